Source: an optimization exercise on an open RTL-to-GDS flow (aim: small area). Production flows keep margins and buffers that such runs may drop.
The RTL was checked by simulation tests, not by an equivalence proof against the original design.
Order is by start time. A run may have started before the one above it ended, and the first run may already hold edits.
Not every run is shown, and edits may drop behaviour that the tests do not exercise.
In runs 8 and 9 the design's own scripts or RTL, not TritonCTS, make the clock network.
No driver is modelled on the clock port, so clock power and skew are understated where the tree is cut down; a real chip needs a root buffer or a tree.
Power figures rest on the tool's default switching activity, not on a simulated workload.

$ cat flow/run.sh
#!/bin/bash
# synth_recipe.tcl (not shown) runs the flow's synth.tcl, then flattens the netlist and writes it again
# the make line also repeats each setting of config.mk as NAME=value (left out here)
make -C /OpenROAD-flow-scripts/flow DESIGN_CONFIG=/design/flow/config.mk WORK_HOME=/design/flow/orfs CLKGATE_MAP_FILE= SYNTH_SCRIPT=/design/flow/synth_recipe.tcl finish
$ cat flow/config.mk
export PLATFORM = sky130hd
export DESIGN_NAME = top
export DESIGN_NICKNAME = top
export VERILOG_FILES = /design/flow/design.v
export SDC_FILE = /design/flow/constraint.sdc
export NUM_CORES = 4
export LEC_CHECK = 0
export CAP_MARGIN = 20
export CORE_MARGIN = 2
export CORE_UTILIZATION = 40
export SLEW_MARGIN = 20
$ cat flow/constraint.sdc
create_clock -name core_clock -period 10.0 [get_ports {clk}]
set_input_delay 2.0000 -clock core_clock [delete_from_list [all_inputs] [get_ports {clk}]]
set_output_delay 2.0000 -clock core_clock [all_outputs]
set_load 0.01 [all_outputs]
$ cat flow/design.v
module clock_div(
	input clk,
	input rst,
	output scan,
	output wrap);
reg [3:0] c;
assign scan = (c == 4'd4);
assign wrap = c[3] & c[0];	 
always @(posedge clk)
	if (rst | wrap)
		c <= 4'd0;
	else
		c <= c + 4'd1;
endmodule
module seg7_counter(
	input clk,
	input rst,
	input en,
	output reg [3:0] d,
	output nine);
assign nine = d[3] & ~d[1] & d[0];
wire [3:0] inc;
assign inc[0] = ~d[0];
assign inc[1] = ~d[3] & (d[1] ^ d[0]);
assign inc[2] = d[2] ^ (d[1] & d[0]);
assign inc[3] = (~d[3] & d[2] & d[1] & d[0]) | (d[3] & ~d[0]);
always @(posedge clk)
	if (rst)
		d <= 4'hf;
	else if (en)
		d <= inc;
endmodule
module seg7_decode(
	input [3:0] d,
	output reg [6:0] seg);
always @(*)
	case (d)
		4'd0: seg = 7'b100_0000;
		4'd1: seg = 7'b111_1001;
		4'd2: seg = 7'b010_0100;
		4'd3: seg = 7'b011_0000;
		4'd4: seg = 7'b001_1001;
		4'd5: seg = 7'b001_0010;
		4'd6: seg = 7'b000_0010;
		4'd7: seg = 7'b111_1000;
		4'd8: seg = 7'b000_0000;
		4'd9: seg = 7'b001_0000;
		4'd15: seg = 7'b100_0000;
		default: seg = 7'bxxx_xxxx;
	endcase
endmodule
module top(
	input clk,
	input rst,
	output reg [5:0] seg_sel,
	output [7:0] seg_data
	);
wire scan, wrap;
clock_div div (.clk(clk), .rst(rst), .scan(scan), .wrap(wrap));
wire tick = wrap & ~(seg_sel[0] & seg_sel[2] & seg_sel[4]);
wire [3:0] d0, d1, d2, d3, d4, d5;
wire n0, n1, n2, n3, n4, n5;
wire e0 = tick;
wire e1 = e0 & n0;
wire e2 = e1 & n1;
wire e3 = e2 & n2;
wire e4 = e3 & n3;
wire e5 = e4 & n4;
seg7_counter c0 (.clk(clk), .rst(rst), .en(e0), .d(d0), .nine(n0));
seg7_counter c1 (.clk(clk), .rst(rst), .en(e1), .d(d1), .nine(n1));
seg7_counter c2 (.clk(clk), .rst(rst), .en(e2), .d(d2), .nine(n2));
seg7_counter c3 (.clk(clk), .rst(rst), .en(e3), .d(d3), .nine(n3));
seg7_counter c4 (.clk(clk), .rst(rst), .en(e4), .d(d4), .nine(n4));
seg7_counter c5 (.clk(clk), .rst(rst), .en(e5), .d(d5), .nine(n5));
wire [5:0] sel_n = {seg_sel[4:0], ~&seg_sel[4:0]};
wire [3:0] dsel = ({4{~sel_n[0]}} & d5) | ({4{~sel_n[1]}} & d4) |
                  ({4{~sel_n[2]}} & d3) | ({4{~sel_n[3]}} & d2) |
                  ({4{~sel_n[4]}} & d1) | ({4{~sel_n[5]}} & d0);
wire [6:0] seg;
seg7_decode dec (.d(dsel), .seg(seg));
reg [6:0] seg_r;
always @(posedge clk)
	if (rst) begin
		seg_sel <= 6'b11_1111;
		seg_r <= 7'b111_1111;
	end else if (scan) begin
		seg_sel <= sel_n;
		seg_r <= seg;
	end
assign seg_data = {seg_sel[0], seg_r};
endmodule
==> results of run 1 <==
cells in the mapped netlist (2+ instances only):
cell        n  area share [%]
clkbuf_1    5            0.88
nor3_1      6             1.4
ha_1       12             7.0
inv_1      23             4.1
o31ai_2     2             1.2
mux2i_1     5             2.3
xnor2_1     4             1.6
a31oi_1     3            0.88
nor2b_1     5             1.5
and3_1      6             1.8
nand4_1     2            0.59
a21oi_1    14             3.3
nand2b_1    3            0.88
nand3b_1    5             1.8
o211ai_1    4             1.4
dfxtp_1    41              39
a211o_1     4             1.6
nor2_1      8             1.4
o21ai_0     7             1.6
nand2_1    34             6.0
o22ai_1     5             1.5
a2111oi_4   3             3.9
xor2_1      4             1.6
nor4_1      2            0.59
o21ai_1     3            0.70
nand3_1    12             2.8
o221ai_1    2            0.82
buf_4       7             2.5
metal layers:
| metal | vias to the layer above | global-route usage (%) | wire length [µm] |
|---|---|---|---|
| met5 | - | 0 | 0 |
| met4 | 0 | 7.68 | 106 |
| met3 | 9 | 3.18 | 164 |
| met2 | 29 | 23.3 | 2000 |
| met1 | 799 | 22.5 | 2130 |
| li1 | 857 | - | - |
final timing paths:
check | from | end | depth (start not counted)
hold reg to reg | seg_sel[5] | seg_sel[5] | 2
setup / recovery | rst | div.c[2] | 3
setup reg to reg | seg_sel[4] | seg_r[6] | 8
hold / removal | seg_sel[5] | seg_sel[5] | 2
cells by family (layout without fill, tap and decap cells):
group	Yosys count	count (layout)	synth area share, %
AO/OA/AOI/OAI	52	52	18.9
XOR/XNOR	8	8	3.29
adder cells (fa/ha/maj)	12	12	7.05
buffers and inverters	38	46	8.34
flip-flops	41	41	38.5
multiplexers	5	5	2.35
AND/OR/NAND/NOR	88	88	21.6
worst max-delay path: cells and delay by family:
kind	cells	cell delay, ns
and+or+nand+nor	1	0.30
buffers and inverters	2	1.55
per-stage QoR:
stage                     total power, W  util, %  std cells  setup slack, ns  hold WS [ns]
after detailed placement        0.000222     44.3        314             5.96         0.462
after CTS                       0.000328     45.9        322             6.28         0.485
after global routing            0.000340     45.9        322             6.14         0.520
final                           0.000323     45.9        322             6.33         0.484
after global placement          0.000222     44.3        314             6.00         0.461
after floorplan                 0.000213        -        244             7.18         0.453
power by group:
group          internal, W  switching, W   total, W
Clock            0.0000496     0.0000551   0.000105
Combinational    0.0000215     0.0000265  0.0000480
Sequential        0.000166    0.00000391   0.000170
cell type report:
class / count / area (µm²)
Timing Repair Buffer: 15 / 150
Sequential cell: 41 / 821
Clock buffer: 8 / 80.1
Multi-Input combinational cell: 165 / 1130
Tap cell: 70 / 87.6
Inverter: 23 / 86.3
Fill cell: 538 / 2780
==> run notes, run 1 <==
- Clock Tree Buf Depth: 2
- Max rail drop VDD: about 0.055 mV
- Avg Vias per Cell: about 5.3
- Cells after synthesis: ~240
- Row cnt: 26
- Via count: 1,694
- Pins over their slew limit: 0
- H-tree depth: 2
- Layout cells sized above 1: under 10%
- Wire per inst: approximately 14 µm
- Post-CTS setup repair buffer count: 0
- Ys flop type: dfxtp_1
- Placement Cell Area: ~2300 µm²
- PortBufs: 15
- Sequential area share after synthesis: about two fifths
- Core area: just over 5000 µm²
- Grt ovf: 0
- Clock Skews: 0.00442 ns
- Total CTS buffers: 5
- Largest net degree at the start of global routing: 27
- Routed Antenna Nets: 0
- HP Class: flip-flop to flip-flop
- Area grow syn2layout: 10.6%
- Syn Nets: between 200 and 300
- Max-Cap Viols: 0
- Crit-path slowest cell: clkdlybuf4s50_1
- RSZ-0062 raised after global routing: false
- Async set or reset register ratio after synthesis: 0%
- Initial antenna violation count: 0
- Startpoint types: input port
- WS Path Type: input port to flip-flop
- Post-route design area: around 2400 µm²
- Mapped Area: ~2100 µm²
- Netlist cell types: between 40 and 50
- Endpoints failing hold: 0
- # IOs: 16
- CTS tree: done
- Worst slew pin tran: slightly above 1 ns
- Leak: 1.04 nW
- Clock-pin slew on the worst setup and hold paths: 0.07 ns
- DRC viols: 0
- Clock latency at the later pin of the worst-skew pair: between 0.2 and 0.3 ns
- Crit. End Element: flip-flop
- Routability congestion estimate: 0.808
- Fmax: approximately 270 MHz
- Initial cell density of the core: between 40% and 50%
- Post-CTS sizing: 0
- Slew HR: 32.4%
- Crit path DAT: approximately 3.9 ns
- Slowest Stage Delay on Critical Path: ~0.97 ns
- CTS Root Cell: clkbuf_8
- Final worst-path cycle share: 36.7%
- Setup TNS: 0 ns
- Drt pass-1 iters: 4
- Ys Warns: 4
- EDFF count, synth: 0
- CP Cell Sequence: clkdlybuf4s50_1 -> inv_1 -> and3_1
- Seq cells post-synth: between 40 and 50
- Synth Area per Inst: between 8 and 9 µm²
- NumNets Final: 265
- Number of global-route vias before repair: about 1,600
- Die width: between 70 and 80 µm
- Minimum clock period: approximately 3.7 ns
- DIE AREA: about 5900 µm²
- Required time worst endpoint: slightly above 10 ns
- Total GRT Usage: between 10% and 20%
- Post-DP HPWL: about 3.2 mm
- Clk sink count: 41
- Commonest non-fill, non-tap cell in the layout: dfxtp_1
- PwrDens: between 100 and 150 nW/µm²
- Number of hold buffers added after CTS: 0
- First-pass GRT wire length: 7.56 mm
- Final setup vio count: 0
- CP Max Fanout: 26
- Reg2reg setup slack: 7.61 ns
- Total wire length: around 4.4 mm
- Outcome: complete, no violations
- Die H: between 70 and 80 µm
- Commonest cells after routing, fill and taps aside: dfxtp_1 (41), nand2_1 (34), inv_1 (23)
- Initial detailed-routing violation count: between 90 and 100
- Diodes inserted: 0
==> run 2, diff against run 1 <==
==> flow/design.v (replaced) <==
module clock_div(
	input clk,
	input rst,
	output [9:0] cd,
	output scan);
reg [4:0] q;
assign cd[0] = ~q[0] & ~q[4];
assign cd[1] = q[0] & ~q[1];
assign cd[2] = q[1] & ~q[2];
assign cd[3] = q[2] & ~q[3];
assign cd[4] = q[3] & ~q[4];
assign cd[5] = q[0] & q[4];
assign cd[6] = ~q[0] & q[1];
assign cd[7] = ~q[1] & q[2];
assign cd[8] = ~q[2] & q[3];
assign cd[9] = ~q[3] & q[4];
assign scan = cd[4];
always @(posedge clk)
	if (rst)
		q <= 5'd0;
	else
		q <= {q[3:0], ~q[4]};
endmodule
module seg7_counter(
	input [3:0] d,
	input en,
	input clr,
	output [3:0] q,
	output nine);
assign nine = d[3] & ~d[1] & d[0];
wire [3:0] inc;
assign inc[0] = ~d[0];
assign inc[1] = ~d[3] & (d[1] ^ d[0]);
assign inc[2] = d[2] ^ (d[1] & d[0]);
assign inc[3] = (~d[3] & d[2] & d[1] & d[0]) | (d[3] & ~d[0]);
assign q = clr ? 4'hf : en ? inc : d;
endmodule
module seg7_decode(
	input [3:0] d,
	output [6:0] seg);
assign seg[0] = ~((~d[3] & d[1]) | (d[3] & ~d[2]) | (~d[2] & ~d[0]) | (d[2] & d[0]));
assign seg[1] = ~(~d[2] | (~d[1] & ~d[0]) | (d[1] & d[0]));
assign seg[2] = ~((~d[3] & d[2]) | ~d[1] | d[0]);
assign seg[3] = ~((~d[3] & d[1] & ~d[0]) | (d[3] & d[0]) | (~d[2] & d[1]) | (~d[2] & ~d[0]) | (d[2] & ~d[1] & d[0]));
assign seg[4] = ~((~d[3] & d[1] & ~d[0]) | (d[3] & d[2] & d[0]) | (~d[2] & ~d[0]));
assign seg[5] = ~((~d[3] & d[2] & ~d[0]) | (d[3] & d[0]) | (d[2] & ~d[1]) | (~d[1] & ~d[0]));
assign seg[6] = (~d[3] & ~d[2] & ~d[1]) | (d[3] & d[2]) | (d[2] & d[1] & d[0]);
endmodule
module top(
	input clk,
	input rst,
	output [5:0] seg_sel,
	output [7:0] seg_data
	);
localparam BLANK = 4'd14;
wire scan;
wire [9:0] cd;
clock_div div (.clk(clk), .rst(rst), .cd(cd), .scan(scan));
reg [2:0] idx;
wire blank = idx[2] & idx[1];
wire start = ((idx == 3'd0) & cd[6]) | ((idx == 3'd1) & cd[4]) |
             ((idx == 3'd4) & cd[8]);
wire last  = ((idx == 3'd0) & cd[1]) | ((idx == 3'd2) & cd[9]) |
             ((idx == 3'd5) & cd[3]);
reg [3:0] r0, r1, r2, r3, r4, r5;
reg carry;
wire clr = rst | blank;
wire en = start | carry;
wire [3:0] head;
wire nine;
seg7_counter hd (.d(r5), .en(en), .clr(clr), .q(head), .nine(nine));
always @(posedge clk) begin
	r0 <= head;
	r1 <= r0;
	r2 <= r1;
	r3 <= r2;
	r4 <= r3;
	r5 <= r4;
	carry <= en & nine & ~clr & ~last;
end
reg [3:0] dsel;
always @(*)
	case (idx)
		3'd0: dsel = r3;
		3'd1: dsel = r2;
		3'd2: dsel = r1;
		3'd3: dsel = r0;
		3'd4: dsel = r5;
		default: dsel = r4;
	endcase
reg [3:0] hold;
always @(posedge clk)
	if (rst) begin
		idx <= 3'd7;
		hold <= BLANK;
	end else if (scan) begin
		idx <= (blank | idx == 3'd5) ? 3'd0 : idx + 3'd1;
		hold <= dsel;
	end
genvar i;
generate for (i = 0; i < 6; i = i + 1) begin : g_sel
	assign seg_sel[i] = ~(idx == i);
end endgenerate
seg7_decode dec (.d(hold), .seg(seg_data[6:0]));
assign seg_data[7] = seg_sel[0];
endmodule
--- a/flow/config.mk
+++ b/flow/config.mk
@@ -5,6 +5,7 @@
 export SDC_FILE = /design/flow/constraint.sdc
 export NUM_CORES = 4
 export LEC_CHECK = 0
+export ABC_AREA = 1
 export CAP_MARGIN = 20
 export CORE_MARGIN = 2
 export CORE_UTILIZATION = 40
==> run notes, run 2 <==
- Endpoints failing hold: 0 (unchanged)
- Core area: 3660 µm² (-29%)
- PwrDens: 174 nW/µm² (+27%)
- Minimum clock period: 3.78 ns (+0.110 ns)
- Mapped Area: 1530 µm² (-28%)
- Crit. End Element: output port
- Die H: 65.8 µm (-15%)
- Slew HR: 74.4% (+42 points)
- HP Class: flip-flop to flip-flop
- Slowest Stage Delay on Critical Path: 0.57 ns (-0.40 ns)
- Async set or reset register ratio after synthesis: 0% (unchanged)
- Max rail drop VDD: 0.104 mV (+90%)
- Initial antenna violation count: 0 (unchanged)
- Outcome: complete, no violations
- Internal: 0.000258 W (+8.6%)
- NumNets Final: 216 (-18%)
- Syn Nets: 197 (-24%)
- Via count: 1,255 (-26%)
- Most frequent cell after synthesis: nand2_1
- Non-filler cells, final: 257 (-20%)
- Drt pass-1 iters: 4 (unchanged)
- Number of global-route vias before repair: 1,174 (-26%)
- RR Startpoint: idx[1]
- Post-CTS sizing: 0 (unchanged)
- CTS Root Cell: clkbuf_8
- CP Cell Sequence: inv_1 -> ha_1 -> nand2_1 -> clkdlybuf4s50_1
- Ys Warns: 2 (-2)
- Layout cells sized above 1: 9.09% (+3.5 points)
- Commonest cells after routing, fill and taps aside: nand2_1 (38), dfxtp_1 (37), nor2_1 (23)
- DP Worst Slack: 6.53 ns (+0.569 ns)
- Ys flop type: dfxtp_1
- Total GRT Usage: 17.0% (+0.99 points)
- Synth Area per Inst: 8.08 µm² (-7.4%)
- Cells after synthesis: 189 (-23%)
- Clock Skews: 0.00167 ns (-0.00275 ns)
- CP Launch Point: idx[1]
- Area grow syn2layout: 21.8%
- Met3 Usage GRT: 5.28% (+2.1 points)
- Netlist cell types: 24 (-41%)
- Sw Pwr: 0.0000657 W (-23%)
- Seq cells post-synth: 37 (-9.8%)
- GRT Max-Usage Layer: met2
- CP Max Fanout: 5 (-81%)
- Post-CTS setup repair buffer count: 0 (unchanged)
- Number of hold buffers added after CTS: 0 (unchanged)
- Leak: 0.881 nW (-15%)
- WS Path Type: flip-flop to output port
- Crit path DAT: 1.78 ns (-2.08 ns)
- Flop pwr share: 46.6% (-6.1 points)
- Reg2reg setup slack: 8.32 ns (+0.71 ns)
- Final hold slack: 0.352 ns (-0.132 ns)
- Largest register FFs: 5
- # IOs: 16 (unchanged)
- Largest net degree at the start of global routing: 14 (-48%)
- Final-layout fill cell count: 344 (-36%)
- Wire per inst: 12.5 µm (-8.6%)
- Setup TNS: 0 ns (unchanged)
- Worst slew pin tran: 0.383 ns (-0.625 ns)
- PortBufs: 15 (unchanged)
- Sequential area share after synthesis: 48.5% (+10 points)
- Clk sink count: 37 (-9.8%)
- Initial detailed-routing violation count: 50 (-46%)
- DIE AREA: 4330 µm² (-27%)
- Row cnt: 22 (-15%)
- Synth cell count leaders: nand2_1 (38), dfxtp_1 (37), nor2_1 (23)
- Grt ovf: 0 (unchanged)
- M2 GR Usage: 27.3% (+3.9 points)
- EDFF count, synth: 0 (unchanged)
- Total wire length: 3.21 mm (-27%)
- Routed Antenna Nets: 0 (unchanged)
- Diodes inserted: 0 (unchanged)
- Net Sw Frac: 20.3% (-6.2 points)
- Initial cell density of the core: 41.7% (+0.27 points)
- Met1 Resource Use GR: 20.9% (-1.6 points)
- Commonest non-fill, non-tap cell in the layout: nand2_1
- H-tree depth: 2 (unchanged)
- Crit-path slowest cell: clkdlybuf4s50_1
- Fmax: 264 MHz (-2.9%)
- CTS tree: done
- Biggest register: div.q
- Startpoint types: flip-flop
- Clock latency at the later pin of the worst-skew pair: 0.29 ns (about the same)
- Final worst-path cycle share: 37.8% (+1.1 points)
- Final setup vio count: 0 (unchanged)
- First-pass GRT wire length: 5.42 mm (-28%)
- Required time worst endpoint: 8.00 ns (-2.18 ns)
- RSZ-0062 raised after global routing: false
- Avg Vias per Cell: 4.88 (-7.2%)
- Routability congestion estimate: 0.887 (+9.9%)
- Post-DP HPWL: 2.42 mm (-23%)
- Most area-hungry cell type in the Yosys netlist: dfxtp_1
- DRC viols: 0 (unchanged)
- Gate power share: 5.8% (-9.1 points)
- Placed Instances: 249 (-21%)
- Total CTS buffers: 5 (unchanged)
- Clock group share of total power: 47.5% (+15 points)
- Final worst setup slack: 6.22 ns (-0.110 ns)
- Max-Cap Viols: 0 (unchanged)
- Share of the synthesized area in the top cell type: 48.5% (+10 points)
- HP Start: r2[2]
- Die width: 65.8 µm (-15%)
- Pins over their slew limit: 0 (unchanged)
- Clock-pin slew on the worst setup and hold paths: 0.07 ns (about the same)
- Clock Tree Buf Depth: 2 (unchanged)
- Top cells by area, synth: dfxtp_1 (48%), nand2_1 (9.3%), nand3_1 (6.6%)
## run 2: metal layers
layer	vias up	part of all wire, %
li1	646	-
met1	572	48
met2	35	47
met3	2	4.7
met4	0	0.90
met5	-	0
## run 2: final timing paths
check,endpoint,cells after the start
worst min-delay path,r3[2],0
worst max-delay path,seg_sel[4],4
worst max register to register,r0[2],8
worst min register to register,r3[2],0
## run 2: power groups by stage
| stage | Clock [W] | Combinational (W) | Sequential (W) |
|---|---|---|---|
| final | 0.000154 | 0.0000189 | 0.000151 |
| after global routing | 0.000162 | 0.0000211 | 0.000151 |
| after CTS | 0.000157 | 0.0000189 | 0.000151 |
| after detailed placement | 0 | 0.0000188 | 0.000154 |
| after global placement | 0 | 0.0000185 | 0.000154 |
| after floorplan | 0 | 0.0000114 | 0.000154 |
## run 2: metrics by stage
stage	area, µm²	util [%]	total power (W)
2_1_floorplan	1530	-	0.000165
3_3_place_gp	1720	47.1	0.000173
3_5_place_dp	1720	47.1	0.000173
4_1_cts	1860	50.8	0.000327
5_1_grt	1860	50.8	0.000335
6_report	1860	50.8	0.000324
## run 2: cells by family (layout without fill, tap and decap cells)
group,Yosys count,after routing,share of synthesized area (%)
flops,37,37,48.5
xor+xnor,1,1,0.573
fa+ha+maj,6,6,4.91
buf+inv,27,47,6.88
compound gates,27,27,11.6
simple gates,91,91,27.5
## run 2: critical path: cells and delay by family (launching register included)
family / cells / cell delay (ns)
buffers and inverters: 2 / 0.68
flip-flops: 1 / 0.38
adder cells (fa/ha/maj): 1 / 0.27
AND/OR/NAND/NOR: 1 / 0.18
## run 2: cell type report
cell class / count / area [µm²] / share of cell area, %
Multi-Input combinational cell: 125 / 682 / 36.7
Timing Repair Buffer: 15 / 150 / 8.07
Inverter: 24 / 90.1 / 4.84
Clock inverter: 3 / 68.8 / 3.70
Clock buffer: 5 / 68.8 / 3.70
Tap cell: 48 / 60.1 / 3.23
Sequential cell: 37 / 741 / 39.8
==> run 3, diff against run 2 <==
--- a/flow/config.mk
+++ b/flow/config.mk
@@ -5,7 +5,6 @@
 export SDC_FILE = /design/flow/constraint.sdc
 export NUM_CORES = 4
 export LEC_CHECK = 0
-export ABC_AREA = 1
 export CAP_MARGIN = 20
 export CORE_MARGIN = 2
 export CORE_UTILIZATION = 40
==> run notes, run 3 <==
- Crit. End Element: output port
- Post-CTS setup repair buffer count: 0 (unchanged)
- Final setup vio count: 0 (unchanged)
- Clock Tree Buf Depth: 2 (unchanged)
- Final worst setup slack: 5.84 ns (-0.379 ns)
- Final hold slack: 0.351 ns (-0.00190 ns)
- Non-filler cells, final: 214 (-17%)
- Sequential area share after synthesis: 50.2% (+1.7 points)
- Placed Instances: 206 (-17%)
- Reg2reg setup slack: 7.90 ns (-0.42 ns)
- Netlist cell types: 39 (+63%)
- Largest register FFs: 5 (unchanged)
- Initial cell density of the core: 40.9% (-0.82 points)
- Slew HR: 63.2% (-11 points)
- Via count: 1,145 (-8.8%)
- Total wire length: 2.89 mm (-9.9%)
- Clk sink count: 37 (unchanged)
- CTS tree: done
- Hold-critical path depth: 0 (unchanged)
- Post-DP HPWL: 2.09 mm (-14%)
- FF+latch area: 741 µm² (unchanged)
- Tot Pwr: 0.000303 W (-6.2%)
- Total CTS buffers: 5 (unchanged)
- CTS Root Cell: clkbuf_8
- Multi-input gate area: 642 µm² (-5.9%)
- CP Max Fanout: 19 (+14)
- Fmax: 240 MHz (-9.1%)
- Post-CTS sizing: 0 (unchanged)
- Layout cells sized above 1: 6.63% (-2.5 points)
- Number of global-route vias before repair: 1,085 (-7.6%)
- Max rail drop VDD: 0.103 mV (-0.35%)
- Ys flop type: dfxtp_1
- Syn Nets: 160 (-19%)
- Required time worst endpoint: 8.00 ns (about the same)
- WS Path Type: flip-flop to output port
- Slowest Stage Delay on Critical Path: 0.67 ns (+0.10 ns)
- Max-Cap Viols: 0 (unchanged)
- Initial antenna violation count: 0 (unchanged)
- Commonest non-fill, non-tap cell in the layout: dfxtp_1
- PwrDens: 173 nW/µm² (-0.33%)
- Async set or reset register ratio after synthesis: 0% (unchanged)
- Endpoints failing hold: 0 (unchanged)
- Clock-pin slew on the worst setup and hold paths: 0.07 ns (about the same)
- Worst slew pin tran: 0.551 ns (+0.167 ns)
- First-pass GRT wire length: 5.06 mm (-6.6%)
- Hold EP: r2[1]
- DIE AREA: 4190 µm² (-3.2%)
- Initial detailed-routing violation count: 47 (-6.0%)
- Commonest cells after routing, fill and taps aside: dfxtp_1 (37), clkdlybuf4s50_1 (15), nor2_1 (13)
- Routed Antenna Nets: 0 (unchanged)
- Most area-hungry cell type in the Yosys netlist: dfxtp_1
- Startpoint types: flip-flop
- Wire per inst: 13.5 µm (+8.2%)
- Clock latency at the later pin of the worst-skew pair: 0.29 ns (about the same)
- Die H: 64.7 µm (-1.6%)
- Final worst-path cycle share: 41.6% (+3.8 points)
- PortBufs: 15 (unchanged)
- Core area: 3610 µm² (-1.5%)
- Crit-path slowest cell: dfxtp_1
- Top cells by area, synth: dfxtp_1 (50%), ha_1 (5.1%), nor2_1 (3.3%)
- FF-to-FF End: hold[0]
- Most frequent cell after synthesis: dfxtp_1
- Seq cells post-synth: 37 (unchanged)
- Avg Vias per Cell: 5.35 (+9.6%)
- DP Worst Slack: 6.19 ns (-0.338 ns)
- Clock Skews: 0.00425 ns (+0.00257 ns)
- Crit path DAT: 2.16 ns (+0.38 ns)
- H-tree depth: 2 (unchanged)
- Largest net degree at the start of global routing: 20 (+6)
- Final-layout fill cell count: 337 (-2.0%)
- Ys Warns: 2 (unchanged)
- Synth cell count leaders: dfxtp_1 (37), nor2_1 (13), inv_1 (10), nand2_1 (10)
- # IOs: 16 (unchanged)
- Share of the synthesized area in the top cell type: 50.2% (+1.7 points)
- DRC viols: 0 (unchanged)
- Die width: 64.7 µm (-1.6%)
- Mapped Area: 1480 µm² (-3.4%)
- EDFF count, synth: 0 (unchanged)
- Diodes inserted: 0 (unchanged)
- Routability congestion estimate: 0.771 (-13%)
- Pins over their slew limit: 0 (unchanged)
- RR Startpoint: idx[2]
- CP Cell Sequence: inv_1 -> ha_1 -> inv_1 -> clkdlybuf4s50_1
- Biggest register: div.q
- NumNets Final: 173 (-20%)
- Number of hold buffers added after CTS: 0 (unchanged)
- Cells after synthesis: 152 (-20%)
- HP Class: flip-flop to flip-flop
- Area grow syn2layout: 18.7%
- Setup TNS: 0 ns (unchanged)
- FF-to-FF path depth: 6 (-2)
- Critical path's most frequent cell: inv_1
- HP Start: r1[1]
- Total GRT Usage: 15.9% (-1.1 points)
- Drt pass-1 iters: 4 (unchanged)
- Minimum clock period: 4.16 ns (+0.379 ns)
- RSZ-0062 raised after global routing: false
- Synth Area per Inst: 9.71 µm² (+20%)
- Grt ovf: 0 (unchanged)
- Outcome: complete, no violations
- Leak: 0.693 nW (-21%)
- Row cnt: 22 (unchanged)
[run 3: cell types whose count changed after synthesis, sizes merged, moves of 3 or more]
cell    before  now
nor2b        0    4
buf          1    5
o211ai       4    0
nand2       43   10
inv         24   10
nor2        24   13
o31ai        0    6
a211oi       0    3
nand3       21    5
[run 3: power breakdown]
part	switching, W	total, W	internal [W]	leakage, nW
combinational	0.00000951	0.0000194	0.00000988	0.335
sequential	0.00000269	0.000152	0.000149	0.301
clock	0.0000512	0.000132	0.0000810	0.0574
total	0.0000634	0.000303	0.000240	0.693
[run 3: routing by layer]
layer	up-vias	routed length (µm)	global-route usage, %
met2	33	1330	24.5
li1	567	-	-
met1	537	1350	20.0
met5	-	0	0
met3	8	135	3.65
met4	0	78	9.57
[run 3: worst max path at each step]
stage | endpoint | depth (start not counted) | slack, ns | startpoint
floorplan | seg_sel[0] | 5 | 6.93 | idx[0]
global placement | seg_sel[3] | 4 | 6.24 | idx[2]
detailed placement | seg_sel[3] | 4 | 6.19 | idx[2]
CTS | seg_sel[3] | 4 | 5.88 | idx[2]
global route | seg_sel[3] | 4 | 5.70 | idx[2]
finish | seg_sel[3] | 4 | 5.84 | idx[2]
[run 3: worst max-delay path: cells and delay by family, from the launching register on]
| family | cells | cell delay, ns |
|---|---|---|
| fa+ha+maj | 1 | 0.36 |
| buf+inv | 3 | 0.86 |
| flops | 1 | 0.67 |
[run 3: area by class of cell]
type / instances / share of cell area (%)
flip-flops and latches: 37 / 42.3
multi-input cells: 96 / 36.7
repair buffers: 15 / 8.58
clock buffers: 6 / 4.72
well taps: 48 / 3.43
clock inverters: 2 / 2.14
inverters: 10 / 2.14
[run 3: kinds of logic (layout without fill, tap and decap cells)]
logic type / Yosys count / after routing / share of synthesized area [%]
mux: 1 / 1 / 0.679
fa+ha+maj: 6 / 6 / 5.09
buf+inv: 19 / 33 / 6.28
flops: 37 / 37 / 50.2
compound gates: 42 / 42 / 19.2
simple gates: 44 / 44 / 16.8
xor+xnor: 3 / 3 / 1.78
[run 3: through the flow]
stage,area [µm²],util [%]
floorplan,1480,-
global placement,1630,45.2
detailed placement,1630,45.2
CTS,1750,48.5
global route,1750,48.5
finish,1750,48.5
==> run 4, diff against run 3 <==
==> flow/flow/run.sh (new file) <==
#!/bin/bash
# Own layout flow: the standard synthesis, then an area-oriented re-mapping of
# the combinational logic only (every flip-flop instance, name and cell is
# kept), then the standard ORFS layout with small port buffers and a small
# clock tree. Each tool's output goes to a log file of its own here.
set -euo pipefail
W=$PWD
R=$W/orfs/results/$FLOW_PLATFORM/top/base
LIB=$FLOW_HOME/platforms/$FLOW_PLATFORM/lib/sky130_fd_sc_hd__tt_025C_1v80.lib

# 1. standard synthesis, unchanged
bash standard.sh synth > $W/synth_std.log 2>&1
cp $R/1_2_yosys.v $W/std_synth.v

# 2. re-map the combinational logic for area
sed -e "s|@LIB@|$LIB|g" -e "s|@IN@|$W/std_synth.v|" -e "s|@OUT@|$W/remapped.v|" \
    -e "s|@ABC@|$W/flow/remap.abc|" -e "s|@DONTUSE@|$(cat $W/flow/dont_use.txt)|" \
    $W/flow/remap.ys > $W/remap_run.ys
yosys -s $W/remap_run.ys > $W/remap.log 2>&1
cp $W/remapped.v $R/1_2_yosys.v
rm -f $R/1_synth.odb $R/1_synth.sdc
bash standard.sh synth > $W/synth_odb.log 2>&1

# 3. the standard layout, with buf_1 port buffers and a small clock tree
export BUFFER_PORTS_ARGS="-buffer_cell sky130_fd_sc_hd__buf_1"
export CTS_ARGS="-sink_clustering_enable -repair_clock_nets -dont_use_dummy_load -buf_list {sky130_fd_sc_hd__clkbuf_2 sky130_fd_sc_hd__clkbuf_4}"
bash standard.sh finish > $W/layout.log 2>&1
==> flow/flow/dont_use.txt (new file) <==
-dont_use sky130_fd_sc_hd__probe_p_8 -dont_use sky130_fd_sc_hd__probec_p_8 -dont_use sky130_fd_sc_hd__lpflow_bleeder_1 -dont_use sky130_fd_sc_hd__lpflow_clkbufkapwr_1 -dont_use sky130_fd_sc_hd__lpflow_clkbufkapwr_16 -dont_use sky130_fd_sc_hd__lpflow_clkbufkapwr_2 -dont_use sky130_fd_sc_hd__lpflow_clkbufkapwr_4 -dont_use sky130_fd_sc_hd__lpflow_clkbufkapwr_8 -dont_use sky130_fd_sc_hd__lpflow_clkinvkapwr_1 -dont_use sky130_fd_sc_hd__lpflow_clkinvkapwr_16 -dont_use sky130_fd_sc_hd__lpflow_clkinvkapwr_2 -dont_use sky130_fd_sc_hd__lpflow_clkinvkapwr_4 -dont_use sky130_fd_sc_hd__lpflow_clkinvkapwr_8 -dont_use sky130_fd_sc_hd__lpflow_decapkapwr_12 -dont_use sky130_fd_sc_hd__lpflow_decapkapwr_3 -dont_use sky130_fd_sc_hd__lpflow_decapkapwr_4 -dont_use sky130_fd_sc_hd__lpflow_decapkapwr_6 -dont_use sky130_fd_sc_hd__lpflow_decapkapwr_8 -dont_use sky130_fd_sc_hd__lpflow_inputiso0n_1 -dont_use sky130_fd_sc_hd__lpflow_inputiso0p_1 -dont_use sky130_fd_sc_hd__lpflow_inputiso1n_1 -dont_use sky130_fd_sc_hd__lpflow_inputiso1p_1 -dont_use sky130_fd_sc_hd__lpflow_inputisolatch_1 -dont_use sky130_fd_sc_hd__lpflow_isobufsrc_1 -dont_use sky130_fd_sc_hd__lpflow_isobufsrc_16 -dont_use sky130_fd_sc_hd__lpflow_isobufsrc_2 -dont_use sky130_fd_sc_hd__lpflow_isobufsrc_4 -dont_use sky130_fd_sc_hd__lpflow_isobufsrc_8 -dont_use sky130_fd_sc_hd__lpflow_isobufsrckapwr_16 -dont_use sky130_fd_sc_hd__lpflow_lsbuf_lh_hl_isowell_tap_1 -dont_use sky130_fd_sc_hd__lpflow_lsbuf_lh_hl_isowell_tap_2 -dont_use sky130_fd_sc_hd__lpflow_lsbuf_lh_hl_isowell_tap_4 -dont_use sky130_fd_sc_hd__lpflow_lsbuf_lh_isowell_4 -dont_use sky130_fd_sc_hd__lpflow_lsbuf_lh_isowell_tap_1 -dont_use sky130_fd_sc_hd__lpflow_lsbuf_lh_isowell_tap_2 -dont_use sky130_fd_sc_hd__lpflow_lsbuf_lh_isowell_tap_4 
==> flow/flow/remap.abc (new file) <==
strash
dch
map -a
topo
==> flow/flow/remap.ys (new file) <==
read_liberty -overwrite -ignore_miss_func -setattr liberty_cell @LIB@
read_verilog @IN@
hierarchy -top top
setattr -mod -set keep_hierarchy 1 sky130_fd_sc_hd__df*
flatten
opt_clean
abc -script @ABC@ -liberty @LIB@ @DONTUSE@
splitnets
opt_clean -purge
hilomap -singleton -hicell sky130_fd_sc_hd__conb_1 HI -locell sky130_fd_sc_hd__conb_1 LO
insbuf -buf sky130_fd_sc_hd__buf_4 A X
tee -o @OUT@.stat stat -liberty @LIB@
select top
write_verilog -noattr -nohex -nodec -selected @OUT@
==> flow/standard.sh (new file) <==
#!/bin/bash
# synth_recipe.tcl (not shown) runs the flow's synth.tcl, then flattens the netlist and writes it again
# the make line also repeats each setting of config.mk as NAME=value (left out here)
make -C /OpenROAD-flow-scripts/flow DESIGN_CONFIG=/design/flow/config.mk WORK_HOME=/design/flow/orfs CLKGATE_MAP_FILE= SYNTH_SCRIPT=/design/flow/synth_recipe.tcl "${@:-finish}"
removed: flow/run.sh
==> run notes, run 4 <==
- Commonest cells after routing, fill and taps aside: dfxtp_1 (37), clkinv_1 (28), nor2_1 (21)
- First-pass GRT wire length: 4.63 mm (-8.5%)
- NumNets Final: 173 (unchanged)
- Minimum clock period: 3.77 ns (-0.397 ns)
- PwrDens: 158 nW/µm² (-8.9%)
- Required time worst endpoint: 8.00 ns (about the same)
- H-tree depth: 2 (unchanged)
- Fmax: 265 MHz (+11%)
- Multi-input gate area: 458 µm² (-29%)
- CTS Root Cell: clkbuf_4
- Post-DP HPWL: 2.25 mm (+7.7%)
- Via count: 1,101 (-3.8%)
- Routed Antenna Nets: 0 (unchanged)
- Clock latency at the later pin of the worst-skew pair: 0.33 ns (+0.04 ns)
- Cells after synthesis: 150 (-1.3%)
- Largest register FFs: 5 (unchanged)
- Area grow syn2layout: 10.8%
- Crit. End Element: output port
- CTS tree: done
- Endpoints failing hold: 0 (unchanged)
- Clock group share of total power: 28.4% (-15 points)
- Final hold slack: 0.338 ns (-0.0129 ns)
- Row cnt: 20 (-9.1%)
- Number of hold buffers added after CTS: 0 (unchanged)
- Clock-pin slew on the worst setup and hold paths: 0.11 ns (+0.04 ns)
- Commonest non-fill, non-tap cell in the layout: dfxtp_1
- Startpoint types: flip-flop
- Sw Pwr: 0.0000527 W (-17%)
- Tot Pwr: 0.000229 W (-24%)
- Core area: 3080 µm² (-15%)
- Total wire length: 2.90 mm (+0.42%)
- Syn Nets: 152 (-5.0%)
- Final-layout fill cell count: 298 (-12%)
- Die H: 61.3 µm (-5.4%)
- Initial cell density of the core: 42.6% (+1.7 points)
- Pins over their slew limit: 0 (unchanged)
- Mapped Area: 1310 µm² (-11%)
- Biggest register: div.q
- Final worst-path cycle share: 37.7% (-4.0 points)
- Total GRT Usage: 17.4% (+1.5 points)
- HP Class: flip-flop to flip-flop
- Clk sink count: 37 (unchanged)
- PortBufs: 15 (unchanged)
- DIE AREA: 3750 µm² (-10%)
- Wire per inst: 13.6 µm (+0.89%)
- RSZ-0062 raised after global routing: false
- Initial detailed-routing violation count: 44 (-6.4%)
- FF+latch area: 741 µm² (unchanged)
- Avg Vias per Cell: 5.17 (-3.4%)
- Number of global-route vias before repair: 1,056 (-2.7%)
- Synth Area per Inst: 8.74 µm² (-9.9%)
- DRC viols: 0 (unchanged)
- Diodes inserted: 0 (unchanged)
- Total CTS buffers: 5 (unchanged)
- Internal: 0.000177 W (-26%)
- Slew HR: 45.2% (-18 points)
- Initial antenna violation count: 0 (unchanged)
- Final setup vio count: 0 (unchanged)
- Setup TNS: 0 ns (unchanged)
- Outcome: complete, no violations
- Clock Tree Buf Depth: 2 (unchanged)
- Die width: 61.3 µm (-5.4%)
- Leak: 0.500 nW (-28%)
- Drt pass-1 iters: 4 (unchanged)
- Largest net degree at the start of global routing: 14 (-30%)
- Post-CTS setup repair buffer count: 0 (unchanged)
- Net Sw Frac: 23.0% (+2.1 points)
- Worst slew pin tran: 0.819 ns (+0.268 ns)
- Flop pwr share: 65.8% (+16 points)
- Gate power share: 5.8% (-0.6 points)
- Clock Skews: 0.0207 ns (+0.0165 ns)
- Crit path DAT: 1.77 ns (-0.39 ns)
- Max rail drop VDD: 0.0672 mV (-35%)
- CP Max Fanout: 7 (-12)
- Max-Cap Viols: 0 (unchanged)
- WS Path Type: flip-flop to output port
- Grt ovf: 0 (unchanged)
- Ys Warns: 2 (unchanged)
- Routability congestion estimate: 0.878 (+14%)
- Post-CTS sizing: 0 (unchanged)
- # IOs: 16 (unchanged)
- Layout cells sized above 1: 2.96% (-3.7 points)
[run 4: worst paths after layout]
check              start    endpoint  slack (ns)  depth (start not counted)
setup reg to reg  idx[1]       r0[1]        7.66                         10
hold / removal     r1[0]       r2[0]        0.34                          0
setup / recovery  idx[1]  seg_sel[0]        6.23                          5
hold reg to reg    r1[0]       r2[0]        0.34                          0
[run 4: per-stage QoR]
step / setup WS, ns / utilization (%) / cells / cell area (µm²)
after floorplan: 6.79 / - / 150 / 1310
after global placement: 6.62 / 46.0 / 208 / 1420
after detailed placement: 6.59 / 46.0 / 208 / 1420
after CTS: 6.24 / 47.2 / 213 / 1450
after global routing: 6.07 / 47.2 / 213 / 1450
final: 6.23 / 47.2 / 213 / 1450
[run 4: worst max-delay path, cell delays in order (launching register included)]
cell and delay, ns:
dfxtp_1 0.38, nor2_1 0.21, clkinv_1 0.16, nor2_1 0.39, clkinv_1 0.15, buf_1 0.15
[run 4: layer usage]
layer	global-route usage [%]	routed length (µm)	part of all wire (%)
met3	5.25	185	6.4
met2	28.1	1340	46
met5	0	0	0
met4	7.76	50	1.7
met1	21.4	1330	46
[run 4: area by class of cell]
type / instances / share of cell area (%)
Clock buffer: 5 / 2.58
Inverter: 28 / 7.24
Multi-Input combinational cell: 84 / 31.5
Sequential cell: 37 / 51.0
Tap cell: 44 / 3.79
Timing Repair Buffer: 15 / 3.88
[run 4: power groups by stage]
stage	sequential (W)	clock (W)	combinational, W
final	0.000151	0.0000650	0.0000133
after global routing	0.000151	0.0000716	0.0000151
after CTS	0.000151	0.0000658	0.0000133
after detailed placement	0.000154	0	0.0000132
after global placement	0.000154	0	0.0000129
after floorplan	0.000154	0	0.00000884
==> run 5, diff against run 4 <==
==> flow/design.v (replaced) <==
module clock_div(
	input clk,
	input rst,
	output [9:0] cd,
	output scan);
reg [4:0] cq;
wire [4:0] cn;
assign cn[0] = ~cq[4];
assign cn[1] = ~cq[0];
assign cn[2] = ~cq[1];
assign cn[3] = ~cq[2];
assign cn[4] = ~cq[3];
assign cd[0] = (~cq[4] & ~cq[0]);
assign cd[1] = (cq[1] & cq[0]);
assign cd[2] = (~cq[2] & ~cq[1]);
assign cd[3] = (cq[3] & cq[2]);
assign cd[4] = (~cq[4] & ~cq[3]);
assign cd[5] = (cq[4] & cq[0]);
assign cd[6] = (~cq[1] & ~cq[0]);
assign cd[7] = (cq[2] & cq[1]);
assign cd[8] = (~cq[3] & ~cq[2]);
assign cd[9] = (cq[4] & cq[3]);
assign scan = cd[4];
always @(posedge clk)
	if (rst)
		cq <= 5'b01010;
	else
		cq <= cn;
endmodule
module seg7_counter(
	input [3:0] d,
	input en,
	input clr,
	output [3:0] q,
	output nine);
wire [3:0] f;
assign f[0] = ~((~en & ~d[0]) | (en & ~d[3] & ~d[2] & ~d[1]) | (en & d[2] & d[1] & d[0]) | (d[3] & ~d[1] & ~d[0]));
assign f[1] = (~en & d[1]) | (en & d[3] & ~d[2]) | (d[1] & ~d[0]);
assign f[2] = (~en & d[2]) | (en & ~d[2] & ~d[1]) | (~d[3] & d[2]);
assign f[3] = (~en & d[3]) | (en & d[2] & d[0]) | (d[3] & ~d[1] & ~d[0]);
assign nine = (d[3] & d[2] & ~d[1] & ~d[0]);
assign q = clr ? 4'b1111 : f;
endmodule
module seg7_decode(
	input [3:0] d,
	output [6:0] seg);
assign seg[0] = ~((~d[3] & ~d[2]) | (d[3] & ~d[1]) | (d[2] & d[0]));
assign seg[1] = (d[3] & ~d[2] & d[1]) | (d[2] & ~d[1] & d[0]);
assign seg[2] = (~d[2] & d[1]);
assign seg[3] = (~d[3] & ~d[0]) | (d[3] & ~d[2] & d[0]) | (d[1] & ~d[0]);
assign seg[4] = (~d[3] & ~d[1]) | (d[3] & ~d[2] & d[0]) | (d[2] & ~d[0]);
assign seg[5] = (~d[2] & d[0]) | (d[1] & ~d[0]);
assign seg[6] = ~(~d[3] | (d[2] & ~d[1]));
endmodule
module top(
	input clk,
	input rst,
	output [5:0] seg_sel,
	output [7:0] seg_data
	);
wire scan;
wire [9:0] cd;
clock_div div (.clk(clk), .rst(rst), .cd(cd), .scan(scan));
reg [2:0] idx;
wire [6:0] ion;
assign ion[0] = (~idx[2] & idx[1] & idx[0]);
assign ion[1] = (~idx[2] & idx[1] & ~idx[0]);
assign ion[2] = (~idx[2] & ~idx[1] & idx[0]);
assign ion[3] = (idx[2] & ~idx[0]);
assign ion[4] = (idx[2] & idx[1] & idx[0]);
assign ion[5] = (idx[2] & ~idx[1]);
assign ion[6] = (~idx[1] & ~idx[0]);
wire blank = ion[6];
wire start = (ion[0] & cd[6]) | (ion[1] & cd[4]) | (ion[4] & cd[8]);
wire last = (ion[0] & cd[1]) | (ion[2] & cd[9]) | (ion[5] & cd[3]);
reg [3:0] r0, r1, r2, r3, r4, r5;
reg carry;
wire clr = rst | blank;
wire en = start | carry;
wire [3:0] head;
wire nine;
seg7_counter hd (.d(r5), .en(en), .clr(clr), .q(head), .nine(nine));
always @(posedge clk) begin
	r0 <= head;
	r1 <= r0;
	r2 <= r1;
	r3 <= r2;
	r4 <= r3;
	r5 <= r4;
	carry <= en & nine & ~clr & ~last;
end
reg [3:0] dsel;
always @(*)
	case (idx)
		3'b011: dsel = r3;
		3'b010: dsel = r2;
		3'b001: dsel = r1;
		3'b110: dsel = r0;
		3'b111: dsel = r5;
		3'b101: dsel = r4;
		default: dsel = r4;
	endcase
reg [3:0] hold;
always @(posedge clk)
	if (rst) begin
		idx <= 3'b000;
		hold <= 4'b1101;
	end else if (scan) begin
		idx <= {(~idx[2] & ~idx[1] & idx[0]) | (idx[2] & idx[1]), (~idx[2] & idx[0]) | (idx[2] & ~idx[0]) | ~idx[1], idx[2] | ~idx[0]};
		hold <= dsel ^ 4'b0110;
	end
assign seg_sel[0] = ~ion[0];
assign seg_sel[1] = ~ion[1];
assign seg_sel[2] = ~ion[2];
assign seg_sel[3] = ~ion[3];
assign seg_sel[4] = ~ion[4];
assign seg_sel[5] = ~ion[5];
seg7_decode dec (.d(hold ^ 4'b0110), .seg(seg_data[6:0]));
assign seg_data[7] = seg_sel[0];
endmodule
==> run notes, run 5 <==
- Met3 wire len: 154 µm (-17%)
- Outcome: complete, no violations
- Initial cell density of the core: 42.6% (about the same)
- WS Path Type: flip-flop to output port
- Area grow syn2layout: 10.8% (about the same)
- Total GRT Usage: 18.0% (+0.59 points)
- Max rail drop VDD: 0.0871 mV (+30%)
- NumNets Final: 177 (+2.3%)
- CP Max Fanout: 12 (+5)
- PwrDens: 157 nW/µm² (-0.63%)
- Final worst-path cycle share: 38.2% (+0.57 points)
- Biggest register: div.cq
- Synth Area per Inst: 8.52 µm² (-2.5%)
- Detail Route met2 WL: 1.26 mm (-5.7%)
- HP Class: flip-flop to flip-flop
- DIE AREA: 3760 µm² (about the same)
- Startpoint types: flip-flop
- Max-Cap Viols: 0 (unchanged)
- Routed Antenna Nets: 0 (unchanged)
- Layout cells sized above 1: 3.47% (+0.51 points)
- Die width: 61.3 µm (about the same)
- Tot Pwr: 0.000228 W (-0.55%)
- Endpoints failing hold: 0 (unchanged)
- Top Metal Used: met4
- PortBufs: 15 (unchanged)
- Largest register FFs: 5 (unchanged)
- Pins over their slew limit: 0 (unchanged)
- First-pass GRT wire length: 4.69 mm (+1.4%)
- Drt pass-1 iters: 4 (unchanged)
- # IOs: 16 (unchanged)
- DRC viols: 0 (unchanged)
- Required time worst endpoint: 8.00 ns (about the same)
- Clock-pin slew on the worst setup and hold paths: 0.10 ns (about the same)
- Syn Nets: 156 (+2.6%)
- Mapped Area: 1310 µm² (about the same)
- Crit. End Element: output port
- Diodes inserted: 0 (unchanged)
- Avg Vias per Cell: 5.14 (-0.51%)
- RSZ-0062 raised after global routing: false
- Largest net degree at the start of global routing: 13 (-1)
- Ys Warns: 2 (unchanged)
- Fmax: 262 MHz (-1.5%)
- Met1 wire length: 1.27 mm (-4.3%)
- Number of hold buffers added after CTS: 0 (unchanged)
- CTS tree: done
- Commonest non-fill, non-tap cell in the layout: dfxtp_1
- Total wire length: 2.76 mm (-4.9%)
- Post-CTS setup repair buffer count: 0 (unchanged)
- Clock Tree Buf Depth: 2 (unchanged)
- Number of global-route vias before repair: 1,039 (-1.6%)
- Clock latency at the later pin of the worst-skew pair: 0.34 ns (about the same)
- Routability congestion estimate: 0.755 (-14%)
- Row cnt: 20 (unchanged)
- Leak: 0.525 nW (+4.9%)
- Core area: 3080 µm² (unchanged)
- Initial detailed-routing violation count: 26 (-41%)
- Total CTS buffers: 5 (unchanged)
- Cells after synthesis: 154 (+2.7%)
- Final setup vio count: 0 (unchanged)
- Slew HR: 47.9% (+2.7 points)
- CTS Root Cell: clkbuf_4
- Final-layout fill cell count: 310 (+4.0%)
- Clk sink count: 37 (unchanged)
- Grt ovf: 0 (unchanged)
- H-tree depth: 2 (unchanged)
- Post-DP HPWL: 2.15 mm (-4.4%)
- Die H: 61.3 µm (about the same)
- Wire per inst: 12.7 µm (-6.6%)
- Setup TNS: 0 ns (unchanged)
- Clock Skews: 0.0305 ns (+0.00974 ns)
- Via count: 1,116 (+1.4%)
- Commonest cells after routing, fill and taps aside: dfxtp_1 (37), clkinv_1 (23), nor2_1 (20), nand2_1 (20), buf_1 (15)
- Initial antenna violation count: 0 (unchanged)
- Worst slew pin tran: 0.778 ns (-0.0405 ns)
- Crit path DAT: 1.82 ns (+0.05 ns)
- Minimum clock period: 3.82 ns (+0.0570 ns)
- Post-CTS sizing: 0 (unchanged)
run 5: critical path, cell delays in order (launching register included):
cell and delay, ns:
dfxtp_1 0.39, clkinv_1 0.12, nor2_1 0.61, nand2_1 0.19, buf_1 0.18
run 5: path summary, 6_finish.rpt:
check	from	to	cells past startpoint	slack, ns
setup / recovery	idx[0]	seg_sel[0]	4	6.18
hold / removal	r0[1]	r1[1]	0	0.36
setup reg to reg	idx[2]	r0[3]	8	7.78
hold reg to reg	r0[1]	r1[1]	0	0.36
run 5: area by class of cell:
type	count	area, µm²	share of cell area, %
flip-flops and latches	37	741	50.9
multi-input cells	93	478	32.9
inverters	23	86.3	5.94
repair buffers	15	56.3	3.87
well taps	44	55.1	3.79
clock buffers	5	37.5	2.58
run 5: stage by stage:
stage / area, µm² / hold slack, ns / utilization, % / std cells / setup slack [ns]
2_1_floorplan: 1310 / 0.326 / - / 154 / 6.71
3_5_place_dp: 1420 / 0.338 / 46.0 / 212 / 6.57
4_1_cts: 1450 / 0.358 / 47.2 / 217 / 6.17
5_1_grt: 1450 / 0.365 / 47.2 / 217 / 5.93
3_3_place_gp: 1420 / 0.337 / 46.0 / 212 / 6.61
6_report: 1450 / 0.357 / 47.2 / 217 / 6.18
run 5: per-layer routing:
metal	track usage, %	vias up
li1	-	577
met3	6.30	7
met2	28.1	27
met1	21.8	505
met4	9.32	0
met5	0	-
run 5: where the power goes:
group          total (W)  switching [W]  internal (W)
sequential      0.000151     0.00000183      0.000149
clock          0.0000644      0.0000409     0.0000234
combinational  0.0000129     0.00000873    0.00000415
==> run 6, diff against run 5 <==
==> flow/flow/run.sh (replaced) <==
#!/bin/bash
# Own layout flow: the standard synthesis, then an area-oriented re-mapping of
# the combinational logic (several ABC scripts, on the standard netlist and on
# a flat synthesis of the RTL; the smallest whose flip-flops pair one-to-one
# with the standard synthesis's, by name and cell, is kept, under the standard
# names), then the standard ORFS layout with buf_1 port buffers and a small
# clock tree. Each tool's output goes to a log file of its own here.
set -euo pipefail
W=$PWD
F=$W/flow
R=$W/orfs/results/$FLOW_PLATFORM/top/base
LIB=$FLOW_HOME/platforms/$FLOW_PLATFORM/lib/sky130_fd_sc_hd__tt_025C_1v80.lib
DU="$(cat $F/dont_use.txt)"

# 1. standard synthesis, unchanged
bash standard.sh synth > $W/synth_std.log 2>&1
cp $R/1_2_yosys.v $W/std_synth.v

# 2. candidates
mkdir -p $W/cand
best=""; best_area=""
for kind in remap own; do
  for abc in map dc2 deep1 deep2; do
    name=${kind}_${abc}
    if [[ $kind == remap ]]; then in=$W/std_synth.v; else in=$W/design.v; fi
    sed -e "s|@LIB@|$LIB|g" -e "s|@IN@|$in|" -e "s|@OUT@|$W/cand/$name.raw.v|g" \
        -e "s|@ABC@|$F/$abc.abc|" -e "s|@DONTUSE@|$DU|g" $F/$kind.ys > $W/cand/$name.ys
    if ! timeout 300 yosys -s $W/cand/$name.ys > $W/cand/$name.log 2>&1; then continue; fi
    if ! python3 $F/pick.py $W/std_synth.v $W/cand/$name.raw.v $W/cand/$name.v >> $W/cand/$name.log 2>&1; then continue; fi
    area=$(grep "Chip area for module '.top'" $W/cand/$name.raw.v.stat | tail -1 | awk '{print $NF}')
    echo "$name $area" >> $W/cand/areas.txt
    if [[ -z $best_area ]] || awk "BEGIN{exit !($area < $best_area)}"; then best=$name; best_area=$area; fi
  done
done
echo "chosen $best $best_area" >> $W/cand/areas.txt
if [[ -n $best ]]; then
  cp $W/cand/$best.v $R/1_2_yosys.v
  rm -f $R/1_synth.odb $R/1_synth.sdc
  bash standard.sh synth > $W/synth_odb.log 2>&1
fi

# 3. the standard layout, with buf_1 port buffers and a small clock tree
export BUFFER_PORTS_ARGS="-buffer_cell sky130_fd_sc_hd__buf_1"
export CTS_ARGS="-sink_clustering_enable -repair_clock_nets -dont_use_dummy_load -buf_list {sky130_fd_sc_hd__clkbuf_2 sky130_fd_sc_hd__clkbuf_4}"
bash standard.sh finish > $W/layout.log 2>&1
==> flow/flow/dc2.abc (new file) <==
strash
dc2
dc2
dch
map -a
topo
==> flow/flow/deep1.abc (new file) <==
strash
&get -n
&deepsyn -T 20 -S 1
&put
dch
map -a
topo
==> flow/flow/deep2.abc (new file) <==
strash
&get -n
&deepsyn -T 20 -S 2
&put
dch
map -a
topo
==> flow/flow/map.abc (new file) <==
strash
dch
map -a
topo
==> flow/flow/own.ys (new file) <==
read_verilog -sv @IN@
synth -nofsm -noshare -flatten -top top
rename -wire
rename -hide w:*$func$*
opt -purge
dfflibmap -liberty @LIB@ @DONTUSE@
opt
abc -script @ABC@ -liberty @LIB@ @DONTUSE@
splitnets
opt_clean -purge
hilomap -singleton -hicell sky130_fd_sc_hd__conb_1 HI -locell sky130_fd_sc_hd__conb_1 LO
insbuf -buf sky130_fd_sc_hd__buf_4 A X
tee -o @OUT@.stat stat -liberty @LIB@
write_verilog -noattr -nohex -nodec @OUT@
==> flow/flow/pick.py (new file) <==
#!/usr/bin/env python3
"""Renames the flip-flop instances of a candidate netlist to the standard
synthesis's names (paired by the register name, the instance name up to its
first '$') and checks that both have the same
flip-flops in the same cells. usage: pick.py STD.v CAND.v OUT.v
Exits 1 (writing nothing) when the flip-flops cannot be paired."""
import re, sys

INST = re.compile(r'^\s*(sky130_fd_sc_hd__\w+)\s+(\\\S+|\w+)\s*\((.*?)\);', re.S | re.M)
PIN = re.compile(r'\.(\w+)\(\s*(.*?)\s*\)\s*(?:,|$)', re.S)

def flops(text):
    out = {}
    for m in INST.finditer(text):
        cell, name, body = m.group(1), m.group(2), m.group(3)
        if not cell.startswith('sky130_fd_sc_hd__df'):
            continue
        key = name.lstrip('\\').split('$')[0]
        if key in out:
            sys.exit(1)
        out[key] = (cell, name, m.start(2), m.end(2))
    return out

std = open(sys.argv[1]).read()
cand = open(sys.argv[2]).read()
fs, fc = flops(std), flops(cand)
if set(fs) != set(fc) or any(fs[q][0] != fc[q][0] for q in fs):
    sys.stderr.write("flip-flops differ: %s\n" % sorted(set(fs) ^ set(fc)))
    sys.exit(1)
names = [v[1] for v in fs.values()]
if len(set(names)) != len(names):
    sys.exit(1)
# rename, from the end so offsets stay valid
for q, (cell, name, a, b) in sorted(fc.items(), key=lambda kv: -kv[1][2]):
    new = fs[q][1]
    cand = cand[:a] + new + (' ' if new.startswith('\\') else '') + cand[b:]
open(sys.argv[3], 'w').write(cand)
removed: flow/flow/remap.abc
==> run notes, run 6 <==
- Outcome: complete, no violations
- DRC viols: 0 (unchanged)
- Die width: 59.9 µm (-2.3%)
- Synth Area per Inst: 9.18 µm² (+7.7%)
- Area grow syn2layout: 10.2%
- Non-filler cells, final: 188 (-13%)
- H-tree depth: 2 (unchanged)
- Slew HR: 55.2% (+7.3 points)
- Routed Antenna Nets: 0 (unchanged)
- CP Max Fanout: 6 (-6)
- Largest net degree at the start of global routing: 11 (-2)
- Post-CTS setup repair buffer count: 0 (unchanged)
- CP Launch Point: idx[0]
- Clock Skews: 0.0169 ns (-0.0136 ns)
- Commonest non-fill, non-tap cell in the layout: dfxtp_1
- Clock latency at the later pin of the worst-skew pair: 0.34 ns (about the same)
- Crit path DAT: 1.92 ns (+0.10 ns)
- Core area: 3000 µm² (-2.4%)
- Crit. End Element: output port
- Total CTS buffers: 5 (unchanged)
- Largest register FFs: 5 (unchanged)
- NumNets Final: 159 (-10%)
- Fmax: 255 MHz (-2.5%)
- Initial antenna violation count: 0 (unchanged)
- PwrDens: 167 nW/µm² (+6.2%)
- Avg Vias per Cell: 5.46 (+6.2%)
- Die H: 59.9 µm (-2.3%)
- Total GRT Usage: 17.2% (-0.76 points)
- Worst slew pin tran: 0.667 ns (-0.112 ns)
- Row cnt: 20 (unchanged)
- CTS Root Cell: clkbuf_4
- Setup TNS: 0 ns (unchanged)
- Final setup vio count: 0 (unchanged)
- Required time worst endpoint: 8.00 ns (about the same)
- Post-CTS sizing: 0 (unchanged)
- FF-to-FF End: r0[0]
- Post-DP HPWL: 1.99 mm (-7.4%)
- Drt pass-1 iters: 4 (unchanged)
- PortBufs: 15 (unchanged)
- RSZ-0062 raised after global routing: false
- Number of hold buffers added after CTS: 0 (unchanged)
- Worst setup endpoint: seg_data[7]
- Mapped Area: 1250 µm² (-4.9%)
- Placed Instances: 183 (-14%)
- First-pass GRT wire length: 4.34 mm (-7.5%)
- Initial cell density of the core: 41.6% (-1.1 points)
- Commonest cells after routing, fill and taps aside: dfxtp_1 (37), clkinv_1 (17), nor2_1 (16)
- Total wire length: 2.66 mm (-3.8%)
- FF-to-FF path depth: 11 (+3)
- Grt ovf: 0 (unchanged)
- Critical path's most frequent cell: clkinv_1
- Final Util: 45.8% (-1.4 points)
- Number of global-route vias before repair: 935 (-10%)
- Clk sink count: 37 (unchanged)
- CP Cell Sequence: clkinv_1 -> nor2_1 -> clkinv_1 -> nor2_1 -> clkinv_1 -> buf_1
- Cells after synthesis: 136 (-12%)
- Max rail drop VDD: 0.0788 mV (-9.5%)
- HP Class: flip-flop to flip-flop
- Layout cells sized above 1: 3.87% (+0.40 points)
- Via count: 1,027 (-8.0%)
- Wire per inst: 14.1 µm (+11%)
- RR Startpoint: idx[0]
- Pins over their slew limit: 0 (unchanged)
- Final worst-path cycle share: 39.2% (+1.0 points)
- Reg2reg setup slack: 7.62 ns (-0.16 ns)
- Clock Tree Buf Depth: 2 (unchanged)
- Slowest Stage Delay on Critical Path: 0.41 ns (-0.20 ns)
- Max-Cap Viols: 0 (unchanged)
- Ys Warns: 2 (unchanged)
- WS Path Type: flip-flop to output port
- Routability congestion estimate: 0.787 (+4.3%)
- # IOs: 16 (unchanged)
- Endpoints failing hold: 0 (unchanged)
- Leak: 0.495 nW (-5.7%)
- CTS tree: done
- Startpoint types: flip-flop
- Minimum clock period: 3.92 ns (+0.100 ns)
- Initial detailed-routing violation count: 43 (+65%)
- Crit-path slowest cell: nor2_1
- Biggest register: div.cq
- Syn Nets: 138 (-12%)
- Clock-pin slew on the worst setup and hold paths: 0.10 ns (about the same)
- Diodes inserted: 0 (unchanged)
- DIE AREA: 3580 µm² (-4.5%)
[run 6: critical path: cells and delay by family, from the launching register on]
family                 cells  cell delay (ns)
AND/OR/NAND/NOR            2             0.56
buffers and inverters      4             0.64
flip-flops                 1             0.39
[run 6: power breakdown]
part	internal (W)	switching, W	total (W)
registers	0.000149	0.00000216	0.000151
logic	0.00000431	0.00000839	0.0000127
clock network	0.0000235	0.0000419	0.0000653
total	0.000177	0.0000524	0.000229
[run 6: through the flow]
step	setup slack, ns	hold WS (ns)	power [W]	cell area, µm²
after detailed placement	6.46	0.343	0.000167	1340
after global routing	5.89	0.346	0.000241	1380
after CTS	6.09	0.348	0.000232	1380
after global placement	6.54	0.339	0.000167	1340
final	6.08	0.339	0.000229	1380
after floorplan	6.69	0.331	0.000163	1250
[run 6: layout make-up]
class	count	area, µm²
flip-flops and latches	37	741
fillers	321	1630
multi-input cells	81	437
clock buffers	5	37.5
inverters	17	63.8
well taps	33	41.3
repair buffers	15	56.3
[run 6: per-layer routing]
layer / vias up / track usage, % / routed length [µm]
li1: 523 / - / -
met1: 474 / 22.0 / 1240
met2: 23 / 25.3 / 1220
met3: 7 / 4.55 / 126
met4: 0 / 11.4 / 66
met5: - / 0 / 0
[run 6: how the worst min path moves through the flow]
stage / startpoint / end / slack [ns] / depth (start not counted)
after detailed placement: r2[2] / r3[2] / 0.34 / 0
after global placement: r4[3] / r5[3] / 0.34 / 0
after floorplan: r3[0] / r4[0] / 0.33 / 0
final: r0[3] / r1[3] / 0.34 / 0
after global routing: r0[3] / r1[3] / 0.35 / 0
after CTS: r0[3] / r1[3] / 0.35 / 0
==> run 7, diff against run 6 <==
--- a/flow/flow/run.sh
+++ b/flow/flow/run.sh
@@ -41,5 +41,5 @@
 
 # 3. the standard layout, with buf_1 port buffers and a small clock tree
 export BUFFER_PORTS_ARGS="-buffer_cell sky130_fd_sc_hd__buf_1"
-export CTS_ARGS="-sink_clustering_enable -repair_clock_nets -dont_use_dummy_load -buf_list {sky130_fd_sc_hd__clkbuf_2 sky130_fd_sc_hd__clkbuf_4}"
+export CTS_ARGS="-sink_clustering_enable -repair_clock_nets -dont_use_dummy_load -sink_clustering_size 13 -buf_list {sky130_fd_sc_hd__clkbuf_4}"
 bash standard.sh finish > $W/layout.log 2>&1
==> run notes, run 7 <==
- Endpoints failing hold: 0 (unchanged)
- Critical path's most frequent cell: clkinv_1
- Grt ovf: 0 (unchanged)
- CTS Root Cell: clkbuf_4
- CTS tree: done
- Post-CTS setup repair buffer count: 0 (unchanged)
- Initial detailed-routing violation count: 43 (unchanged)
- CP Cell Sequence: clkinv_1 -> nor2_1 -> clkinv_1 -> nor2_1 -> clkinv_1 -> buf_1
- Worst slew pin tran: 0.667 ns (unchanged)
- WS Path Type: flip-flop to output port
- Setup TNS: 0 ns (unchanged)
- Largest register FFs: 5 (unchanged)
- CP bufs+invs: 4 (unchanged)
- Flop pwr share: 66.0% (about the same)
- Initial cell density of the core: 41.6% (unchanged)
- Slew HR: 55.2% (unchanged)
- RSZ-0062 raised after global routing: false
- Required time worst endpoint: 8.00 ns (about the same)
- First-pass GRT wire length: 4.34 mm (unchanged)
- Startpoint types: flip-flop
- Commonest cells after routing, fill and taps aside: dfxtp_1 (37), clkinv_1 (17), nor2_1 (16)
- Gate power share: 5.5% (about the same)
- Number of global-route vias before repair: 935 (unchanged)
- Wire per inst: 14.1 µm (unchanged)
- Clock group share of total power: 28.5% (about the same)
- Number of hold buffers added after CTS: 0 (unchanged)
- Post-CTS sizing: 0 (unchanged)
- Fmax: 255 MHz (unchanged)
- Drt pass-1 iters: 4 (unchanged)
- HP Class: flip-flop to flip-flop
- Die width: 59.9 µm (unchanged)
- Crit-path slowest cell: nor2_1
- Largest net degree at the start of global routing: 11 (unchanged)
- Outcome: complete, no violations
- Synth Area per Inst: 9.18 µm² (unchanged)
- Cells after synthesis: 136 (unchanged)
- Max rail drop VDD: 0.0788 mV (unchanged)
- Minimum clock period: 3.92 ns (unchanged)
- Routability congestion estimate: 0.787 (unchanged)
- Routed Antenna Nets: 0 (unchanged)
- Final worst-path cycle share: 39.2% (unchanged)
- CP delay by family, top: buffers and inverters
- Max-Cap Viols: 0 (unchanged)
- Total CTS buffers: 5 (unchanged)
- Post-DP HPWL: 1.99 mm (unchanged)
- Clk sink count: 37 (unchanged)
- Total wire length: 2.66 mm (unchanged)
- PwrDens: 167 nW/µm² (unchanged)
- H-tree depth: 2 (unchanged)
- Die H: 59.9 µm (unchanged)
- Clock Tree Buf Depth: 2 (unchanged)
- Final-layout fill cell count: 321 (unchanged)
- PortBufs: 15 (unchanged)
- Via count: 1,027 (unchanged)
- Crit path DAT: 1.92 ns (about the same)
- Area grow syn2layout: 10.2% (unchanged)
- DRC viols: 0 (unchanged)
- Diodes inserted: 0 (unchanged)
- Core area: 3000 µm² (unchanged)
- Mapped Area: 1250 µm² (unchanged)
- Row cnt: 20 (unchanged)
- Sw Pwr: 0.0000524 W (unchanged)
- DIE AREA: 3580 µm² (unchanged)
- Syn Nets: 138 (unchanged)
- Clock latency at the later pin of the worst-skew pair: 0.34 ns (about the same)
- Biggest register: div.cq
- Clock Skews: 0.0169 ns (unchanged)
- Crit. End Element: output port
- Net Sw Frac: 22.9% (unchanged)
- Layout cells sized above 1: 3.87% (unchanged)
- Commonest non-fill, non-tap cell in the layout: dfxtp_1
- Ys Warns: 2 (unchanged)
- Internal: 0.000177 W (unchanged)
- Slowest Stage Delay on Critical Path: 0.41 ns (about the same)
- Clock-pin slew on the worst setup and hold paths: 0.10 ns (about the same)
- # IOs: 16 (unchanged)
- Final Util: 45.8% (unchanged)
- Pins over their slew limit: 0 (unchanged)
- Total GRT Usage: 17.2% (unchanged)
- NumNets Final: 159 (unchanged)
- Leak: 0.495 nW (unchanged)
- Avg Vias per Cell: 5.46 (unchanged)
- CP Max Fanout: 6 (unchanged)
- Final setup vio count: 0 (unchanged)
- Initial antenna violation count: 0 (unchanged)
==> run 7: cell counts in the layout (fill, tap and decap cells not counted) <==
No cell type changed its count.
==> run 7: power by group through the flow <==
stage               registers (W)    logic, W  clock network [W]
floorplan                0.000154  0.00000854                  0
global placement         0.000154   0.0000124                  0
detailed placement       0.000155   0.0000127                  0
CTS                      0.000151   0.0000127          0.0000681
global route             0.000152   0.0000142          0.0000752
finish                   0.000151   0.0000127          0.0000653
==> run 7: worst reg2reg max path: cells and delay by family, from the launching register on <==
kind                   cells  cell delay (ns)
DFF                        1             0.39
and+or+nand+nor            4             0.80
buffers and inverters      4             0.58
AOI/OAI and AO/OA          3             0.48
==> run 7: metal layers <==
layer / vias up / global-route usage (%) / wire (µm) / share of wire, %
met2: 23 / 25.3 / 1220 / 46
met5: - / 0 / 0 / 0
met3: 7 / 4.55 / 126 / 4.7
met4: 0 / 11.4 / 66 / 2.5
met1: 474 / 22.0 / 1240 / 47
li1: 523 / - / - / -
==> run 7: metrics by stage <==
stage	power (W)	instance area (µm²)	hold slack [ns]	setup WS (ns)	cells
floorplan	0.000163	1250	0.331	6.69	136
global placement	0.000167	1340	0.339	6.54	183
detailed placement	0.000167	1340	0.343	6.46	183
CTS	0.000232	1380	0.348	6.09	188
global route	0.000241	1380	0.346	5.89	188
finish	0.000229	1380	0.339	6.08	188
==> run 7: cell type report <==
type | count | area, µm² | share of cell area, %
Clock buffer | 5 | 37.5 | 2.73
Sequential cell | 37 | 741 | 53.8
Timing Repair Buffer | 15 | 56.3 | 4.09
Tap cell | 33 | 41.3 | 3.00
Inverter | 17 | 63.8 | 4.64
Multi-Input combinational cell | 81 | 437 | 31.7
==> run 7: worst paths after layout <==
check | from | endpoint | slack, ns | depth (start not counted)
worst max-delay path | idx[0] | seg_data[7] | 6.08 | 6
worst min-delay path | r0[3] | r1[3] | 0.34 | 0
worst max register to register | idx[0] | r0[0] | 7.62 | 11
worst min register to register | r0[3] | r1[3] | 0.34 | 0
==> run 8, diff against run 7 <==
--- a/flow/flow/run.sh
+++ b/flow/flow/run.sh
@@ -3,8 +3,8 @@
 # the combinational logic (several ABC scripts, on the standard netlist and on
 # a flat synthesis of the RTL; the smallest whose flip-flops pair one-to-one
 # with the standard synthesis's, by name and cell, is kept, under the standard
-# names), then the standard ORFS layout with buf_1 port buffers and a small
-# clock tree. Each tool's output goes to a log file of its own here.
+# names), then the standard ORFS layout with buf_1 port buffers and, after its CTS,
+# a clock tree of two clkbuf_8 fed from the clock port (flow/clock_tree.tcl). Each tool's output goes to a log file of its own here.
 set -euo pipefail
 W=$PWD
 F=$W/flow
@@ -41,5 +41,6 @@
 
 # 3. the standard layout, with buf_1 port buffers and a small clock tree
 export BUFFER_PORTS_ARGS="-buffer_cell sky130_fd_sc_hd__buf_1"
-export CTS_ARGS="-sink_clustering_enable -repair_clock_nets -dont_use_dummy_load -sink_clustering_size 13 -buf_list {sky130_fd_sc_hd__clkbuf_4}"
+export CTS_ARGS="-sink_clustering_enable -repair_clock_nets -dont_use_dummy_load -buf_list {sky130_fd_sc_hd__clkbuf_2 sky130_fd_sc_hd__clkbuf_4}"
+export POST_CTS_TCL=$F/clock_tree.tcl
 bash standard.sh finish > $W/layout.log 2>&1
==> flow/flow/clock_tree.tcl (new file) <==
# Sourced by ORFS after its CTS (POST_CTS_TCL): replaces the clock tree it
# built by two clkbuf_8 fed straight from the clock port, each driving half
# of the registers (clusters by location), then legalises placement.
# Replace the clock tree by K buffers of type MASTER driven straight from the
# clock port, each driving a cluster of the registers (k-means on location).
proc rebuild_clock_tree {K MASTER} {
  set block [ord::get_db_block]
  set clknet [$block findNet clk]
  # collect sinks through existing clock buffers, and delete those buffers
  set sinks {}
  set todo [list $clknet]
  set bufs {}
  while {[llength $todo]} {
    set net [lindex $todo 0]; set todo [lrange $todo 1 end]
    foreach it [$net getITerms] {
      set inst [$it getInst]
      if {[$it isOutputSignal]} continue
      set m [[$inst getMaster] getName]
      if {[string match "sky130_fd_sc_hd__clkbuf*" $m] || [string match "sky130_fd_sc_hd__clkinv*" $m]} {
        lappend bufs $inst
        lappend todo [[$inst findITerm X] getNet]
      } else {
        lappend sinks $it
      }
    }
  }
  foreach it $sinks { $it disconnect }
  foreach inst $bufs {
    set n [[$inst findITerm X] getNet]
    odb::dbInst_destroy $inst
    if {$n != "NULL" && $n ne $clknet} { odb::dbNet_destroy $n }
  }
  # sink locations
  set pts {}
  foreach it $sinks {
    set b [[$it getInst] getBBox]
    lappend pts [list [expr {([$b xMin]+[$b xMax])/2}] [expr {([$b yMin]+[$b yMax])/2}]]
  }
  set n [llength $pts]
  # k-means init: sort by x, take evenly spaced
  set sorted [lsort -integer -index 0 $pts]
  set cents {}
  for {set k 0} {$k < $K} {incr k} { lappend cents [lindex $sorted [expr {int(($k+0.5)*$n/$K)}]] }
  for {set iter 0} {$iter < 30} {incr iter} {
    set asg {}
    foreach p $pts {
      set best 0; set bd 1e18
      for {set k 0} {$k < $K} {incr k} {
        set c [lindex $cents $k]
        set d [expr {abs([lindex $p 0]-[lindex $c 0]) + abs([lindex $p 1]-[lindex $c 1])}]
        if {$d < $bd} { set bd $d; set best $k }
      }
      lappend asg $best
    }
    set nc {}
    for {set k 0} {$k < $K} {incr k} {
      set sx 0; set sy 0; set m 0
      foreach p $pts a $asg { if {$a == $k} { incr sx [lindex $p 0]; incr sy [lindex $p 1]; incr m } }
      if {$m == 0} { lappend nc [lindex $cents $k] } else { lappend nc [list [expr {$sx/$m}] [expr {$sy/$m}]] }
    }
    set cents $nc
  }
  set master [[ord::get_db] findMaster $MASTER]
  for {set k 0} {$k < $K} {incr k} {
    set inst [odb::dbInst_create $block $master clkbuf_leaf_$k]
    set net [odb::dbNet_create $block clk_leaf_$k]
    $net setSigType CLOCK
    [$inst findITerm A] connect $clknet
    [$inst findITerm X] connect $net
    set c [lindex $cents $k]
    $inst setLocation [lindex $c 0] [lindex $c 1]
    $inst setPlacementStatus PLACED
    foreach it $sinks a $asg { if {$a == $k} { $it connect $net } }
  }
}

rebuild_clock_tree 2 sky130_fd_sc_hd__clkbuf_8
detailed_placement
estimate_parasitics -placement
report_clock_skew
report_worst_slack -min
report_worst_slack -max
--- a/flow/flow/own.ys
+++ b/flow/flow/own.ys
@@ -9,6 +9,6 @@
 splitnets
 opt_clean -purge
 hilomap -singleton -hicell sky130_fd_sc_hd__conb_1 HI -locell sky130_fd_sc_hd__conb_1 LO
-insbuf -buf sky130_fd_sc_hd__buf_4 A X
+insbuf -buf sky130_fd_sc_hd__buf_1 A X
 tee -o @OUT@.stat stat -liberty @LIB@
 write_verilog -noattr -nohex -nodec @OUT@
--- a/flow/flow/remap.ys
+++ b/flow/flow/remap.ys
@@ -8,7 +8,7 @@
 splitnets
 opt_clean -purge
 hilomap -singleton -hicell sky130_fd_sc_hd__conb_1 HI -locell sky130_fd_sc_hd__conb_1 LO
-insbuf -buf sky130_fd_sc_hd__buf_4 A X
+insbuf -buf sky130_fd_sc_hd__buf_1 A X
 tee -o @OUT@.stat stat -liberty @LIB@
 select top
 write_verilog -noattr -nohex -nodec -selected @OUT@
==> run notes, run 8 <==
- Clk sink count: 37 (unchanged)
- DIE AREA: 3570 µm² (-0.27%)
- Final setup vio count: 0 (unchanged)
- Crit path DAT: 1.79 ns (-0.13 ns)
- Final-layout fill cell count: 315 (-1.9%)
- Max rail drop VDD: 0.108 mV (+37%)
- Routability congestion estimate: 0.794 (+0.89%)
- Total GRT Usage: 16.3% (-0.95 points)
- Post-DP HPWL: 1.99 mm (-0.19%)
- Fmax: 264 MHz (+3.5%)
- Synth Area per Inst: 9.15 µm² (-0.30%)
- Routed Antenna Nets: 0 (unchanged)
- Largest register FFs: 5 (unchanged)
- CP delay by family, top: buffers and inverters
- RR Startpoint: idx[0]
- HP Class: flip-flop to flip-flop
- First-pass GRT wire length: 4.33 mm (-0.16%)
- Ys Warns: 2 (unchanged)
- Number of global-route vias before repair: 963 (+3.0%)
- CP bufs+invs: 3 (-1)
- Crit-path slowest cell: nor3_1
- Largest net degree at the start of global routing: 23 (+12)
- Outcome: complete, no violations
- Reg2reg setup slack: 7.66 ns (+0.04 ns)
- PwrDens: 159 nW/µm² (-4.6%)
- Drt pass-1 iters: 4 (unchanged)
- Clock Skews: 0.0143 ns (-0.00260 ns)
- Leak: 0.486 nW (-1.7%)
- Die H: 59.8 µm (-0.13%)
- Slowest Stage Delay on Critical Path: 0.61 ns (+0.20 ns)
- Hold EP: r5[1]
- Mapped Area: 1240 µm² (-0.30%)
- CP Cell Sequence: clkinv_1 -> nor3_1 -> clkinv_1 -> buf_1
- Tot Pwr: 0.000217 W (-5.3%)
- Endpoints failing hold: 0 (unchanged)
- Via count: 1,025 (-0.19%)
- Biggest register: div.cq
- Hold-critical path depth: 0 (unchanged)
- Initial antenna violation count: 0 (unchanged)
- Pins over their slew limit: 0 (unchanged)
- WS Path Type: flip-flop to output port
- Initial detailed-routing violation count: 63 (+47%)
- Final hold slack: 0.358 ns (+0.0185 ns)
- Cells after synthesis: 136 (unchanged)
- PortBufs: 15 (unchanged)
- Layout cells sized above 1: 1.97% (-1.9 points)
- DRC viols: 0 (unchanged)
- Final worst setup slack: 6.21 ns (+0.133 ns)
- Slew HR: 51.9% (-3.3 points)
- Wire per inst: 14.1 µm (-0.25%)
- HP Start: r4[1]
- CP Max Fanout: 9 (+3)
- Commonest non-fill, non-tap cell in the layout: dfxtp_1
- Syn Nets: 138 (unchanged)
- Setup TNS: 0 ns (unchanged)
- Area grow syn2layout: 9.75%
- DP Worst Slack: 6.43 ns (-0.0363 ns)
- Clock-pin slew on the worst setup and hold paths: 0.11 ns (about the same)
- Die width: 59.8 µm (-0.13%)
- Final worst-path cycle share: 37.9% (-1.3 points)
- Minimum clock period: 3.79 ns (-0.133 ns)
- Core area: 3000 µm² (unchanged)
- Commonest cells after routing, fill and taps aside: dfxtp_1 (37), clkinv_1 (17), nor2_1 (16)
- Required time worst endpoint: 8.00 ns (about the same)
- Initial cell density of the core: 41.5% (-0.13 points)
- # IOs: 16 (unchanged)
- Row cnt: 20 (unchanged)
- Critical path's most frequent cell: clkinv_1
- FF-to-FF path depth: 11 (unchanged)
- Diodes inserted: 0 (unchanged)
- Grt ovf: 0 (unchanged)
- Startpoint types: flip-flop
- Avg Vias per Cell: 5.54 (+1.4%)
- Crit. End Element: output port
- Worst slew pin tran: 0.716 ns (+0.0498 ns)
- FF-to-FF End: r0[0]
- Total wire length: 2.61 mm (-1.8%)
- Max-Cap Viols: 0 (unchanged)
- RSZ-0062 raised after global routing: false
- NumNets Final: 156 (-1.9%)
- Clock latency at the later pin of the worst-skew pair: 0.17 ns (-0.17 ns)
## run 8: cell count changes in the layout (fill, tap and decap cells not counted)
cell / delta
clkbuf_8: +2
clkbuf_4: -5
## run 8: routing by layer
metal	global-route usage, %	share of wire, %	wire length (µm)
met5	0	0	0
met4	4.44	1.0	26
met3	4.11	5.2	136
met2	26.9	47	1220
met1	21.1	47	1220
## run 8: worst max path at each step
stage | from | end | cells after the start
6_report | idx[1] | seg_sel[1] | 4
3_3_place_gp | idx[0] | seg_sel[0] | 6
3_5_place_dp | idx[1] | seg_sel[1] | 4
2_1_floorplan | idx[0] | seg_sel[0] | 6
5_1_grt | idx[0] | seg_sel[0] | 6
## run 8: layout make-up
class                      count  area [µm²]  area share (%)
timing repair buffer          15        56.3            4.12
multi-input combinational     81         437            32.0
inverter                      17        63.8            4.67
buffer                         2        27.5            2.01
tap                           33        41.3            3.02
sequential                    37         741            54.2
## run 8: report_power, final
part | internal (W) | switching [W] | total (W) | leakage, nW
clock network | 0.0000186 | 0.0000344 | 0.0000531 | 0.0144
registers | 0.000149 | 0.00000217 | 0.000151 | 0.301
logic | 0.00000431 | 0.00000842 | 0.0000127 | 0.171
## run 8: through the flow
| stage | util (%) | instance area (µm²) | std cells |
|---|---|---|---|
| 3_3_place_gp | 44.6 | 1340 | 183 |
| 6_report | 45.5 | 1370 | 185 |
| 2_1_floorplan | - | 1240 | 136 |
| 5_1_grt | 45.5 | 1370 | 185 |
| 3_5_place_dp | 44.6 | 1340 | 183 |
==> run 9, diff against run 8 <==
==> flow/design.v (replaced) <==
module clock_div(
	input clk,
	input rst,
	output [9:0] cd,
	output scan);
reg [4:0] cq;
wire [4:0] cn;
assign cn[0] = ~cq[4];
assign cn[1] = ~cq[0];
assign cn[2] = ~cq[1];
assign cn[3] = ~cq[2];
assign cn[4] = ~cq[3];
assign cd[0] = (~cq[4] & ~cq[0]);
assign cd[1] = (cq[1] & cq[0]);
assign cd[2] = (~cq[2] & ~cq[1]);
assign cd[3] = (cq[3] & cq[2]);
assign cd[4] = (~cq[4] & ~cq[3]);
assign cd[5] = (cq[4] & cq[0]);
assign cd[6] = (~cq[1] & ~cq[0]);
assign cd[7] = (cq[2] & cq[1]);
assign cd[8] = (~cq[3] & ~cq[2]);
assign cd[9] = (cq[4] & cq[3]);
assign scan = cd[4];
always @(posedge clk)
	if (rst)
		cq <= 5'b01010;
	else
		cq <= cn;
endmodule
module seg7_counter(
	input [3:0] d,
	input en,
	input clr,
	output [3:0] q,
	output nine);
wire [3:0] f;
assign f[0] = (~en & d[0]) | (en & d[1] & ~d[0]) | (~d[1] & d[0]);
assign f[1] = ~((~en & ~d[1]) | (en & ~d[3] & d[1]) | (en & d[2] & d[0]) | (d[3] & d[2] & ~d[1]));
assign f[2] = ~((~en & ~d[2]) | (en & d[3] & d[2]));
assign f[3] = (~en & d[3]) | (en & d[2] & d[0]) | (~d[2] & ~d[0]);
assign nine = (d[3] & d[2] & ~d[1] & ~d[0]);
assign q = clr ? 4'b1111 : f;
endmodule
module seg7_decode(
	input [3:0] d,
	output [6:0] seg);
assign seg[0] = (d[3] & ~d[2] & d[1]) | (d[1] & ~d[0]);
assign seg[1] = (d[3] & ~d[2] & d[1]) | (d[2] & ~d[1] & d[0]);
assign seg[2] = (~d[2] & d[1]);
assign seg[3] = (d[3] & ~d[2] & d[0]) | (d[1] & ~d[0]);
assign seg[4] = (~d[3] & d[2] & ~d[1]) | (d[3] & ~d[2] & d[0]) | (d[2] & ~d[0]);
assign seg[5] = (~d[3] & d[2] & ~d[1] & ~d[0]) | (d[3] & d[1] & ~d[0]) | (~d[2] & d[0]);
assign seg[6] = (d[3] & d[1]) | (~d[2] & ~d[1]);
endmodule
module top(
	input clk,
	input rst,
	output [5:0] seg_sel,
	output [7:0] seg_data
	);
wire scan;
wire [9:0] cd;
clock_div div (.clk(clk), .rst(rst), .cd(cd), .scan(scan));
reg [2:0] idx;
wire [6:0] ion;
assign ion[0] = (~idx[2] & ~idx[1] & idx[0]);
assign ion[1] = (~idx[2] & idx[1] & ~idx[0]);
assign ion[2] = (~idx[2] & idx[1] & idx[0]);
assign ion[3] = (idx[2] & ~idx[0]);
assign ion[4] = (idx[2] & idx[1] & idx[0]);
assign ion[5] = (idx[2] & ~idx[1]);
assign ion[6] = (~idx[1] & ~idx[0]);
wire blank = ion[6];
wire start = (ion[0] & cd[6]) | (ion[1] & cd[4]) | (ion[4] & cd[8]);
wire first = (ion[0] & cd[2]) | (ion[2] & cd[0]) | (ion[4] & cd[4]);
reg [3:0] r0, r1, r2, r3, r4, r5;
wire carry = ((~r0[3] & ~r0[2] & ~r0[1])) & ~first;
wire clr = rst | blank;
wire en = start | carry;
wire [3:0] head;
wire nine;
seg7_counter hd (.d(r5), .en(en), .clr(clr), .q(head), .nine(nine));
always @(posedge clk) begin
	r0 <= head;
	r1 <= r0;
	r2 <= r1;
	r3 <= r2;
	r4 <= r3;
	r5 <= r4;
end
reg [3:0] dsel;
always @(*)
	case (idx)
		3'b001: dsel = r3;
		3'b010: dsel = r2;
		3'b011: dsel = r1;
		3'b110: dsel = r0;
		3'b111: dsel = r5;
		3'b101: dsel = r4;
		default: dsel = r4;
	endcase
reg [3:0] hold;
always @(posedge clk)
	if (rst) begin
		idx <= 3'b000;
		hold <= 4'b1010;
	end else if (scan) begin
		idx <= {~((~idx[2] & ~idx[0]) | ~idx[1]), (~idx[2] & idx[0]) | (idx[1] & ~idx[0]), idx[2] | ~idx[0]};
		hold <= dsel ^ 4'b0001;
	end
assign seg_sel[0] = ~ion[0];
assign seg_sel[1] = ~ion[1];
assign seg_sel[2] = ~ion[2];
assign seg_sel[3] = ~ion[3];
assign seg_sel[4] = ~ion[4];
assign seg_sel[5] = ~ion[5];
seg7_decode dec (.d(hold ^ 4'b0001), .seg(seg_data[6:0]));
assign seg_data[7] = seg_sel[0];
endmodule
--- a/flow/flow/run.sh
+++ b/flow/flow/run.sh
@@ -4,7 +4,8 @@
 # a flat synthesis of the RTL; the smallest whose flip-flops pair one-to-one
 # with the standard synthesis's, by name and cell, is kept, under the standard
 # names), then the standard ORFS layout with buf_1 port buffers and, after its CTS,
-# a clock tree of two clkbuf_8 fed from the clock port (flow/clock_tree.tcl). Each tool's output goes to a log file of its own here.
+# a clock tree of two clkbuf_8 fed from the clock port (flow/clock_tree.tcl).
+# Each tool's output goes to a log file of its own here.
 set -euo pipefail
 W=$PWD
 F=$W/flow
@@ -39,7 +40,7 @@
   bash standard.sh synth > $W/synth_odb.log 2>&1
 fi
 
-# 3. the standard layout, with buf_1 port buffers and a small clock tree
+# 3. the standard layout, with buf_1 port buffers and the clock tree above
 export BUFFER_PORTS_ARGS="-buffer_cell sky130_fd_sc_hd__buf_1"
 export CTS_ARGS="-sink_clustering_enable -repair_clock_nets -dont_use_dummy_load -buf_list {sky130_fd_sc_hd__clkbuf_2 sky130_fd_sc_hd__clkbuf_4}"
 export POST_CTS_TCL=$F/clock_tree.tcl
--- a/flow/config.mk
+++ b/flow/config.mk
@@ -6,6 +6,6 @@
 export NUM_CORES = 4
 export LEC_CHECK = 0
 export CAP_MARGIN = 20
-export CORE_MARGIN = 2
-export CORE_UTILIZATION = 40
+export CORE_AREA = 3 3 63 63
+export DIE_AREA = 0 0 66 66
 export SLEW_MARGIN = 20
==> run notes, run 9 <==
- Mapped Area: 1210 µm² (-3.1%)
- First-pass GRT wire length: 4.09 mm (-5.6%)
- Crit. End Element: output port
- Avg Vias per Cell: 5.13 (-7.4%)
- Max rail drop VDD: 0.0698 mV (-35%)
- Net Sw Frac: 19.9% (-0.89 points)
- Non-filler cells, final: 196 (+5.9%)
- Routed Antenna Nets: 0 (unchanged)
- Final worst setup slack: 6.29 ns (+0.0838 ns)
- Drt pass-1 iters: 4 (unchanged)
- Crit path DAT: 1.71 ns (-0.08 ns)
- Post-DP HPWL: 1.92 mm (-3.4%)
- Worst slew pin tran: 0.730 ns (+0.0135 ns)
- Slowest Stage Delay on Critical Path: 0.64 ns (+0.03 ns)
- DRC viols: 0 (unchanged)
- Final worst-path cycle share: 37.1% (-0.84 points)
- Flop pwr share: 70.4% (+0.7 points)
- HP Class: flip-flop to flip-flop
- Gate power share: 4.9% (-1.0 points)
- RSZ-0062 raised after global routing: false
- DP Worst Slack: 6.50 ns (+0.0755 ns)
- Biggest register: div.cq
- Die width: 66 µm (+10%)
- Clock latency at the later pin of the worst-skew pair: 0.16 ns (about the same)
- WS Path Type: flip-flop to output port
- Syn Nets: 136 (-1.4%)
- Commonest cells after routing, fill and taps aside: dfxtp_1 (36), nand2_1 (18), clkinv_1 (15), nor2_1 (15), buf_1 (15)
- Tot Pwr: 0.000208 W (-4.2%)
- Leak: 0.480 nW (-1.3%)
- Clk sink count: 36 (-2.7%)
- Reg2reg setup slack: 7.66 ns (about the same)
- Clock group share of total power: 24.7% (+0.3 points)
- CP Launch Point: idx[1]
- # IOs: 16 (unchanged)
- RR Startpoint: idx[0]
- Setup TNS: 0 ns (unchanged)
- Die H: 66 µm (+10%)
- DIE AREA: 4360 µm² (+22%)
- Final-layout fill cell count: 351 (+11%)
- Wire per inst: 12.5 µm (-11%)
- Row cnt: 21 (+5.0%)
- Slew HR: 51.0% (-0.91 points)
- FF-to-FF End: r0[1]
- Total wire length: 2.45 mm (-6.0%)
- Commonest non-fill, non-tap cell in the layout: dfxtp_1
- Ys Warns: 2 (unchanged)
- Minimum clock period: 3.71 ns (-0.0838 ns)
- PwrDens: 155 nW/µm² (-2.6%)
- CP Cell Sequence: clkinv_1 -> nor3_1 -> clkinv_1 -> buf_1
- Pins over their slew limit: 0 (unchanged)
- Final setup vio count: 0 (unchanged)
- Outcome: complete, no violations
- Largest register FFs: 5 (unchanged)
- Initial antenna violation count: 0 (unchanged)
- Max-Cap Viols: 0 (unchanged)
- PortBufs: 15 (unchanged)
- Largest net degree at the start of global routing: 21 (-8.7%)
- Synth Area per Inst: 9.00 µm² (-1.7%)
- Layout cells sized above 1: 1.33% (-0.64 points)
- Diodes inserted: 0 (unchanged)
- Grt ovf: 0 (unchanged)
- NumNets Final: 154 (-1.3%)
- Worst setup endpoint: seg_sel[4]
- Area grow syn2layout: 11.4%
- Sw Pwr: 0.0000413 W (-8.3%)
- Cells after synthesis: 134 (-1.5%)
- Final hold slack: 0.340 ns (-0.0176 ns)
- Number of global-route vias before repair: 899 (-6.6%)
- Critical path's most frequent cell: clkinv_1
- Clock-pin slew on the worst setup and hold paths: 0.11 ns (about the same)
- FF-to-FF path depth: 13 (+2)
- Initial cell density of the core: 35.6% (-5.9 points)
- Crit-path slowest cell: nor3_1
- Routability congestion estimate: 0.811 (+2.1%)
- Initial detailed-routing violation count: 57 (-9.5%)
- CP Max Fanout: 8 (-1)
- Total GRT Usage: 12.2% (-4.0 points)
- Endpoints failing hold: 0 (unchanged)
- Via count: 1,006 (-1.9%)
- Clock Skews: 0.0167 ns (+0.00244 ns)
- Startpoint types: flip-flop
- Fmax: 270 MHz (+2.3%)
- Core area: 3390 µm² (+13%)
- Internal: 0.000167 W (-3.1%)
- Placed Instances: 194 (+6.0%)
- Required time worst endpoint: 8.00 ns (about the same)
-- run 9: final cells by class --
type,count,area (µm²),area share [%]
repair buffers,15,56.3,4.19
well taps,46,57.6,4.28
plain buffers,2,27.5,2.05
inverters,15,56.3,4.19
flip-flops and latches,36,721,53.6
multi-input cells,82,425,31.7
-- run 9: metal layers --
| layer | vias up | global-route usage (%) | share of wire, % |
|---|---|---|---|
| met5 | - | 0 | 0 |
| met4 | 0 | 1.52 | 0.41 |
| met3 | 2 | 3.06 | 5.7 |
| met2 | 27 | 20.3 | 48 |
| met1 | 469 | 16.5 | 46 |
| li1 | 508 | - | - |
-- run 9: per-stage QoR --
| stage | cell area [µm²] | util (%) |
|---|---|---|
| after floorplan | 1210 | - |
| after global placement | 1320 | 38.8 |
| after detailed placement | 1320 | 38.8 |
| after global routing | 1340 | 39.6 |
| final | 1340 | 39.6 |
-- run 9: worst min path at each step --
stage,start,cells past startpoint,endpoint
6_report,r1[2],0,r2[2]
3_5_place_dp,r4[2],0,r5[2]
5_1_grt,r1[2],0,r2[2]
2_1_floorplan,r3[0],0,r4[0]
3_3_place_gp,r4[2],0,r5[2]
-- run 9: power groups by stage --
stage / clock network [W] / registers (W) / logic, W
6_report: 0.0000514 / 0.000146 / 0.0000102
3_5_place_dp: 0 / 0.000150 / 0.0000103
3_3_place_gp: 0 / 0.000150 / 0.00000982
2_1_floorplan: 0 / 0.000149 / 0.00000666
5_1_grt: 0.0000583 / 0.000147 / 0.0000116
-- run 9: worst max-delay path, delay by kind of cell (launching register included) --
kind | cells | cell delay, ns
and+or+nand+nor | 1 | 0.64
buffers and inverters | 3 | 0.51
DFF | 1 | 0.39
==> run 10, diff against run 9 <==
==> flow/run.sh (new file) <==
#!/bin/bash
# synth_recipe.tcl (not shown) runs the flow's synth.tcl, then flattens the netlist and writes it again
# the make line also repeats each setting of config.mk as NAME=value (left out here)
make -C /OpenROAD-flow-scripts/flow DESIGN_CONFIG=/design/flow/config.mk WORK_HOME=/design/flow/orfs CLKGATE_MAP_FILE= SYNTH_SCRIPT=/design/flow/synth_recipe.tcl finish
--- a/flow/config.mk
+++ b/flow/config.mk
@@ -6,6 +6,6 @@
 export NUM_CORES = 4
 export LEC_CHECK = 0
 export CAP_MARGIN = 20
-export CORE_AREA = 3 3 63 63
-export DIE_AREA = 0 0 66 66
+export CORE_MARGIN = 2
+export CORE_UTILIZATION = 40
 export SLEW_MARGIN = 20
removed: flow/flow/run.sh
removed: flow/flow/clock_tree.tcl
removed: flow/flow/dc2.abc
removed: flow/flow/deep1.abc
removed: flow/flow/deep2.abc
removed: flow/flow/dont_use.txt
removed: flow/flow/map.abc
removed: flow/flow/own.ys
removed: flow/flow/pick.py
removed: flow/flow/remap.ys
removed: flow/standard.sh
==> run notes, run 10 <==
- Final worst-path cycle share: 42.4% (+5.3 points)
- Layout cells sized above 1: 6.55% (+5.2 points)
- Routability congestion estimate: 0.772 (-4.8%)
- Sequential area share after synthesis: 50.7%
- Initial detailed-routing violation count: 73 (+28%)
- CTS Root Cell: clkbuf_4
- Commonest cells after routing, fill and taps aside: dfxtp_1 (36), nor2_1 (19), clkdlybuf4s50_1 (15)
- Die width: 63.6 µm (-3.6%)
- Clock Tree Buf Depth: 2
- Total GRT Usage: 16.1% (+3.9 points)
- Ys flop type: dfxtp_1
- Post-route design area: 1660 µm² (+24%)
- Crit. End Element: output port
- Synth cell count leaders: dfxtp_1 (36), nor2_1 (19), nand2_1 (12)
- Met3 wire len: 198 µm (+42%)
- Seq cells post-synth: 36
- Endpoints failing hold: 0 (unchanged)
- H-tree depth: 2
- Largest register FFs: 5 (unchanged)
- PwrDens: 158 nW/µm² (+2.3%)
- PortBufs: 15 (unchanged)
- Die H: 63.6 µm (-3.6%)
- Biggest register: div.cq
- Tot Pwr: 0.000263 W (+27%)
- Wire per inst: 13.5 µm (+7.7%)
- Post-CTS setup repair buffer count: 0
- CTS tree: done
- Via count: 1,122 (+12%)
- Drt pass-1 iters: 4 (unchanged)
- Flop pwr share: 56.2% (-14 points)
- Met1 wire length: 1.33 mm (+18%)
- Outcome: complete, no violations
- DRC viols: 0 (unchanged)
- Core area: 3360 µm² (-0.78%)
- Initial cell density of the core: 42.3% (+6.7 points)
- Most frequent cell after synthesis: dfxtp_1
- Netlist cell types: 39
- Detail Route met2 WL: 1.30 mm (+11%)
- Cells after synthesis: 156 (+16%)
- Final setup vio count: 0 (unchanged)
- Total CTS buffers: 5
- DIE AREA: 4050 µm² (-7.1%)
- Post-DP HPWL: 1.97 mm (+2.8%)
- NumNets Final: 169 (+9.7%)
- Number of hold buffers added after CTS: 0
- Syn Nets: 158 (+16%)
- Routed Antenna Nets: 0 (unchanged)
- Clock-pin slew on the worst setup and hold paths: 0.11 ns (about the same)
- Total wire length: 2.88 mm (+18%)
- Max-Cap Viols: 0 (unchanged)
- Internal: 0.000204 W (+23%)
- Crit path DAT: 2.24 ns (+0.53 ns)
- Leak: 0.645 nW (+34%)
- Mapped Area: 1420 µm² (+18%)
- Minimum clock period: 4.24 ns (+0.533 ns)
- FF+latch area: 721 µm² (unchanged)
- Largest net degree at the start of global routing: 25 (+19%)
- Grt ovf: 0 (unchanged)
- Async set or reset register ratio after synthesis: 0%
- Clk sink count: 36 (unchanged)
- Required time worst endpoint: 8.00 ns (about the same)
- Row cnt: 21 (unchanged)
- RSZ-0062 raised after global routing: false
- Number of global-route vias before repair: 1,041 (+16%)
- Worst slew pin tran: 0.842 ns (+0.112 ns)
- Gate power share: 5.0% (about the same)
- WS Path Type: flip-flop to output port
- Initial antenna violation count: 0 (unchanged)
- Clock Skews: 0.00642 ns (-0.0103 ns)
- Clock latency at the later pin of the worst-skew pair: 0.34 ns (+0.18 ns)
- Net Sw Frac: 22.4% (+2.5 points)
- Startpoint types: flip-flop
- Synth Area per Inst: 9.11 µm² (+1.2%)
- HP Class: flip-flop to flip-flop
- # IOs: 16 (unchanged)
- Top Metal Used: met4
- Max rail drop VDD: 0.116 mV (+67%)
- Ys Warns: 2 (unchanged)
- Area grow syn2layout: 17.0%
- Avg Vias per Cell: 5.24 (+2.1%)
- Sw Pwr: 0.0000590 W (+43%)
- Most area-hungry cell type in the Yosys netlist: dfxtp_1
- Diodes inserted: 0 (unchanged)
- Placement Cell Area: 1580 µm² (+20%)
- Final hold slack: 0.353 ns (+0.0127 ns)
- CP Max Fanout: 24 (+16)
- Share of the synthesized area in the top cell type: 50.7%
- EDFF count, synth: 0
- First-pass GRT wire length: 4.91 mm (+20%)
- DP Worst Slack: 6.18 ns (-0.323 ns)
- Pins over their slew limit: 0 (unchanged)
- Fmax: 236 MHz (-13%)
- Post-CTS sizing: 0
- Multi-input gate area: 636 µm² (+49%)
- Final worst setup slack: 5.76 ns (-0.533 ns)
- Setup TNS: 0 ns (unchanged)
- Clock group share of total power: 38.8% (+14 points)
- Top cells by area, synth: dfxtp_1 (51%), nor2_1 (5.0%), mux2i_1 (4.2%)
- Slew HR: 43.8% (-7.2 points)
- Final-layout fill cell count: 331 (-5.7%)
- Commonest non-fill, non-tap cell in the layout: dfxtp_1
[run 10: layer usage]
metal / GRT usage, % / up-vias
met1: 21.5 / 527
met4: 6.52 / 0
met2: 23.7 / 25
met3: 5.54 / 6
met5: 0 / -
li1: - / 564
[run 10: worst paths after layout]
check,from,to,slack (ns),depth (start not counted)
max,idx[0],seg_data[7],5.76,2
min,r1[2],r2[2],0.35,0
max reg2reg,idx[0],r0[3],7.48,5
min reg2reg,r1[2],r2[2],0.35,0
[run 10: layout make-up]
class / count / share of cell area (%)
Clock inverter: 3 / 2.56
Multi-Input combinational cell: 104 / 38.2
Clock buffer: 5 / 2.26
Timing Repair Buffer: 15 / 9.03
Sequential cell: 36 / 43.3
Inverter: 5 / 1.13
Tap cell: 46 / 3.46
[run 10: kinds of logic (layout without fill, tap and decap cells)]
group / after synthesis / after routing / synth area share (%)
muxes: 6 / 6 / 4.23
AOI/OAI and AO/OA: 37 / 37 / 19.1
DFF: 36 / 36 / 50.7
and+or+nand+nor: 61 / 61 / 21.4
buffers and inverters: 16 / 28 / 4.58
[run 10: metrics by stage]
step,cells,utilization (%)
after floorplan,156,-
after global placement,206,47.1
after detailed placement,206,47.1
after CTS,214,49.4
after global routing,214,49.4
final,214,49.4
[run 10: critical path, cell delays in order (launching register included)]
cell and delay [ns]:
dfxtp_1 0.89, or3b_4 0.50, clkdlybuf4s50_1 0.50
[run 10: power groups by stage]
stage          clock (W)  combinational, W  sequential [W]
2_1_floorplan          0        0.00000859        0.000149
3_3_place_gp           0         0.0000130        0.000151
3_5_place_dp           0         0.0000131        0.000151
4_1_cts         0.000105         0.0000132        0.000148
5_1_grt         0.000113         0.0000142        0.000149
6_report        0.000102         0.0000130        0.000148

afterwards: timing with drivers on the ports:
In the flow no input, the clock included, has a driving cell. The finished layouts below were timed again as built, in two steps. Step 1 sets driving cells, clkbuf_16 on the clock port and buf_2 on the other inputs (assumed; they add their load-dependent delay and slew). Step 2 moves the port delays by t, midway between the first and last clock arrival at a register: inputs arrive t later, outputs are due t later. That takes back most of the time a late clock gives input paths. Three values: ideal ports, drivers, drivers and shift; two values: the first two.
run	t, ns	setup slack, ns	worst setup path after step 2	worst slew at a driven data input, ns
run 1	0.316	6.326 / 6.333 / 6.018	input to register	0.03
run 2	0.312	6.215 / 6.187 / 6.500	register to output	0.03
run 3	0.311	5.836 / 5.812 / 6.123	register to output	0.03
run 4	0.346	6.233 / 6.209 / 6.555	register to output	0.03
run 5	0.350	6.176 / 6.153 / 6.503	register to output	0.03
run 6	0.351	6.076 / 6.055 / 6.406	register to output	0.03
run 7	0.351	6.076 / 6.055 / 6.406	register to output	0.03
run 8	0.194	6.210 / 6.174 / 6.368	register to output	0.03
run 9	0.188	6.294 / 6.261 / 6.449	register to output	0.03
run 10	0.361	5.761 / 5.739 / 6.101	register to output	0.03
After both steps every run listed still meets setup and hold. For run 1, which loses most, drivers alone change the setup slack by +0.007 ns; drivers and shift together by -0.308 ns.
